From an optimization exercise on the open Yosys and OpenROAD flow, aimed at small area; shortcuts taken in it are not production practice. RTL that was checked went through simulation tests only; none was proved equivalent to the original. Order is by start time. A run may have started before the one above it ended, and the first run may already hold edits. The series may have gaps, and a smaller design here may also do less where the tests do not look. Only the layout flow was run in runs 3 and 9; the RTL was not checked for function there. The clock port is modelled as an ideal driver; clocking choices that lean on that would not hold on a real chip. Power is estimated from default activity; no workload was simulated.

==> flow/design.v <==
module vga_sync(clk, ce, reset, in_r, in_g, in_b,
	px, py, vga_r, vga_g, vga_b, hsync, vsync, vga_sync, vga_blank, vga_clk);
	input clk, ce;
	input reset;
	input [9:0] in_r, in_g, in_b;
	output reg [9:0] px, py;  
	output [9:0] vga_r, vga_b, vga_g;
	output reg hsync, vsync;
	output vga_sync, vga_blank;
	output vga_clk;
	reg video_on;
	reg [9:0] hcount, vcount;
	always @(posedge clk or posedge reset) begin
		if(reset) hcount<=0;
		else if(ce) begin
			if(hcount==799) hcount<=0;
			else hcount <= hcount+1;
		end
	end
	always @(posedge clk or posedge reset) begin
		if(reset) hsync <= 1;
		else if(ce) if((hcount>=659)&&(hcount<=755)) hsync <= 0;
		else hsync <= 1;
	end
	always @(posedge clk or posedge reset) begin
		if(reset)
			vcount <= 0;
		else if (ce && hcount==799) begin
			if(vcount == 524) vcount <= 0;
			else vcount <= vcount +1;
		end
	end
	always @(posedge clk or posedge reset) begin
		if(reset) vsync <= 1;
		else if(ce) if((vcount >= 493)&&(vcount <= 494)) vsync <= 0;
		else vsync <= 1;
	end
	always @(posedge clk or posedge reset) begin
		if(reset) begin
			video_on <= 0;
			px <= 0;
			py <= 0;
		end else if(ce) begin
			video_on <= (hcount <=639) && (vcount <= 479);
			px <= hcount;
			py <= vcount;
		end
	end
	assign vga_clk = ce;
	assign vga_blank = hsync & vsync;
	assign vga_sync = 1'b0;
	assign vga_r = video_on ? in_r : 10'h000;
	assign vga_g = video_on ? in_g : 10'h000;
	assign vga_b = video_on ? in_b : 10'h000;
endmodule
module vga_datapath(clk, reset, pixel,
	ovga_clk, ovga_r, ovga_g, ovga_b,
	ovga_hs, ovga_vs, ovga_sync_n, ovga_blank_n, px, py);
	input clk, reset;
	input [23:0] pixel;
	output reg ovga_clk;
	output reg [7:0] ovga_r, ovga_g, ovga_b;
	output reg ovga_hs, ovga_vs;
	output reg ovga_sync_n;
	output reg ovga_blank_n;
	output [9:0] px, py;
	wire [7:0] in_r, in_g, in_b;
	wire [7:0] vga_r, vga_g, vga_b;
	wire hsync, vsync, vga_sync, vga_blank, vga_clk;
	reg clk25;
	always @(posedge clk or posedge reset) begin
		if(reset) clk25 <= 0;
		else clk25 <= ~clk25;
	end
	vga_sync u1 (clk, ~clk25, reset, in_r, in_g, in_b, px, py, vga_r, vga_g, vga_b, hsync, vsync, vga_sync, vga_blank, vga_clk);
	always @* begin
		ovga_clk = vga_clk;
		{ovga_r, ovga_g, ovga_b} = {vga_r, vga_g, vga_b};
		{ovga_hs, ovga_vs} = {hsync, vsync};
		ovga_sync_n = vga_sync;
		ovga_blank_n = vga_blank;
	end
	assign in_r = pixel[23:16];
	assign in_g = pixel[15:8];
	assign in_b = pixel[7:0];
endmodule
module monitor_output(clk, reset, pixel, ovga_clk, ovga_r, ovga_g, ovga_b,
	ovga_hs, ovga_vs, ovga_sync_n, ovga_blank_n, px, py);
	input clk, reset;
	input [23:0] pixel;
	output ovga_clk;
	output [7:0] ovga_r, ovga_g, ovga_b;
	output ovga_hs, ovga_vs;
	output ovga_sync_n;
	output ovga_blank_n;
	output [9:0] px, py;
	vga_datapath u1 (clk, reset, pixel, ovga_clk, ovga_r, ovga_g, ovga_b,
		ovga_hs, ovga_vs, ovga_sync_n, ovga_blank_n, px, py);
endmodule
module game_controller(clk, reset, ready_button, right, left,
		sig_dead,  ready_sig, start_sig,  play_sig,  pause_sig, left_sig, right_sig);
	input clk, reset, ready_button;
	input right, left;
	input sig_dead;
	output reg ready_sig, start_sig, play_sig, pause_sig, left_sig, right_sig;
	parameter S0=0, S1=1, S2=2, S3=3, S4=4;
	reg [3:0] state;
	always @(posedge clk or posedge reset) begin
		if(reset) begin	 
			state <= S0;
			play_sig <= 0;
			pause_sig <= 0;
			ready_sig <= 0;
			start_sig <= 0;
			left_sig <= 0;
			right_sig <= 0;
			end
		else begin
			ready_sig <= 0;
			start_sig <= 0;
			left_sig <= 0;
			right_sig <= 0;
			case(state)
			S0 : if(ready_button) begin  
					ready_sig <= 1;
					play_sig <= 0;
					pause_sig <= 0;
					state <= S1;
					end
			S1 : begin
					start_sig <= 1;
					play_sig <= 1;
					state <= S2;
				  end
			S2 : if (sig_dead) begin state <= S3; play_sig <= 0; end
				  else if (left) left_sig <= 1;
				  else if (right) right_sig <= 1;
			S3 : begin
					ready_sig <= 0;
					play_sig <= 0;
					start_sig <= 0;
					pause_sig <= 1;
					state <= S0;
					end
			default : state <= S0;
			endcase
		end  
	end  
endmodule
module game_datapath(clk, game_clk, reset, px, py,
	ready_sig, start_sig, play_sig, pause_sig, left_sig, right_sig,
	pixel, sig_dead);
	input clk, game_clk, reset;
	input [9:0] px, py;
	input ready_sig, start_sig, play_sig, pause_sig, left_sig, right_sig;
	output reg [23:0] pixel;
	output reg sig_dead;
	reg [7:0] player_bar_size_x, player_bar_size_y;
	reg [9:0] player_bar_x, player_bar_y;  
	reg [7:0] player_bar_vx;
	reg [7:0] ai_bar_size_x, ai_bar_size_y;
	reg [9:0] ai_bar_x, ai_bar_y;  
	reg [7:0] ai_bar_vx;
	reg [7:0] ball_size;
	reg [9:0] ball_x, ball_y;  
	reg [7:0] ball_vx, ball_vy; 
	reg ball_vxd, ball_vyd;	 
	always @(posedge clk or posedge reset) begin
		if(reset) pixel <= 24'h000000;
		else if (pause_sig) pixel <= 24'h000000;
		else begin  
			pixel <= 24'h000000;
			if ((px>=player_bar_x)&&(px<player_bar_x+player_bar_size_x)&&(py>=player_bar_y)&&(py<player_bar_y+player_bar_size_y)) begin
				if (!pause_sig && play_sig) pixel <= 24'h00ffff;  
			end else if ((px>=ai_bar_x)&&(px<=ai_bar_x+ai_bar_size_x)&&(py>=ai_bar_y)&&(py<=ai_bar_y+ai_bar_size_y)) begin
				if (!pause_sig && play_sig) pixel <= 24'hf000ff;
			end else if ((px>=ball_x)&&(px<ball_x+ball_size)&&(py>=ball_y)&&(py<ball_y+ball_size)) begin  
				if((px-ball_x >= 3)&&(px-ball_x<7)&&(py-ball_y==0||py-ball_y==9)) begin
					if(!pause_sig && play_sig) pixel <= 24'hfff0ff; 
				end else if((px-ball_x>=1) && (px-ball_x<9) &&(py-ball_y>=1 && py-ball_y<3 || py-ball_y>=7 && py-ball_y<9)) begin
					if(!pause_sig && play_sig) pixel <= 24'hfff0ff;
				end else if(py-ball_y>=3 && py-ball_y<7) begin
					if(!pause_sig && play_sig) pixel<=24'hfff0ff;
				end else begin  
						pixel<=24'h000000;
				end  
			end  
		end  
	end  
	always @(posedge clk or posedge reset) begin	 
		if(reset) begin
			player_bar_x<=290;
			player_bar_y<=450;
			player_bar_vx<=0;
			player_bar_size_x<=0;
			player_bar_size_y<=0;
		end else begin  
			if(ready_sig) begin
				player_bar_x<=290;
				player_bar_y<=450;
				player_bar_vx<=0;
				player_bar_size_x<=60;
				player_bar_size_y<=10;
			end else if(start_sig) begin
				player_bar_vx <= 10;
			end else begin  
				if(play_sig && !pause_sig) begin
					if(game_clk) begin	 
						if(left_sig) begin  
							if(player_bar_x-player_bar_vx <= 0 || player_bar_x-player_bar_vx > 640) player_bar_x <= 0;
							else player_bar_x<=player_bar_x-player_bar_vx;
						end
						else if(right_sig) begin  
							if(player_bar_x+player_bar_vx+player_bar_size_x>=640||player_bar_x+player_bar_size_x+player_bar_vx < 0) 
								player_bar_x <= 640-player_bar_size_x;
							else player_bar_x <= player_bar_x+player_bar_vx;
						end  
					end  
				end  
			end  
		end  
	end  
	always @(posedge clk or posedge reset) begin  
		if(reset) begin
			ai_bar_x <= 290;
			ai_bar_y <= 30;
			ai_bar_vx <= 0;
			ai_bar_size_x <= 0;
			ai_bar_size_y <= 0;
		end else begin  
			if(ready_sig) begin
				ai_bar_x <= 290;
				ai_bar_y <= 30;
				ai_bar_vx <= 0;
				ai_bar_size_x <= 60;
				ai_bar_size_y <= 10;
			end else if (start_sig) begin
				ai_bar_vx <= 20;
				ai_bar_x <= 290;
			end else begin  
				if(play_sig && !pause_sig)	begin
					if(ball_x+ball_size < ai_bar_x) ai_bar_x <= ball_x - 30;
					else if (ball_x > ai_bar_x+ai_bar_size_x) ai_bar_x <= ball_x + 30;
					else if(ai_bar_x-ai_bar_vx<=0 || ai_bar_x-ai_bar_vx>640) ai_bar_x <= 0;
					else if(ai_bar_x+ai_bar_vx+ai_bar_size_x>=640) ai_bar_x <= 640-ai_bar_size_x;
				end 
			end  
		end  
	end  
	always @(posedge clk or posedge reset) begin  
		if(reset) begin  
			ball_y <= 430;
			ball_vy <= 0;
			ball_vyd <= 0;
			ball_x <= 315;
			ball_vx <= 0;
			ball_vxd <= 0;
			ball_size <= 0;
			sig_dead <= 0;
		end else begin  
			sig_dead <= 0;
			if(ready_sig) begin  
				ball_y <= 430;
				ball_vy <= 0;
				ball_x <= 315;
				ball_vx <= 0;
				ball_size <= 10;
			end else if(start_sig) begin  
				ball_vy <= 1; 
				ball_vyd <= 1;  
				ball_vx <=1; 
				ball_vxd <= 1;  
			end else begin  
				if(play_sig&&!pause_sig) begin  
					if(game_clk) begin
						if(ball_vyd) begin  
							if(ball_y+ball_vy+ball_size>=480) begin ball_vyd <= ~ball_vyd; sig_dead <= 1; end 	 
							else if ( ball_x + ball_size > player_bar_x
									&& ball_x < player_bar_x + player_bar_size_x
									&& ball_y + ball_vy + ball_size >= player_bar_y
									&& ball_y + ball_vy <= player_bar_y + player_bar_size_y ) ball_vyd <= ~ball_vyd;
							else ball_y <= ball_y+ball_vy;
						end  
						else begin  
							if(ball_y-ball_vy <= 0) begin sig_dead <= 1; ball_vyd <= ~ball_vyd; end
							else if (ball_x+ball_size > ai_bar_x
									&& ball_x < ai_bar_x + ai_bar_size_x
									&& ball_y - ball_vy <= ai_bar_y + ai_bar_size_y
									&& ball_y+ball_size-ball_vy > ai_bar_y) ball_vyd <= ~ball_vyd;
							else ball_y <= ball_y-ball_vy;
						end  
						if(ball_vxd) begin  
								if(ball_x>=479) ball_vxd <= ~ball_vxd;
								else ball_x <= ball_x + ball_vx;
						end  
						else begin  
								if(ball_x<=1) ball_vxd <= ~ball_vxd;
								else ball_x <= ball_x - ball_vx;
						end  
						end  
					end  
				end  
			end  
		end  
endmodule	
module pong_main(clk, reset, right, left, ready_button,
	px, py, pixel );
	input clk, reset;
	input [9:0] px, py;
	input right, left;
	input ready_button;
	output [23:0] pixel;
	reg [19:0] game_clk_counter;  
	reg game_clk;
	wire sig_dead;
	wire ready_sig, start_sig, play_sig, pause_sig, left_sig, right_sig;
	always @(posedge clk or posedge reset) begin
		if(reset) begin
			game_clk_counter<=20'h00000;
			game_clk<=0;
		end else begin
			game_clk<=0;
			if(game_clk_counter<20'h003E7) begin
				game_clk_counter<=game_clk_counter+1;
			end else begin
				game_clk_counter<=20'h00000;
				game_clk<=1;
			end
		end
	end
	game_controller u1 (clk, reset, ready_button, right, left, sig_dead,
		ready_sig, start_sig, play_sig, pause_sig, left_sig, right_sig);
	game_datapath u2 (clk, game_clk, reset, px, py, ready_sig, start_sig,
		play_sig, pause_sig, left_sig, right_sig, pixel, sig_dead);
endmodule
module pongproject(clk, reset, 
	ready_button, 
	right, left,
	ovga_clk, ovga_r, ovga_g, ovga_b,
	ovga_hs, ovga_vs, ovga_sync_n, ovga_blank_n);
	input clk, reset;
	input ready_button;
	input right, left;
	output ovga_clk;
	output [7:0] ovga_r, ovga_g, ovga_b;
	output ovga_hs, ovga_vs;
	output ovga_sync_n;
	output ovga_blank_n;
	wire [9:0] px, py;
	wire [23:0] pixel;
	monitor_output u2 (clk, reset, pixel, ovga_clk, ovga_r, ovga_g,
		ovga_b, ovga_hs, ovga_vs, ovga_sync_n, ovga_blank_n, px, py);
	pong_main u1(clk, reset, right, left, ready_button, px, py, pixel);
endmodule
==> flow/run.sh <==
#!/bin/bash
# synth_recipe.tcl (not shown) runs the flow's synth.tcl, then flattens the netlist and writes it again
# the make line also repeats each setting of config.mk as NAME=value (left out here)
make -C /OpenROAD-flow-scripts/flow DESIGN_CONFIG=/design/flow/config.mk WORK_HOME=/design/flow/orfs CLKGATE_MAP_FILE= SYNTH_SCRIPT=/design/flow/synth_recipe.tcl finish
==> flow/config.mk <==
export PLATFORM = sky130hd
export DESIGN_NAME = pongproject
export DESIGN_NICKNAME = pongproject
export VERILOG_FILES = /design/flow/design.v
export SDC_FILE = /design/flow/constraint.sdc
export NUM_CORES = 4
export LEC_CHECK = 0
export CAP_MARGIN = 20
export CORE_MARGIN = 2
export CORE_UTILIZATION = 40
export SLEW_MARGIN = 20
==> flow/constraint.sdc <==
create_clock -name core_clock -period 10.0 [get_ports {clk}]
set_input_delay 2.0000 -clock core_clock [delete_from_list [all_inputs] [get_ports {clk}]]
set_output_delay 2.0000 -clock core_clock [all_outputs]
set_load 0.01 [all_outputs]
==> results.tsv, run 1 <==
stage	metric	value	unit
route	routed vias/inst	5.81	
clock_network	H-tree Lvls	4	
clock_network	post-CTS sizing	0	
logic_synthesis	share of the yosys chip area belonging to registers	25.2	%
logic_synthesis	Yosys reg bits	122	
logic_synthesis	Syn Inst Count	1406	
logic_synthesis	Synth top area share	20.9	%
sta	endpoints failing setup	0	
route	Post-Route WL	34600	µm
clock_network	Reg clk slew, reported paths	0.06	ns
min_path	Hold Crit Start	u1.u2.sig_dead$_DFF_PP0_	
clock_network	CTS tree	yes	
final_layout	diodes inserted	0	
sta	share of the clock period used by the worst path after layout	46.9	%
global_route	first-pass GRT wire length	56000	µm
sta	Final min period	4.69	ns
logic_synthesis	Unique masters post-synth	91	
logic_synthesis	syn_area_per_cell	8.69	µm²
global_route	vias in the first global route	10398	
route	met1 wire length	16400	µm
pwr	Power Dens Cells	248	nW/µm²
route	Routed Antenna Nets	0	
placed_design	DP HPWL	26200	µm
floorplan	die footprint	32000	µm²
clock_network	clock latency at the later pin of the worst-skew pair	0.45	ns
route	Wirelength per Cell	19.0	µm
route	WL met3	1450	µm
sta	clk_skew	0.0224	ns
setup_path	CP Capture Type	flop	
min_path	worst hold-check path type	reg -> reg	
final_layout	synthesis-to-finish area growth	9.39	%
setup_path	Reg2Reg Setup Slack	5.31	ns
global_route	pin count of the biggest net entering global routing	67	
logic_synthesis	Synth async-reset ratio	100	%
placed_design	IO buf count	32	
setup_path	CP startpoint kind	flop	
logic_synthesis	number of synthesized flops with an enable pin	0	
sta	Final Hold Fails	0	
floorplan	Die W	179	µm
sta	pin slew with the least headroom to its limit	0.874	ns
clock_network	Num CTS Buffers	17	
clock_network	clock sinks	122	
clock_network	Max Buffers Root-to-Sink	2	
floorplan	Core Region	29900	µm²
route	met2 wire len	15900	µm
clock_network	Post-CTS Hold Buffers	0	
global_route	GRT Overall Usage	22.4	%
route	1st-iter DRT viols	723	
final_layout	# nets final	1613	
sta	total negative slack	0	ns
logic_synthesis	largest area contributor in the netlist	dfrtp_1	
route	# DRC	0	
setup_path	Worst Path Class, Setup	reg -> reg	
logic_synthesis	Warnings, synthesis	11	
setup_path	Crit path required time	10.34	ns
logic_synthesis	Synth area leaders	dfrtp_1, ha_1, xnor2_1	
setup_path	FF-to-FF End	u1.u2.ai_bar_x[2]$_DFFE_PP0P_	
logic_synthesis	synthesized area	12200	µm²
placed_design	placed cells	1786	
route	top sig layer	met4	
sta	max-slew violation count	0	
floorplan	# rows	63	
sta	worst hold margin	0.470	ns
pwr	Peak VDD IR	121	µV
setup_path	Worst Path Max Fanout	26	
min_path	WHS Endpoint	u1.u1.left_sig$_DFF_PP0_	
global_route	initial antenna violation count	0	
setup_path	r2r startpoint	u1.u2.ball_size[1]$_DFFE_PP0P_	
clock_network	Post-CTS Setup Bufs	0	
floorplan	Initial Utilization	40.9	%
placed_design	GP Congestion	0.916	
setup_path	Worst Path Arrival	5.03	ns
setup_path	Reg2Reg Depth	16	
sta	Worst slew margin	41.7	%
min_path	hold path depth	1	
run	Max-Cap Viols	0	
final_layout	post-route insts no fill	1818	
floorplan	# IOs	34	
pwr	total power	3.32	mW
pwr	LEAKAGE	6.06	nW
outcome	status	finished clean	
route	DR pass1 iterations	5	
final_layout	FILL cells	2928	
floorplan	Die H	179	µm
sta	RSZ-0062 raised after global routing	false	
route	via count	10558	
final_layout	share of cells above drive strength 1	7.63	%
clock_network	CTS root buf	clkbuf_16	
logic_synthesis	dominant synthesized flop cell	dfrtp_1	
global_route	gr ovfl total	0	
sta	Max Clk Rate	213	MHz
[Yosys cell counts (all sizes together) (21+ instances only)]
library cell	number
dfrtp	102
nor2b	25
mux2	21
clkbuf	23
nor2	98
nand3	44
nand4	27
ha	182
o21ai	70
xnor2	68
a21oi	84
buf	34
inv	106
xor2	27
nor3	33
a21o	28
nand2	84
[worst max path at each step]
| stage | start | endpoint | slack (ns) | cells after the start |
|---|---|---|---|---|
| floorplan | reset | u1.game_clk$_DFF_PP0_ | 4.79 | 1 |
| global placement | u1.u2.ball_size[1]$_DFFE_PP0P_ | u1.u2.ai_bar_x[5]$_DFFE_PP1P_ | 5.51 | 16 |
| detailed placement | u1.u2.ball_size[1]$_DFFE_PP0P_ | u1.u2.ai_bar_x[2]$_DFFE_PP0P_ | 5.37 | 16 |
| CTS | u1.u2.ball_size[1]$_DFFE_PP0P_ | u1.u2.ai_bar_x[2]$_DFFE_PP0P_ | 5.33 | 16 |
| global route | u1.u2.ball_size[1]$_DFFE_PP0P_ | u1.u2.ai_bar_x[2]$_DFFE_PP0P_ | 4.92 | 16 |
| finish | u1.u2.ball_size[1]$_DFFE_PP0P_ | u1.u2.ai_bar_x[2]$_DFFE_PP0P_ | 5.31 | 16 |
[cells by family after synthesis]
family / count (synthesis) / synth area share, %
AO/OA/AOI/OAI: 356 / 19.7
XOR/XNOR: 96 / 6.99
adder cells (fa/ha/maj): 194 / 20.5
buffers and inverters: 166 / 5.88
flip-flops: 122 / 25.2
multiplexers: 32 / 2.84
other: 1 / 0.0307
AND/OR/NAND/NOR: 439 / 18.9
[cells in the final DEF, fill, tap and decap left out, types with 16 or more instances in the layout]
cell type          n
nand2_1           84
a21oi_1           84
a21o_1            28
mux2_2            21
nand4_1           27
o21ai_0           69
dfrtp_1          102
nor2_1            97
ha_1             182
nor3_1            32
xnor2_1           68
clkdlybuf4s50_1   32
nor4_1            20
dfstp_2           20
nand3_1           42
nor2b_1           25
or3_1             16
clkbuf_16         17
inv_1            103
xor2_1            27
a31oi_1           18
a211oi_1          17
o211ai_1          17
[metrics by stage]
stage | area [µm²] | worst slack (ns) | utilization, %
after global routing | 13400 | 4.92 | 44.8
after detailed placement | 12800 | 5.37 | 42.9
after floorplan | 12300 | 4.79 | -
after CTS | 13400 | 5.33 | 44.8
after global placement | 12800 | 5.51 | 42.8
final | 13400 | 5.31 | 44.8
[report_power, final]
group,total (mW),switching (mW),internal (mW)
Combinational,1.97,1.15,0.817
Sequential,0.732,0.163,0.570
Clock,0.619,0.289,0.331
Total,3.32,1.60,1.72
[critical path: stages (launching register included)]
cell and delay, ns:
dfrtp_1 0.37, buf_4 0.26, ha_1 0.29, fa_1 0.41, a21o_1 0.18, a21oi_1 0.22
nor3_1 0.09, xnor2_1 0.23, ha_1 0.29, nand4_1 0.12, inv_1 0.05, a221oi_1 0.75
or2_2 0.28, and3_1 0.24, a21o_1 0.45, a211oi_1 0.10, a211oi_1 0.24
[per-layer routing]
metal | GRT usage, % | vias to the layer above
met1 | 31.0 | 5095
met2 | 36.3 | 263
met5 | 0 | -
met3 | 3.10 | 54
met4 | 7.01 | 0
li1 | - | 5146
[area by class of cell]
class | count | area [µm²] | share of cell area (%)
Inverter | 109 | 412 | 3.08
Sequential cell | 122 | 3080 | 23.0
Timing Repair Buffer | 37 | 358 | 2.68
Tap cell | 390 | 488 | 3.65
Clock inverter | 15 | 140 | 1.05
Clock buffer | 17 | 425 | 3.18
Multi-Input combinational cell | 1128 | 8470 | 63.3
[registers in the layout, indices dropped and copies added, names as in the netlist, 2 cells and up]
signal / flops
u2.u1.u1.hcount: 10
u2.u1.u1.px: 10
u1.game_clk_counter: 20
u2.u1.u1.py: 10
u1.u2.ball_x: 10
u1.u1.state: 2
u2.u1.u1.vcount: 10
u1.u2.pixel: 5
u1.u2.ball_y: 10
u1.u2.player_bar_x: 9
u1.u2.ai_bar_x: 10
==> inputs of run 2 (changes only) <==
==> flow/design.v (replaced) <==
module pongproject(clk, reset,
	ready_button,
	right, left,
	ovga_clk, ovga_r, ovga_g, ovga_b,
	ovga_hs, ovga_vs, ovga_sync_n, ovga_blank_n);
	input clk, reset;
	input ready_button;
	input right, left;
	output ovga_clk;
	output [7:0] ovga_r, ovga_g, ovga_b;
	output ovga_hs, ovga_vs;
	output ovga_sync_n;
	output ovga_blank_n;
	reg clk25;
	reg [9:0] px, py;
	wire ce = ~clk25;
	wire hend = px[9] & px[8] & (&px[4:0]);       
	wire vend = py[9] & py[3] & py[2];            
	always @(posedge clk or posedge reset)
		if (reset) clk25 <= 1'b0;
		else clk25 <= ~clk25;
	always @(posedge clk or posedge reset)
		if (reset) begin
			px <= 10'd799;
			py <= 10'd524;
		end else if (ce) begin
			px <= hend ? 10'd0 : px + 10'd1;
			if (hend) py <= vend ? 10'd0 : py + 10'd1;
		end
	wire hs = ~((px >= 10'd659) & (px <= 10'd755));
	wire vs = ~((py == 10'd493) | (py == 10'd494));
	reg [9:0] gc;
	wire tick = (gc == 10'b1000111000);
	always @(posedge clk or posedge reset)
		if (reset) gc <= 10'b0000111000;
		else gc <= {gc[8:0], gc[9] ^ gc[6] ^ tick};
	reg p, q1, q0;
	reg lsig, rsig;
	wire init = q0;             
	wire run  = p & ~q0;        
	wire dead;
	always @(posedge clk or posedge reset)
		if (reset) begin
			p <= 1'b0; q1 <= 1'b0; q0 <= 1'b0;
			lsig <= 1'b0; rsig <= 1'b0;
		end else begin
			p  <= q0 | (p & ~q1);
			q0 <= ~p & (q0 | (~q1 & ready_button));
			q1 <= p & (q1 | dead);
			lsig <= p & ~q1 & left;
			rsig <= p & ~q1 & ~left & right;
		end
	reg [8:0] bx, by;           
	reg vxd, vyd;
	reg [8:0] plh;              
	reg [9:0] ax;               
	wire [9:0] plx = {plh, 1'b0};
	wire move = tick & run;
	wire pick_pl = tick & vyd;
	wire [9:0] ysel = pick_pl ? plx : ax;
	wire [10:0] db = {2'b10, bx} - {1'b0, ysel};
	wire hit_x = (db >= 11'd1015) & (db <= 11'd1083);
	wire far_l = (db <= 11'd1013);
	wire far_r = (db >= 11'd1085);
	wire hit_pl = hit_x & (by >= 9'd439) & (by <= 9'd459);
	wire hit_ai = hit_x & (by >= 9'd22) & (by <= 9'd41);
	wire bot = (by >= 9'd469);
	wire top = (by <= 9'd1);
	assign dead = move & (vyd ? bot : top);
	always @(posedge clk or posedge reset)
		if (reset) begin
			bx <= 9'd315; by <= 9'd430; vxd <= 1'b0; vyd <= 1'b0;
		end else if (init) begin
			bx <= 9'd315; by <= 9'd430; vxd <= 1'b1; vyd <= 1'b1;
		end else if (move) begin
			if (vyd) begin
				if (bot | hit_pl) vyd <= 1'b0;
				else by <= by + 9'd1;
			end else begin
				if (top | hit_ai) vyd <= 1'b1;
				else by <= by - 9'd1;
			end
			if (vxd) begin
				if (bx >= 9'd479) vxd <= 1'b0;
				else bx <= bx + 9'd1;
			end else begin
				if (bx <= 9'd1) vxd <= 1'b1;
				else bx <= bx - 9'd1;
			end
		end
	always @(posedge clk or posedge reset)
		if (reset) plh <= 9'd145;
		else if (init) plh <= 9'd145;
		else if (tick & lsig) plh <= (plh <= 9'd5) ? 9'd0 : plh - 9'd5;
		else if (tick & rsig) plh <= (plh >= 9'd285) ? 9'd290 : plh + 9'd5;
	always @(posedge clk or posedge reset)
		if (reset) ax <= 10'd290;
		else if (init) ax <= 10'd290;
		else if (run & ~tick) begin
			if (far_l) ax <= {1'b0, bx} - 10'd30;
			else if (far_r) ax <= {1'b0, bx} + 10'd30;
			else if (ax <= 10'd20) ax <= 10'd0;
		end
	wire pl_row = (py >= 10'd450) & (py < 10'd460);
	wire ai_row = (py >= 10'd30) & (py <= 10'd40);
	wire [9:0] xrow = py[8] ? plx : ax;
	wire [10:0] dpx = {1'b0, px} - {1'b0, xrow};
	wire in_pl = pl_row & ~dpx[10] & (dpx[9:0] <= 10'd59) & ~(ce & (px == 10'd639));
	wire in_ai = ai_row & ~dpx[10] & (dpx[9:0] <= 10'd60);
	wire [9:0] pbx = px - {1'b0, bx};
	wire [9:0] pby = py - {1'b0, by};
	wire in_bx = (px >= {1'b0, bx}) & (pbx < 10'd10) & (py >= {1'b0, by}) & (pby < 10'd10);
	wire edge_row = (pby == 10'd0) | (pby == 10'd9);
	wire near_row = (pby == 10'd1) | (pby == 10'd2) | (pby == 10'd7) | (pby == 10'd8);
	wire shape = edge_row ? (pbx >= 10'd3 && pbx < 10'd7) :
	             near_row ? (pbx >= 10'd1 && pbx < 10'd9) : 1'b1;
	wire in_ball = in_bx & shape;
	reg [1:0] c;
	always @(posedge clk or posedge reset)
		if (reset) c <= 2'b00;
		else if (~p) c <= 2'b00;
		else if (in_pl) c <= 2'b01;
		else if (in_ai) c <= 2'b10;
		else if (in_ball) c <= 2'b11;
		else c <= 2'b00;
	wire b_on = c[1] | c[0];
	assign ovga_r = {{4{c[1]}}, {4{c[1] & c[0]}}};
	assign ovga_g = {{4{c[0]}}, {4{c[0] & ~c[1]}}};
	assign ovga_b = {8{b_on}};
	assign ovga_clk = ce;
	assign ovga_hs = hs;
	assign ovga_vs = vs;
	assign ovga_sync_n = 1'b0;
	assign ovga_blank_n = hs & vs;
endmodule
--- a/flow/config.mk
+++ b/flow/config.mk
@@ -7,5 +7,5 @@
 export LEC_CHECK = 0
 export CAP_MARGIN = 20
 export CORE_MARGIN = 2
-export CORE_UTILIZATION = 40
+export CORE_UTILIZATION = 70
 export SLEW_MARGIN = 20
==> run 2 against run 1 <==
Effect of this change: still clean; via count down 36%; combinational power is 75% lower; setup slack got worse by 0.71 ns; critical path depth is 2 higher; non-clock buffer count shrank 3; critical endpoint is now by[8]$_DFFE_PP1P_; largest power group unchanged.
==> results.tsv, run 2 <==
stage	metric	value	unit	change
setup_path	CP startpoint kind	flop		
setup_path	Worst Path Class, Setup	reg -> reg		
final_layout	FILL cells	739		-75%
global_route	vias in the first global route	6316		-39%
placed_design	GP Congestion	0.938		+2.3%
clock_network	clock latency at the later pin of the worst-skew pair	0.38	ns	-0.07 ns
final_layout	share of cells above drive strength 1	8.21	%	+0.58 points
floorplan	Initial Utilization	71.0	%	+30 points
route	routed vias/inst	6.73		+16%
floorplan	Die W	106	µm	-41%
sta	RSZ-0062 raised after global routing	false		
logic_synthesis	Synth top area share	15.9	%	-5.0 points
setup_path	Worst Path Arrival	5.72	ns	+0.69 ns
run	Max-Cap Viols	0		unchanged
logic_synthesis	Unique masters post-synth	87		-4.4%
final_layout	synthesis-to-finish area growth	5.26	%	
placed_design	IO buf count	32		unchanged
sta	Final min period	5.39	ns	+0.708 ns
logic_synthesis	most instantiated library cell after synthesis	nor2_1		
final_layout	diodes inserted	0		unchanged
sta	endpoints failing setup	0		unchanged
final_layout	# nets final	925		-43%
logic_synthesis	Synth async-reset ratio	100	%	unchanged
logic_synthesis	share of the yosys chip area belonging to registers	27.2	%	+2.0 points
logic_synthesis	Synth area leaders	dfrtp_1, dfstp_2, ha_1		
clock_network	H-tree Lvls	3		-1
floorplan	Die H	106	µm	-41%
clock_network	post-CTS sizing	0		unchanged
route	# DRC	0		unchanged
logic_synthesis	list of most frequent post-synthesis cells	nor2_1, o21ai_0, nand2_1, ha_1, inv_1		
logic_synthesis	Syn Inst Count	875		-38%
clock_network	clock sinks	77		-37%
clock_network	Num CTS Buffers	9		-8
clock_network	Reg clk slew, reported paths	0.09	ns	+0.03 ns
floorplan	# rows	37		-41%
pwr	Power Dens Cells	142	nW/µm²	-43%
logic_synthesis	largest area contributor in the netlist	dfrtp_1		
logic_synthesis	dominant synthesized flop cell	dfrtp_1		
sta	clk_skew	0.00804	ns	-0.0143 ns
setup_path	Crit path required time	10.33	ns	about the same
final_layout	most common cell after layout, fill and taps aside	nor2_1		
floorplan	# IOs	34		unchanged
route	Post-Route WL	18300	µm	-47%
sta	Max Clk Rate	185	MHz	-13%
final_layout	FF+latch area	1970	µm²	-36%
logic_synthesis	Yosys reg bits	77		-37%
clock_network	Post-CTS Setup Bufs	0		unchanged
pwr	total power	1.08	mW	-67%
clock_network	Max Buffers Root-to-Sink	2		unchanged
route	1st-iter DRT viols	667		-7.7%
logic_synthesis	Warnings, synthesis	1		-10
global_route	initial antenna violation count	0		unchanged
route	via count	6738		-36%
global_route	pin count of the biggest net entering global routing	55		-18%
setup_path	Reg2Reg Depth	18		+2
logic_synthesis	number of synthesized flops with an enable pin	0		unchanged
sta	total negative slack	0	ns	unchanged
placed_design	placed cells	985		-45%
floorplan	die footprint	11200	µm²	-65%
sta	share of the clock period used by the worst path after layout	53.9	%	+7.1 points
sta	max-slew violation count	0		unchanged
final_layout	post-route insts no fill	1001		-45%
min_path	hold path depth	0		-1
sta	Worst slew margin	48.1	%	+6.4 points
route	DR pass1 iterations	8		+3
sta	Final Hold Fails	0		unchanged
clock_network	Post-CTS Hold Buffers	0		unchanged
placed_design	DP HPWL	13600	µm	-48%
global_route	gr ovfl total	0		unchanged
outcome	status	finished clean		
setup_path	Worst Path Max Fanout	12		-54%
clock_network	CTS root buf	clkbuf_8		
logic_synthesis	synthesized area	7230	µm²	-41%
route	Routed Antenna Nets	0		unchanged
global_route	GRT Overall Usage	33.5	%	+11 points
final_layout	area of the multi-input gates	4740	µm²	-44%
clock_network	CTS tree	yes		
pwr	LEAKAGE	3.22	nW	-47%
logic_synthesis	syn_area_per_cell	8.26	µm²	-5.0%
route	Wirelength per Cell	18.3	µm	-3.8%
placed_design	Place WS	4.75	ns	-0.624 ns
global_route	first-pass GRT wire length	30400	µm	-46%
floorplan	Core Region	10200	µm²	-66%
min_path	worst hold-check path type	reg -> reg		
pwr	Peak VDD IR	141	µV	+16%
sta	fin worst setup slack	4.61	ns	-0.708 ns
sta	pin slew with the least headroom to its limit	0.778	ns	-0.0954 ns
setup_path	CP Capture Type	flop		
final_layout	most frequent cells in the layout	nor2_1, o21ai_0, nand2_1, ha_1, inv_1		
[run 2: changes by cell type after synthesis, moves of 21 or more]
cell / delta
ha_1: -126
dfrtp_1: -56
inv_1: -51
xnor2_1: -38
a21oi_1: -35
nand2_1: -26
nand3_1: -25
nor2_1: -21
[run 2: metrics by stage]
stage / utilization [%] / hold WS [ns] / cell area (µm²)
after global routing: 74.7 / 0.379 / 7610
final: 74.7 / 0.374 / 7610
after floorplan: - / 0.354 / 7230
after CTS: 74.7 / 0.376 / 7610
after global placement: 72.9 / 0.356 / 7420
after detailed placement: 72.9 / 0.359 / 7420
[run 2: area by class of cell]
type,count,area share [%]
multi-input combinational,683,62.3
sequential,77,25.8
timing repair buffer,34,4.41
inverter,55,2.71
tap,136,2.24
clock buffer,9,1.63
clock inverter,7,0.839
[run 2: logic make-up after synthesis]
group                      share of synthesized area [%]
AOI/OAI and AO/OA                                   23.5
adders and majority gates                           10.8
muxes                                               4.52
other                                             0.0519
DFF                                                 27.2
buffers and inverters                               7.18
xor gates and xnor gates                            5.33
and+or+nand+nor                                     21.4
[run 2: report_power, final]
group	switching, mW	total [mW]	internal (mW)	leakage, nW
clock network	0.140	0.237	0.0961	0.0907
logic	0.291	0.486	0.195	2.20
registers	0.0267	0.361	0.334	0.928
[run 2: path summary, 6_finish.rpt]
kind / end / slack [ns] / startpoint
min in group asynchronous: py[5]$_DFFE_PP0P_ / 1.96 / reset
max: by[8]$_DFFE_PP1P_ / 4.61 / gc[5]$_DFF_PP1_
max in group asynchronous: bx[6]$_DFFE_PP0P_ / 6.97 / reset
max reg2reg: by[8]$_DFFE_PP1P_ / 4.61 / gc[5]$_DFF_PP1_
min: gc[5]$_DFF_PP1_ / 0.37 / gc[4]$_DFF_PP1_
min reg2reg: gc[5]$_DFF_PP1_ / 0.37 / gc[4]$_DFF_PP1_
[run 2: metal layers]
metal / wire, µm / part of all wire, % / track usage, % / vias to the layer above
met5: 0 / 0 / 0 / -
met4: 533 / 2.9 / 12.0 / 0
met3: 1360 / 7.4 / 5.19 / 42
met2: 8510 / 46 / 54.7 / 311
met1: 7930 / 43 / 45.1 / 3239
li1: - / - / - / 3146
[run 2: critical path, cell delays in order, from the launching register on]
cell	delay, ns
dfstp_2	0.54
nor4b_2	0.22
and3b_1	0.27
and2_1	0.22
nand2_1	0.33
and2_1	0.32
ha_1	0.20
inv_1	0.07
fa_1	0.23
a211oi_2	0.15
o21a_1	0.23
o311ai_0	0.47
o31ai_1	0.21
a2111oi_4	0.46
a32oi_2	0.20
nor4_4	0.68
o31ai_1	0.18
o41ai_1	0.23
or2_1	0.14
==> inputs of run 3 (changes only) <==
==> flow/design.v (replaced) <==
module pongproject(clk, reset,
	ready_button,
	right, left,
	ovga_clk, ovga_r, ovga_g, ovga_b,
	ovga_hs, ovga_vs, ovga_sync_n, ovga_blank_n);
	input clk, reset;
	input ready_button;
	input right, left;
	output ovga_clk;
	output [7:0] ovga_r, ovga_g, ovga_b;
	output ovga_hs, ovga_vs;
	output ovga_sync_n;
	output ovga_blank_n;
	function [10:0] add11;       
		input [10:0] a, b;
		input ci;
		reg c;
		integer i;
		begin
			c = ci;
			for (i = 0; i < 11; i = i + 1) begin
				add11[i] = a[i] ^ b[i] ^ c;
				c = (a[i] & b[i]) | (a[i] & c) | (b[i] & c);
			end
		end
	endfunction
	function ge11;               
		input [10:0] a, b;
		reg c;
		integer i;
		begin
			c = 1'b1;
			for (i = 0; i < 11; i = i + 1)
				c = (a[i] & ~b[i]) | (a[i] & c) | (~b[i] & c);
			ge11 = c;
		end
	endfunction
	reg clk25;
	reg [9:0] px, py;
	wire ce = ~clk25;
	wire hend = px[9] & px[8] & (&px[4:0]);       
	wire vend = py[9] & py[3] & py[2];            
	always @(posedge clk or posedge reset)
		if (reset) clk25 <= 1'b0;
		else clk25 <= ~clk25;
	always @(posedge clk or posedge reset)
		if (reset) begin
			px <= 10'd799;
			py <= 10'd524;
		end else if (ce) begin
			px <= hend ? 10'd0 : add11({1'b0, px}, 11'd0, 1'b1);
			if (hend) py <= vend ? 10'd0 : add11({1'b0, py}, 11'd0, 1'b1);
		end
	wire hs = ~(ge11({1'b0, px}, 11'd659) & ~ge11({1'b0, px}, 11'd756));
	wire vs = ~((py == 10'd493) | (py == 10'd494));
	reg [9:0] gc;
	wire tick = (gc == 10'b1000111000);
	always @(posedge clk or posedge reset)
		if (reset) gc <= 10'b0000111000;
		else gc <= {gc[8:0], gc[9] ^ gc[6] ^ tick};
	reg p, q1, q0;
	reg lsig, rsig;
	wire init = q0;             
	wire run  = p & ~q0;        
	wire dead;
	always @(posedge clk or posedge reset)
		if (reset) begin
			p <= 1'b0; q1 <= 1'b0; q0 <= 1'b0;
			lsig <= 1'b0; rsig <= 1'b0;
		end else begin
			p  <= q0 | (p & ~q1);
			q0 <= ~p & (q0 | (~q1 & ready_button));
			q1 <= p & (q1 | dead);
			lsig <= p & ~q1 & left;
			rsig <= p & ~q1 & ~left & right;
		end
	reg [8:0] bx, by;           
	reg vxd, vyd;
	reg [8:0] plh;              
	reg [9:0] ta;               
	wire [9:0] plx = {plh, 1'b0};
	wire ta_off = ~ge11({1'b0, ta}, 11'd30);
	wire move = tick & run;
	wire pick_pl = tick & vyd;
	wire [9:0] ysel = pick_pl ? plx : ta;
	wire [10:0] db = add11({2'b10, bx}, ~{1'b0, ysel}, 1'b1);
	wire hit_plx = ge11(db, 11'd1015) & ~ge11(db, 11'd1084);               
	wire hit_aix = ~ta_off & ge11(db, 11'd985) & ~ge11(db, 11'd1054);      
	wire far_l = ta_off | ~ge11(db, 11'd984);                              
	wire far_r = ge11(db, 11'd1055);                                       
	wire hit_pl = hit_plx & ge11({2'b0, by}, 11'd439) & ~ge11({2'b0, by}, 11'd460);
	wire hit_ai = hit_aix & ge11({2'b0, by}, 11'd22) & ~ge11({2'b0, by}, 11'd42);
	wire bot = ge11({2'b0, by}, 11'd469);
	wire top = ~ge11({2'b0, by}, 11'd2);
	assign dead = move & (vyd ? bot : top);
	wire ystop = vyd ? (bot | hit_pl) : (top | hit_ai);
	wire xstop = vxd ? ge11({2'b0, bx}, 11'd479) : ~ge11({2'b0, bx}, 11'd2);
	wire [10:0] by_n = add11({2'b0, by}, {11{~vyd}}, vyd);
	wire [10:0] bx_n = add11({2'b0, bx}, {11{~vxd}}, vxd);
	always @(posedge clk or posedge reset)
		if (reset) begin
			bx <= 9'd315; by <= 9'd430; vxd <= 1'b0; vyd <= 1'b0;
		end else if (init) begin
			bx <= 9'd315; by <= 9'd430; vxd <= 1'b1; vyd <= 1'b1;
		end else if (move) begin
			if (ystop) vyd <= ~vyd;
			else by <= by_n[8:0];
			if (xstop) vxd <= ~vxd;
			else bx <= bx_n[8:0];
		end
	always @(posedge clk or posedge reset)
		if (reset) plh <= 9'd145;
		else if (init) plh <= 9'd145;
		else if (tick & lsig) plh <= ~ge11({2'b0, plh}, 11'd6) ? 9'd0 : add11({2'b0, plh}, 11'h7fb, 1'b0);
		else if (tick & rsig) plh <= ge11({2'b0, plh}, 11'd285) ? 9'd290 : add11({2'b0, plh}, 11'd5, 1'b0);
	always @(posedge clk or posedge reset)
		if (reset) ta <= 10'd320;
		else if (init) ta <= 10'd320;
		else if (run & ~tick) begin
			if (far_l) ta <= {1'b0, bx};
			else if (far_r) ta <= add11({2'b0, bx}, 11'd60, 1'b0);
			else if (~ge11({1'b0, ta}, 11'd51)) ta <= 10'd30;
		end
	wire pl_row = ge11({1'b0, py}, 11'd450) & ~ge11({1'b0, py}, 11'd460);
	wire ai_row = ge11({1'b0, py}, 11'd30) & ~ge11({1'b0, py}, 11'd41);
	wire [9:0] xrow = py[8] ? plx : ta;
	wire [10:0] dpx = add11({1'b1, px}, ~{1'b0, xrow}, 1'b1);
	wire in_pl = pl_row & ge11(dpx, 11'd1024) & ~ge11(dpx, 11'd1084) & ~(ce & (px == 10'd639));
	wire in_ai = ai_row & ~ta_off & ge11(dpx, 11'd994) & ~ge11(dpx, 11'd1055);
	wire [10:0] pbx = add11({1'b0, px}, ~{2'b0, bx}, 1'b1);
	wire [10:0] pby = add11({1'b0, py}, ~{2'b0, by}, 1'b1);
	wire in_bx = ~pbx[10] & (pbx[9:4] == 6'd0) & (pbx[3:0] < 4'd10) & ~pby[10] & (pby[9:4] == 6'd0) & (pby[3:0] < 4'd10);
	wire edge_row = (pby[3:0] == 4'd0) | (pby[3:0] == 4'd9);
	wire near_row = (pby[3:0] == 4'd1) | (pby[3:0] == 4'd2) | (pby[3:0] == 4'd7) | (pby[3:0] == 4'd8);
	wire shape = edge_row ? (pbx[3:0] >= 4'd3 && pbx[3:0] < 4'd7) :
	             near_row ? (pbx[3:0] >= 4'd1 && pbx[3:0] < 4'd9) : 1'b1;
	wire in_ball = in_bx & shape;
	reg [1:0] c;
	always @(posedge clk or posedge reset)
		if (reset) c <= 2'b00;
		else if (~p) c <= 2'b00;
		else if (in_pl) c <= 2'b01;
		else if (in_ai) c <= 2'b10;
		else if (in_ball) c <= 2'b11;
		else c <= 2'b00;
	wire b_on = c[1] | c[0];
	assign ovga_r = {{4{c[1]}}, {4{c[1] & c[0]}}};
	assign ovga_g = {{4{c[0]}}, {4{c[0] & ~c[1]}}};
	assign ovga_b = {8{b_on}};
	assign ovga_clk = ce;
	assign ovga_hs = hs;
	assign ovga_vs = vs;
	assign ovga_sync_n = 1'b0;
	assign ovga_blank_n = hs & vs;
endmodule
==> flow/flow/run.sh (new file) <==
#!/bin/bash
# Layout flow: the standard synthesis, then the combinational logic of
# that netlist is re-mapped for area with ABC (the flip-flops are kept as
# the standard synthesis made them: same instances, names and cells), then
# the standard layout from floorplan to finish.
set -euo pipefail
WORK=$(pwd)
R=$WORK/orfs/results/$FLOW_PLATFORM/pongproject/base
LIB=$FLOW_HOME/platforms/$FLOW_PLATFORM/lib/sky130_fd_sc_hd__tt_025C_1v80.lib
YOSYS=${YOSYS_EXE:-$(command -v yosys || echo $FLOW_HOME/../tools/install/yosys/bin/yosys)}

bash standard.sh synth > $WORK/flow_synth.log 2>&1
cp $R/1_2_yosys.v $WORK/std_synth.v

sed -e "s#@LIB@#$LIB#g" -e "s#@IN@#$WORK/std_synth.v#g" -e "s#@OUT@#$WORK/reopt.v#g" \
    -e "s#@ABC@#$WORK/flow/area.abc#g" -e "s#@TOP@#$FLOW_TOP#g" \
    flow/reopt.ys > $WORK/reopt.ys
$YOSYS -s $WORK/reopt.ys > $WORK/flow_reopt.log 2>&1

cp $WORK/reopt.v $R/1_2_yosys.v
rm -f $R/1_synth.odb $R/1_synth.sdc
bash standard.sh finish > $WORK/flow_finish.log 2>&1
==> flow/flow/area.abc (new file) <==
strash; &get -n; &deepsyn -T 60; &put; dch -f; map -a; topo; dnsize
==> flow/flow/reopt.ys (new file) <==
# Cell functions from the library; flip-flops stay black boxes so that
# they pass through untouched.
read_liberty -ignore_miss_func @LIB@
blackbox sky130_fd_sc_hd__df* sky130_fd_sc_hd__dl* sky130_fd_sc_hd__sdf* sky130_fd_sc_hd__edf* sky130_fd_sc_hd__sedf*
read_verilog @IN@
hierarchy -top @TOP@
flatten
opt -purge
abc -liberty @LIB@ -dont_use *probe* -dont_use *lpflow* -script @ABC@
opt_clean -purge
setundef -zero
hilomap -singleton -hicell sky130_fd_sc_hd__conb_1 HI -locell sky130_fd_sc_hd__conb_1 LO
insbuf -buf sky130_fd_sc_hd__buf_4 A X
splitnets
opt_clean -purge
stat -liberty @LIB@
write_verilog -noattr -nohex -nodec @OUT@
==> flow/standard.sh (new file) <==
#!/bin/bash
# synth_recipe.tcl (not shown) runs the flow's synth.tcl, then flattens the netlist and writes it again
# the make line also repeats each setting of config.mk as NAME=value (left out here)
make -C /OpenROAD-flow-scripts/flow DESIGN_CONFIG=/design/flow/config.mk WORK_HOME=/design/flow/orfs CLKGATE_MAP_FILE= SYNTH_SCRIPT=/design/flow/synth_recipe.tcl "${@:-finish}"
removed: flow/run.sh
==> run 3 against run 2 <==
Effect of this change: still clean; synthesized cell count shrank 5.6%; clock-buffer cell count grew 2; cell count shrank 4.7%; global-route usage grew 4.5 points; first-iteration DRC count grew 1.6%; utilization grew 3.2 points.
==> results.tsv, run 3 <==
stage	metric	value	unit	change
setup_path	Crit path required time	10.28	ns	-0.05 ns
clock_network	post-CTS sizing	0		unchanged
clock_network	Max Buffers Root-to-Sink	2		unchanged
setup_path	Reg2Reg Depth	39		+21
route	via count	5915		-12%
outcome	status	finished clean		
clock_network	Num CTS Buffers	9		unchanged
final_layout	# nets final	853		-7.8%
final_layout	FF+latch area	1960	µm²	about the same
min_path	WHS Endpoint	gc[5]$_DFF_PP1_		
clock_network	H-tree Lvls	3		unchanged
clock_network	CTS root buf	clkbuf_8		
clock_network	Post-CTS Setup Bufs	0		unchanged
route	# DRC	0		unchanged
setup_path	CP Capture Type	flop		
setup_path	Slowest Stage Delay on Critical Path	0.59	ns	-0.09 ns
logic_synthesis	synthesized area	5480	µm²	-24%
final_layout	most frequent cells in the layout	nor2_1, nand2_1, clkinv_1, o21ai_0, a21oi_1		
floorplan	Initial Utilization	71.6	%	+0.66 points
global_route	first-pass GRT wire length	25500	µm	-16%
setup_path	FF-to-FF End	by[8]$_DFFE_PP1P_		
final_layout	share of cells above drive strength 1	5.63	%	-2.6 points
global_route	initial antenna violation count	0		unchanged
sta	clk_skew	0.00579	ns	-0.00225 ns
route	1st-iter DRT viols	678		+1.6%
setup_path	Worst Path Arrival	6.53	ns	+0.81 ns
route	DR pass1 iterations	6		-2
floorplan	# IOs	34		unchanged
global_route	GRT Overall Usage	37.9	%	+4.5 points
setup_path	r2r startpoint	gc[5]$_DFF_PP1_		
clock_network	Reg clk slew, reported paths	0.08	ns	about the same
setup_path	Slowest-stage cell, CP	nor2_1		
setup_path	Crit path top cell by count	clkinv_1		
route	Routed Antenna Nets	0		unchanged
sta	Final Hold Fails	0		unchanged
min_path	hold path depth	0		unchanged
sta	Worst slew margin	35.1	%	-13 points
sta	endpoints failing setup	0		unchanged
setup_path	Worst Path Max Fanout	13		+1
sta	pin slew with the least headroom to its limit	0.973	ns	+0.195 ns
global_route	pin count of the biggest net entering global routing	78		+42%
final_layout	most common cell after layout, fill and taps aside	nor2_1		
min_path	worst hold-check path type	reg -> reg		
floorplan	# rows	32		-14%
floorplan	Core Region	7650	µm²	-25%
route	routed vias/inst	6.20		-7.9%
placed_design	GP Congestion	0.990		+5.6%
global_route	vias in the first global route	5489		-13%
final_layout	FILL cells	557		-25%
floorplan	Die H	92.5	µm	-12%
route	Post-Route WL	15800	µm	-14%
setup_path	CP startpoint kind	flop		
min_path	Hold Crit Start	gc[4]$_DFF_PP1_		
floorplan	die footprint	8550	µm²	-23%
sta	max-slew violation count	0		unchanged
final_layout	final core occ	77.9	%	+3.2 points
logic_synthesis	Warnings, synthesis	1		unchanged
final_layout	area of the multi-input gates	2840	µm²	-40%
clock_network	clock latency at the later pin of the worst-skew pair	0.36	ns	-0.02 ns
final_layout	synthesis-to-finish area growth	8.79	%	
route	Wirelength per Cell	16.5	µm	-9.8%
placed_design	IO buf count	32		unchanged
clock_network	clock sinks	77		unchanged
setup_path	Reg2Reg Setup Slack	3.75	ns	-0.86 ns
logic_synthesis	syn_area_per_cell	6.63	µm²	-20%
sta	RSZ-0062 raised after global routing	false		
run	Max-Cap Viols	0		unchanged
final_layout	diodes inserted	0		unchanged
floorplan	Die W	92.5	µm	-12%
sta	Final min period	6.25	ns	+0.855 ns
clock_network	CTS tree	yes		
sta	Max Clk Rate	160	MHz	-14%
setup_path	Worst Path Class, Setup	reg -> reg		
placed_design	DP HPWL	11900	µm	-12%
logic_synthesis	Syn Inst Count	826		-5.6%
clock_network	Post-CTS Hold Buffers	0		unchanged
sta	total negative slack	0	ns	unchanged
global_route	gr ovfl total	0		unchanged
sta	share of the clock period used by the worst path after layout	62.5	%	+8.6 points
[run 3: cell types whose count changed in the layout (fill, tap and decap cells not counted), moves of 27 or more]
| cell | previous run | this run |
|---|---|---|
| nor2_1 | 76 | 167 |
| nand2_1 | 58 | 135 |
| mux2i_1 | 27 | 0 |
| inv_1 | 52 | 0 |
| ha_1 | 56 | 0 |
| clkinv_1 | 2 | 134 |
[run 3: through the flow]
step / hold WS [ns] / std cells / setup WS, ns / instance area, µm²
floorplan: 0.354 / 826 / 4.95 / 5480
global placement: 0.356 / 939 / 4.23 / 5770
detailed placement: 0.363 / 939 / 3.87 / 5770
CTS: 0.373 / 954 / 3.82 / 5960
global route: 0.380 / 954 / 2.84 / 5960
finish: 0.374 / 954 / 3.75 / 5960
[run 3: per-layer routing]
layer / routed length, µm / track usage (%) / share of wire (%)
met4: 655 / 17.3 / 4.2
met5: 0 / 0 / 0
met3: 1530 / 8.06 / 9.7
met1: 6150 / 47.3 / 39
met2: 7430 / 63.3 / 47
[run 3: area by class of cell]
cell class / instances / area share, %
Multi-Input combinational cell: 592 / 47.7
Sequential cell: 77 / 33.0
Inverter: 135 / 8.50
Timing Repair Buffer: 33 / 5.50
Clock buffer: 11 / 2.37
Tap cell: 102 / 2.14
Clock inverter: 4 / 0.840
[run 3: worst max path at each step]
stage / startpoint / to / slack, ns
after global routing: gc[5]$_DFF_PP1_ / by[8]$_DFFE_PP1P_ / 2.84
final: gc[5]$_DFF_PP1_ / by[8]$_DFFE_PP1P_ / 3.75
after CTS: gc[5]$_DFF_PP1_ / by[8]$_DFFE_PP1P_ / 3.82
after global placement: gc[5]$_DFF_PP1_ / by[8]$_DFFE_PP1P_ / 4.23
after detailed placement: gc[5]$_DFF_PP1_ / by[8]$_DFFE_PP1P_ / 3.87
after floorplan: gc[5]$_DFF_PP1_ / by[8]$_DFFE_PP1P_ / 4.95
[run 3: critical path: cells and delay by family, from the launching register on]
kind	cells	cell delay, ns
buffers and inverters	10	1.25
flip-flops	1	0.54
AO/OA/AOI/OAI	11	1.80
AND/OR/NAND/NOR	18	2.56
Power of run 3 is not shown: the default activity estimate is doubtful for this run.
==> inputs of run 4 (changes only) <==
--- a/flow/design.v
+++ b/flow/design.v
@@ -24,6 +24,32 @@
 			end
 		end
 	endfunction
+	function [9:0] ud9x;         
+		input [9:0] x;
+		input en;
+		reg t;
+		integer i;
+		begin
+			t = en;
+			for (i = 0; i < 10; i = i + 1) begin
+				ud9x[i] = x[i] ^ t;
+				t = t & x[i];
+			end
+		end
+	endfunction
+	function [8:0] ud9;          
+		input [8:0] x;
+		input en, dn;
+		reg t;
+		integer i;
+		begin
+			t = en;
+			for (i = 0; i < 9; i = i + 1) begin
+				ud9[i] = x[i] ^ t;
+				t = t & (x[i] ^ dn);
+			end
+		end
+	endfunction
 	function ge11;               
 		input [10:0] a, b;
 		reg c;
@@ -47,17 +73,22 @@
 		if (reset) begin
 			px <= 10'd799;
 			py <= 10'd524;
-		end else if (ce) begin
-			px <= hend ? 10'd0 : add11({1'b0, px}, 11'd0, 1'b1);
-			if (hend) py <= vend ? 10'd0 : add11({1'b0, py}, 11'd0, 1'b1);
+		end else begin
+			px <= (ce & hend) ? 10'd0 : ud9x(px, ce);
+			py <= (ce & hend & vend) ? 10'd0 : ud9x(py, ce & hend);
 		end
 	wire hs = ~(ge11({1'b0, px}, 11'd659) & ~ge11({1'b0, px}, 11'd756));
 	wire vs = ~((py == 10'd493) | (py == 10'd494));
-	reg [9:0] gc;
-	wire tick = (gc == 10'b1000111000);
+	reg [2:0] pm5;              
 	always @(posedge clk or posedge reset)
-		if (reset) gc <= 10'b0000111000;
-		else gc <= {gc[8:0], gc[9] ^ gc[6] ^ tick};
+		if (reset) pm5 <= 3'd4;
+		else if (ce & hend) pm5 <= (pm5 == 3'd4) ? 3'd0 : pm5 + 3'd1;
+	wire tick = ce & (
+		((pm5 == 3'd0) & (px == 10'd499)) |
+		((pm5 == 3'd1) & ((px == 10'd199) | (px == 10'd699))) |
+		((pm5 == 3'd2) & (px == 10'd399)) |
+		((pm5 == 3'd3) & ((px == 10'd99) | (px == 10'd599))) |
+		((pm5 == 3'd4) & ((px == 10'd299) | (px == 10'd799))));
 	reg p, q1, q0;
 	reg lsig, rsig;
 	wire init = q0;             
@@ -95,27 +126,23 @@
 	assign dead = move & (vyd ? bot : top);
 	wire ystop = vyd ? (bot | hit_pl) : (top | hit_ai);
 	wire xstop = vxd ? ge11({2'b0, bx}, 11'd479) : ~ge11({2'b0, bx}, 11'd2);
-	wire [10:0] by_n = add11({2'b0, by}, {11{~vyd}}, vyd);
-	wire [10:0] bx_n = add11({2'b0, bx}, {11{~vxd}}, vxd);
-	always @(posedge clk or posedge reset)
-		if (reset) begin
-			bx <= 9'd315; by <= 9'd430; vxd <= 1'b0; vyd <= 1'b0;
-		end else if (init) begin
+	always @(posedge clk)
+		if (init) begin
 			bx <= 9'd315; by <= 9'd430; vxd <= 1'b1; vyd <= 1'b1;
-		end else if (move) begin
-			if (ystop) vyd <= ~vyd;
-			else by <= by_n[8:0];
-			if (xstop) vxd <= ~vxd;
-			else bx <= bx_n[8:0];
+		end else begin
+			vyd <= vyd ^ (move & ystop);
+			by <= ud9(by, move & ~ystop, ~vyd);
+			vxd <= vxd ^ (move & xstop);
+			bx <= ud9(bx, move & ~xstop, ~vxd);
 		end
-	always @(posedge clk or posedge reset)
-		if (reset) plh <= 9'd145;
-		else if (init) plh <= 9'd145;
-		else if (tick & lsig) plh <= ~ge11({2'b0, plh}, 11'd6) ? 9'd0 : add11({2'b0, plh}, 11'h7fb, 1'b0);
-		else if (tick & rsig) plh <= ge11({2'b0, plh}, 11'd285) ? 9'd290 : add11({2'b0, plh}, 11'd5, 1'b0);
-	always @(posedge clk or posedge reset)
-		if (reset) ta <= 10'd320;
-		else if (init) ta <= 10'd320;
+	wire pl_l = tick & lsig & (plh != 9'd0);
+	wire pl_r = tick & rsig & (plh != 9'd290);
+	wire [10:0] pl_step = pl_l ? 11'h7fb : pl_r ? 11'd5 : 11'd0;
+	always @(posedge clk)
+		if (init) plh <= 9'd145;
+		else plh <= add11({2'b0, plh}, pl_step, 1'b0);
+	always @(posedge clk)
+		if (init) ta <= 10'd320;
 		else if (run & ~tick) begin
 			if (far_l) ta <= {1'b0, bx};
 			else if (far_r) ta <= add11({2'b0, bx}, 11'd60, 1'b0);
--- a/flow/flow/run.sh
+++ b/flow/flow/run.sh
@@ -2,7 +2,7 @@
 # Layout flow: the standard synthesis, then the combinational logic of
 # that netlist is re-mapped for area with ABC (the flip-flops are kept as
 # the standard synthesis made them: same instances, names and cells), then
-# the standard layout from floorplan to finish.
+# the standard layout from floorplan to finish, with small port buffers.
 set -euo pipefail
 WORK=$(pwd)
 R=$WORK/orfs/results/$FLOW_PLATFORM/pongproject/base
@@ -19,4 +19,8 @@
 
 cp $WORK/reopt.v $R/1_2_yosys.v
 rm -f $R/1_synth.odb $R/1_synth.sdc
+# Port buffers of the smallest size (every port still gets its own buffer),
+# and no dummy clock loads from CTS.
+export BUFFER_PORTS_ARGS="-buffer_cell sky130_fd_sc_hd__buf_1"
+export CTS_ARGS="-sink_clustering_enable -repair_clock_nets -dont_use_dummy_load"
 bash standard.sh finish > $WORK/flow_finish.log 2>&1
==> run 4 against run 3 <==
Effect of this change: still clean on timing, DRC and antenna; critical path depth rose by 2; global-route usage shrank 0.27 points; maximum frequency shrank 8.7%; cell count decreased by 1.9%; utilization fell by 3.4 points; hold slack improved by 0.097 ns; clock-buffer cell count decreased by 2; sequential share of layout area down 3.6 points; register-to-register slack got worse by 0.60 ns; clock skew up 0.022 ns; non-clock buffer count is the same; die area shrank 6.3%; critical path type unchanged; critical endpoint is now by[8]$_SDFF_PP1_.
==> results.tsv, run 4 <==
stage	metric	value	unit	change
outcome	status	finished clean		
sta	Worst slew margin	33.0	%	-2.1 points
sta	clk_skew	0.0278	ns	+0.0220 ns
global_route	gr ovfl total	0		unchanged
sta	Final Hold Fails	0		unchanged
placed_design	DP HPWL	11300	µm	-5.7%
placed_design	IO buf count	32		unchanged
setup_path	Worst Path Class, Setup	reg -> reg		
global_route	met2 usage	57.4	%	-5.9 points
logic_synthesis	Syn Inst Count	817		-1.1%
placed_design	GP Congestion	1.10		+11%
setup_path	Crit path top cell by count	nand2_1		
floorplan	Initial Utilization	71.4	%	-0.29 points
route	DR pass1 iterations	6		unchanged
route	Post-Route WL	14500	µm	-7.8%
global_route	Most Crowded Layer GR	met2		
setup_path	CP delay by family, top	compound AO/OA/AOI/OAI gates		
setup_path	Worst Path Arrival	7.14	ns	+0.61 ns
clock_network	CTS root buf	clkbuf_8		
setup_path	Crit path required time	10.29	ns	about the same
sta	Final min period	6.85	ns	+0.598 ns
logic_synthesis	synthesized area	5120	µm²	-6.6%
global_route	pin count of the biggest net entering global routing	25		-68%
final_layout	share of cells above drive strength 1	3.70	%	-1.9 points
final_layout	# nets final	844		-1.1%
global_route	vias in the first global route	5008		-8.8%
final_layout	most frequent cells in the layout	nor2_1, nand2_1, clkinv_1, o21ai_0, a21oi_1		
floorplan	# rows	31		-3.1%
clock_network	post-CTS sizing	0		unchanged
final_layout	FILL cells	593		+6.5%
route	Wirelength per Cell	15.5	µm	-6.0%
global_route	first-pass GRT wire length	23000	µm	-9.7%
setup_path	Worst Path Max Fanout	19		+6
global_route	met1 Use GR	50.4	%	+3.0 points
final_layout	biggest regs	px x10, py x10, ta x10		
logic_synthesis	Warnings, synthesis	1		unchanged
global_route	initial antenna violation count	0		unchanged
route	routed vias/inst	6.06		-2.3%
clock_network	Reg clk slew, reported paths	0.09	ns	about the same
setup_path	Slowest-stage cell, CP	dfstp_2		
logic_synthesis	syn_area_per_cell	6.27	µm²	-5.5%
setup_path	CP startpoint kind	flop		
clock_network	clock latency at the later pin of the worst-skew pair	0.36	ns	about the same
clock_network	Post-CTS Setup Bufs	0		unchanged
sta	Max Clk Rate	146	MHz	-8.7%
setup_path	r2r startpoint	px[9]$_DFF_PP1_		
setup_path	Bufs and invs on worst path	8		-2
clock_network	Max Buffers Root-to-Sink	2		unchanged
floorplan	die footprint	8010	µm²	-6.3%
final_layout	FF+latch area	1570	µm²	-20%
sta	endpoints failing setup	0		unchanged
clock_network	Post-CTS Hold Buffers	0		unchanged
sta	pin slew with the least headroom to its limit	0.997	ns	+0.0243 ns
sta	max-slew violation count	0		unchanged
route	1st-iter DRT viols	574		-15%
sta	share of the clock period used by the worst path after layout	68.5	%	+6.0 points
setup_path	Worst Setup SP	px[9]$_DFF_PP1_		
clock_network	H-tree Lvls	3		unchanged
global_route	GR Util met3	6.74	%	-1.3 points
run	Max-Cap Viols	0		unchanged
final_layout	diodes inserted	0		unchanged
route	Routed Antenna Nets	0		unchanged
final_layout	area of the multi-input gates	2930	µm²	+3.1%
floorplan	Die W	89.5	µm	-3.2%
clock_network	clock sinks	70		-9.1%
global_route	GRT Overall Usage	37.7	%	-0.27 points
route	via count	5670		-4.1%
sta	RSZ-0062 raised after global routing	false		
route	# DRC	0		unchanged
min_path	Hold Crit Start	clk25$_DFF_PP0_		
min_path	worst hold-check path type	reg -> reg		
clock_network	CTS tree	yes		
setup_path	Slowest Stage Delay on Critical Path	0.55	ns	-0.04 ns
final_layout	most common cell after layout, fill and taps aside	nor2_1		
sta	total negative slack	0	ns	unchanged
floorplan	# IOs	34		unchanged
floorplan	Core Region	7180	µm²	-6.2%
floorplan	Die H	89.5	µm	-3.2%
clock_network	Num CTS Buffers	9		unchanged
setup_path	CP Capture Type	flop		
final_layout	synthesis-to-finish area growth	4.50	%	
[run 4: area by class of cell]
cell class	count	area share (%)
Multi-Input combinational cell	604	54.8
Sequential cell	70	29.3
Inverter	121	8.49
Timing Repair Buffer	33	2.76
Clock buffer	9	2.32
Tap cell	99	2.32
[run 4: layer usage]
layer / part of all wire, % / routed length [µm] / vias up
li1: - / - / 2760
met1: 43 / 6190 / 2521
met2: 44 / 6330 / 327
met3: 8.8 / 1290 / 62
met4: 5.0 / 731 / 0
met5: 0 / 0 / -
[run 4: path summary, 6_finish.rpt]
path,to,slack (ns),cells past startpoint
worst max-delay path,by[8]$_SDFF_PP1_,3.15,41
worst max register to register,by[8]$_SDFF_PP1_,3.15,41
min in group asynchronous,c[1]$_DFF_PP0_,1.62,2
worst min register to register,px[0]$_DFF_PP1_,0.47,1
max in group asynchronous,px[9]$_DFF_PP1_,7.81,3
worst min-delay path,px[0]$_DFF_PP1_,0.47,1
[run 4: stage by stage]
step | setup slack [ns] | hold WS (ns) | instance area (µm²) | std cells | utilization, %
after global routing | 2.45 | 0.515 | 5350 | 936 | 74.6
after CTS | 3.38 | 0.479 | 5350 | 936 | 74.6
after floorplan | 4.53 | 0.441 | 5120 | 817 | -
after detailed placement | 3.43 | 0.467 | 5230 | 927 | 72.8
final | 3.15 | 0.471 | 5350 | 936 | 74.6
after global placement | 3.92 | 0.456 | 5200 | 926 | 72.4
Power of run 4 is not shown: the default activity estimate is doubtful for this run.
==> inputs of run 5 (changes only) <==
--- a/flow/flow/run.sh
+++ b/flow/flow/run.sh
@@ -22,5 +22,5 @@
 # Port buffers of the smallest size (every port still gets its own buffer),
 # and no dummy clock loads from CTS.
 export BUFFER_PORTS_ARGS="-buffer_cell sky130_fd_sc_hd__buf_1"
-export CTS_ARGS="-sink_clustering_enable -repair_clock_nets -dont_use_dummy_load"
+export CTS_ARGS="-sink_clustering_enable -repair_clock_nets -dont_use_dummy_load -buf_list sky130_fd_sc_hd__clkbuf_4 -sink_clustering_size 12 -sink_clustering_max_diameter 50"
 bash standard.sh finish > $WORK/flow_finish.log 2>&1
==> flow/flow/area.abc (replaced) <==
strash; &get -n; &deepsyn -T 120; &put; &get -n; &nf -R 1000 -a; &put; topo; dnsize
--- a/flow/flow/reopt.ys
+++ b/flow/flow/reopt.ys
@@ -6,7 +6,7 @@
 hierarchy -top @TOP@
 flatten
 opt -purge
-abc -liberty @LIB@ -dont_use *probe* -dont_use *lpflow* -script @ABC@
+abc -liberty @LIB@ -dont_use *probe* -dont_use *lpflow* -dont_use sky130_fd_sc_hd__inv_1 -dont_use sky130_fd_sc_hd__clkinv_1 -script @ABC@
 opt_clean -purge
 setundef -zero
 hilomap -singleton -hicell sky130_fd_sc_hd__conb_1 HI -locell sky130_fd_sc_hd__conb_1 LO
==> run 5 against run 4 <==
Effect of this change: first-iteration DRC count down 22%; flip-flop and latch count unchanged; synthesized cell count down 20%; critical path type unchanged; die area down 1.2%; global-route usage down 3.3 points; clock skew up 0.0096 ns; utilization up 1.1 points; maximum frequency up 7.8%; clock-buffer cell count unchanged; non-clock buffer count up 1.
==> results.tsv, run 5 <==
stage	metric	value	unit	change
outcome	status	finished clean		
floorplan	Die H	89.0	µm	-0.61%
final_layout	FILL cells	562		-5.2%
global_route	first-pass GRT wire length	21000	µm	-8.7%
clock_network	post-CTS sizing	0		unchanged
final_layout	most frequent cells in the layout	nand2_1, a21oi_1, nor2_1, o21ai_0, dfxtp_1		
sta	Final Hold Fails	0		unchanged
route	DR pass1 iterations	5		-1
route	Wirelength per Cell	16.9	µm	+8.6%
logic_synthesis	synthesized area	5050	µm²	-1.3%
floorplan	Initial Utilization	73.2	%	+1.8 points
floorplan	die footprint	7920	µm²	-1.2%
route	Routed Antenna Nets	0		unchanged
setup_path	CP startpoint kind	flop		
sta	total negative slack	0	ns	unchanged
setup_path	Worst Path Max Fanout	11		-8
final_layout	most common cell after layout, fill and taps aside	nand2_1		
route	routed vias/inst	6.49		+7.1%
sta	endpoints failing setup	0		unchanged
clock_network	clock sinks	70		unchanged
floorplan	# rows	30		-3.2%
setup_path	r2r startpoint	px[3]$_DFF_PP1_		
global_route	GRT Overall Usage	34.4	%	-3.3 points
clock_network	Num CTS Buffers	9		unchanged
pwr	Power Dens Cells	163	nW/µm²	
placed_design	DP HPWL	9680	µm	-14%
pwr	LEAKAGE	1.95	nW	
clock_network	CTS tree	yes		
setup_path	Crit path required time	10.33	ns	+0.04 ns
logic_synthesis	syn_area_per_cell	7.72	µm²	+23%
logic_synthesis	Syn Inst Count	655		-20%
global_route	vias in the first global route	4418		-12%
setup_path	Worst Setup SP	px[3]$_DFF_PP1_		
placed_design	GP Congestion	1.02		-7.4%
clock_network	Max Buffers Root-to-Sink	2		unchanged
final_layout	share of cells above drive strength 1	7.40	%	+3.7 points
sta	pin slew with the least headroom to its limit	0.914	ns	-0.0831 ns
final_layout	diodes inserted	0		unchanged
pwr	Peak VDD IR	140	µV	
setup_path	Worst Path Arrival	6.68	ns	-0.46 ns
clock_network	Reg clk slew, reported paths	0.12	ns	+0.03 ns
sta	Final min period	6.35	ns	-0.498 ns
sta	Worst slew margin	38.9	%	+5.9 points
route	via count	5010		-12%
clock_network	clock latency at the later pin of the worst-skew pair	0.42	ns	+0.06 ns
min_path	Hold Crit Start	clk25$_DFF_PP0_		
sta	clk_skew	0.0374	ns	+0.00962 ns
route	# DRC	0		unchanged
final_layout	biggest regs	px x10, py x10, ta x10		
route	Post-Route WL	13000	µm	-10%
min_path	worst hold-check path type	reg -> reg		
clock_network	Post-CTS Hold Buffers	0		unchanged
placed_design	Place WS	3.45	ns	+0.0205 ns
setup_path	CP Capture Type	flop		
placed_design	IO buf count	32		unchanged
global_route	initial antenna violation count	0		unchanged
sta	share of the clock period used by the worst path after layout	63.5	%	-5.0 points
clock_network	CTS root buf	clkbuf_4		
run	Max-Cap Viols	0		unchanged
global_route	pin count of the biggest net entering global routing	37		+48%
final_layout	# nets final	683		-19%
sta	max-slew violation count	0		unchanged
floorplan	Die W	89.0	µm	-0.61%
clock_network	H-tree Lvls	3		unchanged
setup_path	Worst Path Class, Setup	reg -> reg		
clock_network	Post-CTS Setup Bufs	0		unchanged
logic_synthesis	Warnings, synthesis	1		unchanged
sta	Max Clk Rate	158	MHz	+7.8%
sta	fin worst setup slack	3.65	ns	+0.498 ns
global_route	gr ovfl total	0		unchanged
floorplan	Core Region	6910	µm²	-3.7%
final_layout	synthesis-to-finish area growth	3.44	%	
floorplan	# IOs	34		unchanged
sta	RSZ-0062 raised after global routing	false		
route	1st-iter DRT viols	448		-22%
[run 5: worst max-delay path: stages, from the launching register on]
cell and delay (ns):
dfstp_2 0.66, inv_2 0.07, nor2_1 0.14, nand3b_1 0.11, a221oi_1 0.33, a21oi_1 0.17, nor4_4 0.67, o21ai_0 0.29
maj3_1 0.43, nor2_1 0.16, a211oi_1 0.09, a21o_1 0.18, o21ai_0 0.28, xnor2_1 0.20, and3_1 0.21, o21ai_0 0.10
a21boi_0 0.70, nand4_1 0.15, o21ai_0 0.17, o21ai_0 0.13, nand3_1 0.20, a221o_1 0.18, a21oi_1 0.08, o2111ai_1 0.17
nand2b_1 0.19, nor2_1 0.05, nor2_1 0.09, nand2_1 0.06
[run 5: final cells by class]
class,instances,area [µm²],share of cell area [%]
Clock buffer,9,67.6,1.29
Inverter,27,101,1.94
Timing Repair Buffer,34,135,2.58
Multi-Input combinational cell,536,3230,61.9
Tap cell,96,120,2.30
Sequential cell,70,1570,30.0
[run 5: path summary, 6_finish.rpt]
| kind | to | slack (ns) | cells after the start |
|---|---|---|---|
| max | by[8]$_SDFF_PP1_ | 3.65 | 27 |
| min | px[0]$_DFF_PP1_ | 0.47 | 1 |
| max reg2reg | by[8]$_SDFF_PP1_ | 3.65 | 27 |
| min reg2reg | px[0]$_DFF_PP1_ | 0.47 | 1 |
| max in group asynchronous | py[8]$_DFF_PP0_ | 7.90 | 2 |
| min in group asynchronous | py[1]$_DFF_PP0_ | 1.66 | 2 |
[run 5: power breakdown]
part / leakage (nW) / internal [mW] / switching [mW]
Combinational: 1.21 / 0.151 / 0.226
Sequential: 0.699 / 0.303 / 0.0379
Clock: 0.0414 / 0.0419 / 0.0914
Total: 1.95 / 0.496 / 0.355
[run 5: metal layers]
metal / GRT usage, % / vias up / routed length, µm
met3: 6.83 / 56 / 1180
met2: 53.8 / 274 / 5860
li1: - / 2410 / -
met4: 16.0 / 0 / 566
met5: 0 / - / 0
met1: 46.0 / 2270 / 5410
[run 5: metrics by stage]
| stage | instances | power (mW) | util, % | cell area (µm²) | hold WS (ns) |
|---|---|---|---|---|---|
| detailed placement | 763 | 0.706 | 74.6 | 5150 | 0.456 |
| global placement | 763 | 0.691 | 74.6 | 5150 | 0.436 |
| finish | 772 | 0.851 | 75.7 | 5230 | 0.473 |
| global route | 772 | 0.908 | 75.7 | 5230 | 0.499 |
| floorplan | 655 | 0.629 | - | 5050 | 0.429 |
| CTS | 772 | 0.838 | 75.6 | 5220 | 0.484 |
==> inputs of run 6 (changes only) <==
--- a/flow/flow/run.sh
+++ b/flow/flow/run.sh
@@ -22,5 +22,5 @@
 # Port buffers of the smallest size (every port still gets its own buffer),
 # and no dummy clock loads from CTS.
 export BUFFER_PORTS_ARGS="-buffer_cell sky130_fd_sc_hd__buf_1"
-export CTS_ARGS="-sink_clustering_enable -repair_clock_nets -dont_use_dummy_load -buf_list sky130_fd_sc_hd__clkbuf_4 -sink_clustering_size 12 -sink_clustering_max_diameter 50"
+export CTS_ARGS="-sink_clustering_enable -repair_clock_nets -dont_use_dummy_load -root_buf sky130_fd_sc_hd__clkbuf_8 -buf_list sky130_fd_sc_hd__clkbuf_4 -sink_clustering_size 16 -sink_clustering_max_diameter 60"
 bash standard.sh finish > $WORK/flow_finish.log 2>&1
==> run 6 against run 5 <==
Effect of this change: global-route usage increased by 0.67 points; flip-flop and latch count unchanged; routed wire length increased by 2.3%; via count increased by 2.0%; register-to-register slack about the same; cell count unchanged; clock skew decreased by 0.012 ns; sequential power about the same; cell area increased by 1.1%; hold slack got worse by 0.0061 ns; highest routed layer unchanged.
==> results.tsv, run 6 <==
stage	metric	value	unit	change
floorplan	Initial Utilization	73.2	%	unchanged
final_layout	diodes inserted	0		unchanged
min_path	Hold Crit Start	clk25$_DFF_PP0_		
global_route	gr ovfl total	0		unchanged
placed_design	GP Congestion	1.02		unchanged
sta	Final Hold Fails	0		unchanged
route	DR pass1 iterations	5		unchanged
outcome	status	finished clean		
final_layout	# nets final	683		unchanged
placed_design	IO buf count	32		unchanged
route	1st-iter DRT viols	508		+13%
final_layout	share of cells above drive strength 1	7.40	%	unchanged
floorplan	Die H	89.0	µm	unchanged
final_layout	final core occ	76.5	%	+0.82 points
route	Routed Antenna Nets	0		unchanged
final_layout	biggest regs	px x10, py x10, ta x10		
clock_network	CTS tree	yes		
pwr	Peak VDD IR	140	µV	+0.27%
global_route	pin count of the biggest net entering global routing	37		unchanged
floorplan	# rows	30		unchanged
setup_path	Worst Path Class, Setup	reg -> reg		
setup_path	CP startpoint kind	flop		
setup_path	Worst Setup SP	px[3]$_DFF_PP1_		
sta	worst hold margin	0.467	ns	-0.00610 ns
clock_network	Post-CTS Hold Buffers	0		unchanged
pwr	total power	0.901	mW	+5.9%
logic_synthesis	Warnings, synthesis	1		unchanged
route	routed vias/inst	6.62		+2.0%
setup_path	CP Capture Type	flop		
sta	fin worst setup slack	3.65	ns	+0.00249 ns
sta	max-slew violation count	0		unchanged
pwr	Power Dens Cells	170	nW/µm²	+4.7%
clock_network	clock latency at the later pin of the worst-skew pair	0.35	ns	-0.07 ns
sta	Max Clk Rate	158	MHz	about the same
pwr	LEAKAGE	1.97	nW	+1.2%
min_path	worst hold-check path type	reg -> reg		
global_route	initial antenna violation count	0		unchanged
clock_network	Reg clk slew, reported paths	0.07	ns	-0.05 ns
sta	total negative slack	0	ns	unchanged
run	Max-Cap Viols	0		unchanged
logic_synthesis	syn_area_per_cell	7.72	µm²	unchanged
final_layout	synthesis-to-finish area growth	4.55	%	
floorplan	Die W	89.0	µm	unchanged
logic_synthesis	synthesized area	5050	µm²	unchanged
sta	clk_skew	0.0257	ns	-0.0118 ns
global_route	GRT Overall Usage	35.0	%	+0.67 points
setup_path	r2r startpoint	px[3]$_DFF_PP1_		
sta	endpoints failing setup	0		unchanged
route	Wirelength per Cell	17.3	µm	+2.3%
clock_network	Post-CTS Setup Bufs	0		unchanged
sta	pin slew with the least headroom to its limit	0.902	ns	-0.0123 ns
sta	RSZ-0062 raised after global routing	false		
clock_network	H-tree Lvls	3		unchanged
setup_path	Worst Path Arrival	6.60	ns	-0.08 ns
sta	share of the clock period used by the worst path after layout	63.5	%	about the same
setup_path	Worst Path Max Fanout	11		unchanged
clock_network	Num CTS Buffers	9		unchanged
route	Post-Route WL	13300	µm	+2.3%
logic_synthesis	Syn Inst Count	655		unchanged
global_route	first-pass GRT wire length	21500	µm	+2.2%
clock_network	CTS root buf	clkbuf_8		
placed_design	Place WS	3.45	ns	unchanged
global_route	vias in the first global route	4469		+1.2%
floorplan	# IOs	34		unchanged
route	via count	5108		+2.0%
floorplan	die footprint	7920	µm²	unchanged
sta	Worst slew margin	39.7	%	+0.82 points
clock_network	clock sinks	70		unchanged
placed_design	DP HPWL	9680	µm	unchanged
setup_path	Crit path required time	10.25	ns	-0.08 ns
route	# DRC	0		unchanged
clock_network	post-CTS sizing	0		unchanged
clock_network	Max Buffers Root-to-Sink	2		unchanged
final_layout	most common cell after layout, fill and taps aside	nand2_1		
floorplan	Core Region	6910	µm²	unchanged
final_layout	most frequent cells in the layout	nand2_1, a21oi_1, nor2_1, o21ai_0, dfxtp_1		
sta	Final min period	6.35	ns	-0.00249 ns
## run 6: power by group
part           switching, mW  internal (mW)
registers             0.0380          0.303
clock network         0.0983         0.0803
logic                  0.230          0.151
## run 6: routing by layer
metal	vias up	GRT usage (%)	part of all wire [%]
li1	2403	-	-
met1	2346	46.7	41
met2	285	55.6	45
met3	74	6.19	8.7
met4	0	16.4	4.9
met5	-	0	0
## run 6: final timing paths
check,slack [ns],cells after the start,to
hold / removal,0.47,1,px[0]$_DFF_PP1_
hold reg to reg,0.47,1,px[0]$_DFF_PP1_
max in group asynchronous,7.83,2,py[7]$_DFF_PP0_
min in group asynchronous,1.74,2,rsig$_DFF_PP0_
setup reg to reg,3.65,27,by[8]$_SDFF_PP1_
setup / recovery,3.65,27,by[8]$_SDFF_PP1_
## run 6: layout make-up
cell class                      count  area (µm²)
Multi-Input combinational cell    536        3230
Fill cell                         560        1620
Sequential cell                    70        1570
Timing Repair Buffer               34         135
Clock buffer                        9         124
Tap cell                           96         120
Inverter                           27         101
## run 6: worst max-delay path, stage by stage, from the launching register on
cell,delay (ns)
dfstp_2,0.65
inv_2,0.07
nor2_1,0.14
nand3b_1,0.10
a221oi_1,0.30
a21oi_1,0.18
nor4_4,0.69
o21ai_0,0.29
maj3_1,0.42
nor2_1,0.16
a211oi_1,0.09
a21o_1,0.18
o21ai_0,0.29
xnor2_1,0.19
and3_1,0.21
o21ai_0,0.10
a21boi_0,0.69
nand4_1,0.15
o21ai_0,0.18
o21ai_0,0.13
nand3_1,0.20
a221o_1,0.18
a21oi_1,0.08
o2111ai_1,0.17
nand2b_1,0.18
nor2_1,0.05
nor2_1,0.10
nand2_1,0.06
## run 6: stage by stage
| step | cells | cell area (µm²) |
|---|---|---|
| 4_1_cts | 772 | 5280 |
| 5_1_grt | 772 | 5290 |
| 3_3_place_gp | 763 | 5150 |
| 3_5_place_dp | 763 | 5150 |
| 2_1_floorplan | 655 | 5050 |
| 6_report | 772 | 5290 |
==> inputs of run 7 (changes only) <==
--- a/flow/flow/run.sh
+++ b/flow/flow/run.sh
@@ -22,5 +22,5 @@
 # Port buffers of the smallest size (every port still gets its own buffer),
 # and no dummy clock loads from CTS.
 export BUFFER_PORTS_ARGS="-buffer_cell sky130_fd_sc_hd__buf_1"
-export CTS_ARGS="-sink_clustering_enable -repair_clock_nets -dont_use_dummy_load -root_buf sky130_fd_sc_hd__clkbuf_8 -buf_list sky130_fd_sc_hd__clkbuf_4 -sink_clustering_size 16 -sink_clustering_max_diameter 60"
+export CTS_ARGS="-sink_clustering_enable -repair_clock_nets -dont_use_dummy_load -root_buf sky130_fd_sc_hd__clkbuf_8 -buf_list sky130_fd_sc_hd__clkbuf_4 -sink_clustering_size 12 -sink_clustering_max_diameter 50"
 bash standard.sh finish > $WORK/flow_finish.log 2>&1
--- a/flow/flow/reopt.ys
+++ b/flow/flow/reopt.ys
@@ -10,7 +10,7 @@
 opt_clean -purge
 setundef -zero
 hilomap -singleton -hicell sky130_fd_sc_hd__conb_1 HI -locell sky130_fd_sc_hd__conb_1 LO
-insbuf -buf sky130_fd_sc_hd__buf_4 A X
+insbuf -buf sky130_fd_sc_hd__buf_1 A X
 splitnets
 opt_clean -purge
 stat -liberty @LIB@
==> run 7 against run 6 <==
Effect of this change: clock power hardly changed; sequential share of layout area did not move; non-clock buffer count is the same; power hardly changed; combinational power about the same; global-route usage grew 0.74 points; area after synthesis down 1.6%; setup slack got worse by 0.044 ns; utilization grew 0.84 points; synthesized cell count stayed put; register-to-register slack got worse by 0.04 ns; critical path depth increased by 1; critical endpoint unchanged.
==> results.tsv, run 7 <==
stage	metric	value	unit	change
final_layout	final core occ	77.4	%	+0.84 points
route	Routed Antenna Nets	0		unchanged
clock_network	clock latency at the later pin of the worst-skew pair	0.36	ns	about the same
global_route	initial antenna violation count	0		unchanged
route	Wirelength per Cell	17.5	µm	+1.2%
sta	max-slew violation count	0		unchanged
setup_path	Crit path top cell by count	o21ai_0		
clock_network	Post-CTS Hold Buffers	0		unchanged
route	routed vias/inst	6.56		-0.86%
placed_design	GP Congestion	0.950		-6.7%
route	Post-Route WL	13500	µm	+1.2%
placed_design	IO buf count	32		unchanged
setup_path	Bufs and invs on worst path	1		unchanged
setup_path	Slowest-stage cell, CP	a21boi_0		
route	# DRC	0		unchanged
route	via count	5064		-0.86%
floorplan	# rows	30		unchanged
outcome	status	finished clean		
setup_path	Slowest Stage Delay on Critical Path	0.79	ns	+0.10 ns
pwr	Peak VDD IR	172	µV	+23%
sta	RSZ-0062 raised after global routing	false		
floorplan	Die W	88.3	µm	-0.78%
setup_path	Worst Path Class, Setup	reg -> reg		
final_layout	diodes inserted	0		unchanged
route	1st-iter DRT viols	464		-8.7%
clock_network	clock sinks	70		unchanged
sta	clk_skew	0.0185	ns	-0.00714 ns
clock_network	Reg clk slew, reported paths	0.08	ns	about the same
sta	share of the clock period used by the worst path after layout	63.9	%	+0.44 points
setup_path	Worst Path Arrival	6.65	ns	+0.05 ns
sta	Worst slew margin	33.3	%	-6.4 points
floorplan	Core Region	6830	µm²	-1.1%
final_layout	# nets final	683		unchanged
logic_synthesis	Warnings, synthesis	1		unchanged
clock_network	CTS root buf	clkbuf_8		
floorplan	Initial Utilization	72.8	%	-0.40 points
logic_synthesis	syn_area_per_cell	7.59	µm²	-1.6%
setup_path	CP delay by family, top	compound AO/OA/AOI/OAI gates		
global_route	gr ovfl total	0		unchanged
final_layout	share of cells above drive strength 1	7.40	%	unchanged
sta	Final Hold Fails	0		unchanged
setup_path	CP Capture Type	flop		
sta	pin slew with the least headroom to its limit	0.991	ns	+0.0894 ns
floorplan	# IOs	34		unchanged
final_layout	biggest regs	px x10, py x10, ta x10		
run	Max-Cap Viols	0		unchanged
global_route	vias in the first global route	4395		-1.7%
pwr	LEAKAGE	1.97	nW	unchanged
sta	endpoints failing setup	0		unchanged
clock_network	Post-CTS Setup Bufs	0		unchanged
logic_synthesis	Syn Inst Count	655		unchanged
placed_design	Place WS	3.43	ns	-0.0204 ns
pwr	Power Dens Cells	170	nW/µm²	about the same
route	DR pass1 iterations	6		+1
clock_network	CTS tree	yes		
global_route	GRT Overall Usage	35.8	%	+0.74 points
setup_path	CP startpoint kind	flop		
sta	fin worst setup slack	3.61	ns	-0.0444 ns
final_layout	synthesis-to-finish area growth	6.29	%	
min_path	worst hold-check path type	reg -> reg		
final_layout	most frequent cells in the layout	nand2_1, a21oi_1, nor2_1, o21ai_0, dfxtp_1		
clock_network	H-tree Lvls	3		unchanged
sta	Max Clk Rate	156	MHz	-0.70%
global_route	pin count of the biggest net entering global routing	38		+2.7%
clock_network	Num CTS Buffers	9		unchanged
clock_network	Max Buffers Root-to-Sink	2		unchanged
sta	Final min period	6.39	ns	+0.0444 ns
floorplan	Die H	88.3	µm	-0.78%
global_route	first-pass GRT wire length	21600	µm	+0.45%
logic_synthesis	synthesized area	4970	µm²	-1.6%
placed_design	DP HPWL	9960	µm	+2.9%
floorplan	die footprint	7790	µm²	-1.6%
final_layout	most common cell after layout, fill and taps aside	nand2_1		
setup_path	Crit path required time	10.26	ns	about the same
setup_path	Worst Path Max Fanout	11		unchanged
sta	total negative slack	0	ns	unchanged
clock_network	post-CTS sizing	0		unchanged
[run 7: where the power goes]
group          total [mW]  switching, mW  internal (mW)
logic               0.383          0.231          0.151
registers           0.339         0.0365          0.303
clock network       0.179         0.0984         0.0803
[run 7: path summary, 6_finish.rpt]
| path | start | endpoint | slack, ns | depth (start not counted) |
|---|---|---|---|---|
| worst max-delay path | px[3]$_DFF_PP1_ | by[8]$_SDFF_PP1_ | 3.61 | 28 |
| worst min-delay path | clk25$_DFF_PP0_ | px[0]$_DFF_PP1_ | 0.47 | 1 |
| worst max register to register | px[3]$_DFF_PP1_ | by[8]$_SDFF_PP1_ | 3.61 | 28 |
| worst min register to register | clk25$_DFF_PP0_ | px[0]$_DFF_PP1_ | 0.47 | 1 |
| max in group asynchronous | reset | py[8]$_DFF_PP0_ | 7.88 | 2 |
| min in group asynchronous | reset | px[5]$_DFF_PP0_ | 1.71 | 2 |
[run 7: layout make-up]
| type | instances | area [µm²] |
|---|---|---|
| tap | 96 | 120 |
| fill | 521 | 1550 |
| multi-input combinational | 536 | 3230 |
| inverter | 27 | 101 |
| clock buffer | 9 | 124 |
| sequential | 70 | 1570 |
| timing repair buffer | 34 | 135 |
[run 7: worst register-to-register path, delay by kind of cell, from the launching register on]
family	cells	cell delay (ns)
DFF	1	0.66
buffers and inverters	1	0.07
adders and majority gates	1	0.26
AOI/OAI and AO/OA	16	3.57
and+or+nand+nor	10	1.75
[run 7: metal layers]
metal	vias to the layer above	global-route usage, %	part of all wire [%]
li1	2406	-	-
met1	2382	48.1	43
met2	230	58.9	46
met3	46	4.94	7.4
met4	0	13.2	3.4
met5	-	0	0
[run 7: metrics by stage]
step,std cells,hold slack [ns],total power [mW],instance area [µm²]
finish,772,0.470,0.901,5290
global route,772,0.486,0.952,5290
CTS,772,0.472,0.887,5280
detailed placement,763,0.461,0.710,5150
global placement,763,0.445,0.693,5150
floorplan,655,0.429,0.629,4970
==> inputs of run 8 (changes only) <==
--- a/flow/flow/run.sh
+++ b/flow/flow/run.sh
@@ -22,5 +22,5 @@
 # Port buffers of the smallest size (every port still gets its own buffer),
 # and no dummy clock loads from CTS.
 export BUFFER_PORTS_ARGS="-buffer_cell sky130_fd_sc_hd__buf_1"
-export CTS_ARGS="-sink_clustering_enable -repair_clock_nets -dont_use_dummy_load -root_buf sky130_fd_sc_hd__clkbuf_8 -buf_list sky130_fd_sc_hd__clkbuf_4 -sink_clustering_size 12 -sink_clustering_max_diameter 50"
+export CTS_ARGS="-sink_clustering_enable -repair_clock_nets -dont_use_dummy_load -buf_list sky130_fd_sc_hd__clkbuf_4 -sink_clustering_size 9 -sink_clustering_max_diameter 40"
 bash standard.sh finish > $WORK/flow_finish.log 2>&1
==> run 8 against run 7 <==
Effect of this change: still clean; hold slack improved by 0.0056 ns; utilization decreased by 0.82 points; synthesized cell count unchanged; routed wire length increased by 0.22%; clock-buffer cell count unchanged; sequential share of layout area increased by 0.32 points; largest cell class unchanged; largest power group unchanged.
==> results.tsv, run 8 <==
stage	metric	value	unit	change
outcome	status	finished clean		
min_path	WHS Endpoint	px[0]$_DFF_PP1_		
run	Max-Cap Viols	0		unchanged
setup_path	Reg2Reg Setup Slack	3.57	ns	-0.04 ns
clock_network	Max Buffers Root-to-Sink	2		unchanged
setup_path	r2r startpoint	px[3]$_DFF_PP1_		
global_route	met2 usage	58.9	%	-0.068 points
setup_path	Bufs and invs on worst path	1		unchanged
logic_synthesis	Syn Inst Count	655		unchanged
floorplan	Core Region	6830	µm²	unchanged
clock_network	Num CTS Buffers	9		unchanged
clock_network	CTS tree	yes		
final_layout	share of cells above drive strength 1	7.40	%	unchanged
route	Wirelength per Cell	17.5	µm	+0.22%
sta	endpoints failing setup	0		unchanged
pwr	Power Dens Cells	164	nW/µm²	-4.0%
setup_path	Crit path required time	10.34	ns	+0.08 ns
pwr	LEAKAGE	1.95	nW	-1.2%
logic_synthesis	syn_area_per_cell	7.59	µm²	unchanged
setup_path	Worst Path Max Fanout	11		unchanged
route	# DRC	0		unchanged
route	routed vias/inst	6.46		-1.5%
setup_path	Worst Path Class, Setup	reg -> reg		
route	1st-iter DRT viols	521		+12%
sta	RSZ-0062 raised after global routing	false		
final_layout	FILL cells	532		+2.1%
final_layout	most frequent cells in the layout	nand2_1, a21oi_1, nor2_1, o21ai_0, dfxtp_1		
pwr	Peak VDD IR	183	µV	+6.2%
sta	share of the clock period used by the worst path after layout	64.3	%	+0.39 points
setup_path	Slowest Stage Delay on Critical Path	0.83	ns	+0.04 ns
min_path	Hold Crit Start	clk25$_DFF_PP0_		
setup_path	Crit path top cell by count	o21ai_0		
placed_design	IO buf count	32		unchanged
route	Post-Route WL	13500	µm	+0.22%
clock_network	post-CTS sizing	0		unchanged
final_layout	final core occ	76.5	%	-0.82 points
sta	Final Hold Fails	0		unchanged
floorplan	Initial Utilization	72.8	%	unchanged
sta	clk_skew	0.0308	ns	+0.0122 ns
clock_network	clock sinks	70		unchanged
global_route	Most Crowded Layer GR	met2		
min_path	hold path depth	1		unchanged
route	Routed Antenna Nets	0		unchanged
floorplan	Die H	88.3	µm	unchanged
placed_design	DP HPWL	9960	µm	unchanged
setup_path	Worst Setup SP	px[3]$_DFF_PP1_		
logic_synthesis	Warnings, synthesis	1		unchanged
global_route	gr ovfl total	0		unchanged
global_route	initial antenna violation count	0		unchanged
floorplan	# rows	30		unchanged
final_layout	biggest regs	px x10, py x10, ta x10		
setup_path	FF-to-FF End	by[8]$_SDFF_PP1_		
clock_network	clock latency at the later pin of the worst-skew pair	0.42	ns	+0.06 ns
sta	Max Clk Rate	156	MHz	-0.61%
floorplan	Die W	88.3	µm	unchanged
final_layout	most common cell after layout, fill and taps aside	nand2_1		
placed_design	placed cells	763		unchanged
final_layout	synthesis-to-finish area growth	5.16	%	
final_layout	diodes inserted	0		unchanged
placed_design	GP Congestion	0.950		unchanged
global_route	GR Util met3	6.53	%	+1.6 points
logic_synthesis	synthesized area	4970	µm²	unchanged
setup_path	Reg2Reg Depth	27		-3.6%
setup_path	CP startpoint kind	flop		
sta	Worst slew margin	31.0	%	-2.3 points
clock_network	Reg clk slew, reported paths	0.12	ns	+0.04 ns
clock_network	H-tree Lvls	3		unchanged
sta	pin slew with the least headroom to its limit	1.03	ns	+0.0349 ns
setup_path	CP Capture Type	flop		
global_route	pin count of the biggest net entering global routing	38		unchanged
route	DR pass1 iterations	5		-1
global_route	first-pass GRT wire length	21500	µm	-0.19%
clock_network	Post-CTS Hold Buffers	0		unchanged
setup_path	Worst Path Arrival	6.77	ns	+0.12 ns
clock_network	CTS root buf	clkbuf_4		
global_route	GRT Overall Usage	35.8	%	unchanged
floorplan	die footprint	7790	µm²	unchanged
floorplan	# IOs	34		unchanged
clock_network	Post-CTS Setup Bufs	0		unchanged
sta	total negative slack	0	ns	unchanged
final_layout	area of the multi-input gates	3230	µm²	unchanged
setup_path	Slowest-stage cell, CP	a21boi_0		
route	via count	4987		-1.5%
final_layout	# nets final	683		unchanged
setup_path	CP delay by family, top	compound AO/OA/AOI/OAI gates		
min_path	worst hold-check path type	reg -> reg		
final_layout	FF+latch area	1570	µm²	unchanged
global_route	vias in the first global route	4406		+0.25%
sta	max-slew violation count	0		unchanged
sta	Final min period	6.43	ns	+0.0390 ns
pwr	total power	0.855	mW	-5.0%
global_route	met1 Use GR	47.6	%	-0.47 points
final_layout	post-route insts no fill	772		unchanged
run 8: worst reg2reg max path: stages (launching register included):
cell and delay [ns]:
dfstp_2 0.67, inv_2 0.07, nor2_1 0.13, nand3b_1 0.09, a221oi_1 0.30, a21oi_1 0.17
nor4_4 0.71, o21ai_0 0.29, maj3_1 0.42, nor2_1 0.18, a211oi_1 0.10, a21o_1 0.18
o21ai_0 0.26, xnor2_1 0.19, and3_1 0.20, o21ai_0 0.08, a21boi_0 0.83, nand4_1 0.16
o21ai_0 0.20, o21ai_0 0.14, nand3_1 0.20, a221o_1 0.18, a21oi_1 0.09, o2111ai_1 0.17
nand2b_1 0.16, nor2_1 0.04, nor2_1 0.09, nand2_1 0.05
run 8: per-stage QoR:
step	cell area, µm²	hold WS [ns]	worst slack [ns]
6_report	5230	0.476	3.57
2_1_floorplan	4970	0.429	3.79
4_1_cts	5220	0.477	3.35
3_3_place_gp	5150	0.445	3.75
5_1_grt	5230	0.490	3.04
3_5_place_dp	5150	0.461	3.43
run 8: cell type report:
type                       instances  area share [%]
clock buffer                       9            1.29
inverter                          27            1.94
multi-input combinational        536            61.9
sequential                        70            30.0
tap                               96            2.30
timing repair buffer              34            2.58
run 8: how the worst max path moves through the flow:
stage                        to  slack, ns  cells after the start
2_1_floorplan  by[8]$_SDFF_PP1_       3.79                     27
3_3_place_gp   by[8]$_SDFF_PP1_       3.75                     27
3_5_place_dp   by[8]$_SDFF_PP1_       3.43                     27
4_1_cts        by[8]$_SDFF_PP1_       3.35                     28
5_1_grt        by[8]$_SDFF_PP1_       3.04                     28
6_report       by[8]$_SDFF_PP1_       3.57                     27
run 8: metal layers:
layer | wire (µm) | vias to the layer above
met5 | 0 | -
met4 | 375 | 0
met3 | 1040 | 39
met2 | 6260 | 216
met1 | 5830 | 2327
li1 | - | 2405
run 8: where the power goes:
| group | total (mW) | leakage, nW | switching [mW] | internal, mW |
|---|---|---|---|---|
| clock | 0.135 | 0.0414 | 0.0936 | 0.0419 |
| combinational | 0.380 | 1.21 | 0.229 | 0.151 |
| sequential | 0.339 | 0.699 | 0.0367 | 0.303 |
==> inputs of run 9 (changes only) <==
--- a/flow/design.v
+++ b/flow/design.v
@@ -62,7 +62,9 @@
 		end
 	endfunction
 	reg clk25;
-	reg [9:0] px, py;
+	reg [9:0] pxs, pys;
+	wire [9:0] px = pxs ^ 10'd799;
+	wire [9:0] py = pys ^ 10'd524;
 	wire ce = ~clk25;
 	wire hend = px[9] & px[8] & (&px[4:0]);       
 	wire vend = py[9] & py[3] & py[2];            
@@ -71,18 +73,19 @@
 		else clk25 <= ~clk25;
 	always @(posedge clk or posedge reset)
 		if (reset) begin
-			px <= 10'd799;
-			py <= 10'd524;
+			pxs <= 10'd0;
+			pys <= 10'd0;
 		end else begin
-			px <= (ce & hend) ? 10'd0 : ud9x(px, ce);
-			py <= (ce & hend & vend) ? 10'd0 : ud9x(py, ce & hend);
+			pxs <= ((ce & hend) ? 10'd0 : ud9x(px, ce)) ^ 10'd799;
+			pys <= ((ce & hend & vend) ? 10'd0 : ud9x(py, ce & hend)) ^ 10'd524;
 		end
 	wire hs = ~(ge11({1'b0, px}, 11'd659) & ~ge11({1'b0, px}, 11'd756));
 	wire vs = ~((py == 10'd493) | (py == 10'd494));
-	reg [2:0] pm5;              
+	reg [2:0] pm5s;             
+	wire [2:0] pm5 = pm5s ^ 3'd4;
 	always @(posedge clk or posedge reset)
-		if (reset) pm5 <= 3'd4;
-		else if (ce & hend) pm5 <= (pm5 == 3'd4) ? 3'd0 : pm5 + 3'd1;
+		if (reset) pm5s <= 3'd0;
+		else if (ce & hend) pm5s <= ((pm5 == 3'd4) ? 3'd0 : pm5 + 3'd1) ^ 3'd4;
 	wire tick = ce & (
 		((pm5 == 3'd0) & (px == 10'd499)) |
 		((pm5 == 3'd1) & ((px == 10'd199) | (px == 10'd699))) |
@@ -154,9 +157,9 @@
 	wire [10:0] dpx = add11({1'b1, px}, ~{1'b0, xrow}, 1'b1);
 	wire in_pl = pl_row & ge11(dpx, 11'd1024) & ~ge11(dpx, 11'd1084) & ~(ce & (px == 10'd639));
 	wire in_ai = ai_row & ~ta_off & ge11(dpx, 11'd994) & ~ge11(dpx, 11'd1055);
-	wire [10:0] pbx = add11({1'b0, px}, ~{2'b0, bx}, 1'b1);
-	wire [10:0] pby = add11({1'b0, py}, ~{2'b0, by}, 1'b1);
-	wire in_bx = ~pbx[10] & (pbx[9:4] == 6'd0) & (pbx[3:0] < 4'd10) & ~pby[10] & (pby[9:4] == 6'd0) & (pby[3:0] < 4'd10);
+	wire [10:0] pbx = add11({2'b0, px[8:0]}, ~{2'b0, bx}, 1'b1);
+	wire [10:0] pby = add11({2'b0, py[8:0]}, ~{2'b0, by}, 1'b1);
+	wire in_bx = ~px[9] & ~py[9] & ~pbx[10] & (pbx[8:4] == 5'd0) & (pbx[3:0] < 4'd10) & ~pby[10] & (pby[8:4] == 5'd0) & (pby[3:0] < 4'd10);
 	wire edge_row = (pby[3:0] == 4'd0) | (pby[3:0] == 4'd9);
 	wire near_row = (pby[3:0] == 4'd1) | (pby[3:0] == 4'd2) | (pby[3:0] == 4'd7) | (pby[3:0] == 4'd8);
 	wire shape = edge_row ? (pbx[3:0] >= 4'd3 && pbx[3:0] < 4'd7) :
--- a/flow/flow/run.sh
+++ b/flow/flow/run.sh
@@ -20,7 +20,9 @@
 cp $WORK/reopt.v $R/1_2_yosys.v
 rm -f $R/1_synth.odb $R/1_synth.sdc
 # Port buffers of the smallest size (every port still gets its own buffer),
-# and no dummy clock loads from CTS.
+# no dummy clock loads from CTS, small clock buffers with a larger one at
+# the root of the tree.
 export BUFFER_PORTS_ARGS="-buffer_cell sky130_fd_sc_hd__buf_1"
 export CTS_ARGS="-sink_clustering_enable -repair_clock_nets -dont_use_dummy_load -buf_list sky130_fd_sc_hd__clkbuf_4 -sink_clustering_size 9 -sink_clustering_max_diameter 40"
+export POST_CTS_TCL=$WORK/flow/post_cts.tcl
 bash standard.sh finish > $WORK/flow_finish.log 2>&1
==> flow/flow/post_cts.tcl (new file) <==
# After CTS: drive the top of the clock tree with a larger buffer, and
# upsize any clock buffer whose estimated output slew is high, so that
# every flip-flop clock pin gets a sharp edge; then legalise the placement.
if { [llength [get_cells -quiet clkbuf_0_clk]] == 1 } {
  replace_cell clkbuf_0_clk sky130_fd_sc_hd__clkbuf_8
}
estimate_parasitics -placement
foreach c [get_cells -quiet clkbuf_*] {
  set n [get_full_name $c]
  set s [get_property [get_pins $n/X] slew_max]
  puts "clock buffer $n [get_property [get_lib_cells -of_objects $c] name] slew $s"
  if { $s > 0.105 && [get_property [get_lib_cells -of_objects $c] name] ne "sky130_fd_sc_hd__clkbuf_8" } {
    replace_cell $n sky130_fd_sc_hd__clkbuf_8
    puts "  upsized $n"
  }
}
detailed_placement
check_placement -verbose
==> run 9 against run 8 <==
Effect of this change: via count increased by 1.1%; non-clock buffer count rose by 1; routed wire length is 1.3% lower; largest cell class unchanged; cell area down 0.96%; setup slack got worse by 1.4 ns; clock-buffer cell count unchanged; utilization fell by 0.31 points; still clean; first-iteration DRC count down 6.9%; sequential power fell by 1%.
==> results.tsv, run 9 <==
stage	metric	value	unit	change
sta	max-slew violation count	0		unchanged
sta	RSZ-0062 raised after global routing	false		
route	# DRC	0		unchanged
setup_path	Worst Path Class, Setup	reg -> reg		
final_layout	share of cells above drive strength 1	5.74	%	-1.7 points
final_layout	biggest regs	pxs x10, pys x10, ta x10		
logic_synthesis	syn_area_per_cell	7.67	µm²	+0.98%
setup_path	Crit path top cell by count	maj3_1		
clock_network	clock latency at the later pin of the worst-skew pair	0.36	ns	-0.06 ns
route	routed vias/inst	6.65		+2.9%
global_route	initial antenna violation count	0		unchanged
final_layout	synthesis-to-finish area growth	5.56	%	
setup_path	Worst Path Arrival	8.02	ns	+1.25 ns
setup_path	Reg2Reg Setup Slack	2.21	ns	-1.36 ns
outcome	status	finished clean		
clock_network	CTS tree	yes		
placed_design	IO buf count	32		unchanged
global_route	gr ovfl total	0		unchanged
global_route	GRT Overall Usage	35.9	%	+0.098 points
pwr	Power Dens Cells	168	nW/µm²	+2.8%
floorplan	Die H	87.7	µm	-0.64%
sta	Final min period	7.79	ns	+1.36 ns
logic_synthesis	synthesized area	4910	µm²	-1.3%
logic_synthesis	Warnings, synthesis	1		unchanged
pwr	Peak VDD IR	93.1	µV	-49%
placed_design	GP Congestion	0.971		+2.3%
sta	Worst slew margin	45.7	%	+15 points
pwr	total power	0.871	mW	+1.8%
run	Max-Cap Viols	0		unchanged
floorplan	# rows	30		unchanged
setup_path	CP Capture Type	flop		
global_route	pin count of the biggest net entering global routing	35		-7.9%
setup_path	CP startpoint kind	flop		
sta	share of the clock period used by the worst path after layout	77.9	%	+14 points
sta	Max Clk Rate	128	MHz	-17%
sta	clk_skew	0.0237	ns	-0.00703 ns
global_route	vias in the first global route	4545		+3.2%
setup_path	Crit path required time	10.23	ns	-0.11 ns
global_route	first-pass GRT wire length	21700	µm	+0.73%
floorplan	Core Region	6790	µm²	-0.55%
final_layout	most common cell after layout, fill and taps aside	nand2_1		
route	Post-Route WL	13300	µm	-1.3%
pwr	LEAKAGE	2.01	nW	+3.2%
sta	pin slew with the least headroom to its limit	0.811	ns	-0.215 ns
placed_design	Post-DP Area	5090	µm²	-1.3%
min_path	worst hold-check path type	reg -> reg		
setup_path	Worst Path Max Fanout	13		+2
setup_path	Slowest Stage Delay on Critical Path	0.65	ns	-0.18 ns
floorplan	Die W	87.7	µm	-0.64%
route	via count	5040		+1.1%
clock_network	clock sinks	70		unchanged
route	Wirelength per Cell	17.6	µm	+0.49%
floorplan	# IOs	34		unchanged
placed_design	DP HPWL	9890	µm	-0.65%
logic_synthesis	Syn Inst Count	640		-2.3%
clock_network	Reg clk slew, reported paths	0.10	ns	-0.02 ns
final_layout	# nets final	669		-2.0%
sta	endpoints failing setup	0		unchanged
route	1st-iter DRT viols	485		-6.9%
route	Routed Antenna Nets	0		unchanged
sta	worst hold margin	0.502	ns	+0.0258 ns
sta	total negative slack	0	ns	unchanged
final_layout	most frequent cells in the layout	nand2_1, a21oi_1, nor2_1, o21ai_0, xnor2_1		
final_layout	diodes inserted	0		unchanged
sta	Final Hold Fails	0		unchanged
final_layout	post-route cell area	5180	µm²	-0.96%
floorplan	Initial Utilization	72.2	%	-0.57 points
floorplan	die footprint	7690	µm²	-1.3%
setup_path	Slowest-stage cell, CP	dfrtp_1		
route	DR pass1 iterations	6		+1
==> run 9: critical path, delay by kind of cell, from the launching register on <==
| kind | cells | cell delay [ns] |
|---|---|---|
| AO/OA/AOI/OAI | 11 | 1.96 |
| AND/OR/NAND/NOR | 11 | 3.06 |
| adder cells (fa/ha/maj) | 5 | 2.00 |
| flip-flops | 1 | 0.65 |
==> run 9: layout make-up <==
type                       count  area, µm²
multi-input combinational    523       3180
sequential                    70       1560
timing repair buffer          35        143
inverter                      25       93.8
tap                           96        120
fill                         506       1620
clock buffer                   9       86.3
==> run 9: power breakdown <==
part           switching [mW]  internal (mW)  total, mW  leakage, nW
sequential             0.0330          0.302      0.335        0.692
combinational           0.229          0.154      0.383         1.27
clock                  0.0978         0.0552      0.153       0.0492
==> run 9: path summary, 6_finish.rpt <==
| path | from | to | cells after the start |
|---|---|---|---|
| worst min-delay path | ta[7]$_SDFFE_PP0P_ | ta[7]$_SDFFE_PP0P_ | 2 |
| worst max register to register | pxs[4]$_DFF_PP0_ | by[8]$_SDFF_PP1_ | 27 |
| max in group asynchronous | reset | pxs[8]$_DFF_PP0_ | 2 |
| worst min register to register | ta[7]$_SDFFE_PP0P_ | ta[7]$_SDFFE_PP0P_ | 2 |
| worst max-delay path | pxs[4]$_DFF_PP0_ | by[8]$_SDFF_PP1_ | 27 |
| min in group asynchronous | reset | pys[4]$_DFF_PP0_ | 2 |
==> run 9: through the flow <==
step,setup slack [ns],instances,utilization [%]
3_5_place_dp,2.46,749,74.9
5_1_grt,1.73,758,76.2
2_1_floorplan,3.51,640,-
3_3_place_gp,2.83,749,74.9
6_report,2.21,758,76.2
==> run 9: metal layers <==
metal / vias to the layer above / share of wire, % / GRT usage [%] / routed length [µm]
met5: - / 0 / 0 / 0
met4: 0 / 3.4 / 14.0 / 456
met3: 55 / 8.3 / 5.47 / 1100
met2: 298 / 47 / 59.4 / 6200
met1: 2359 / 42 / 47.2 / 5570
li1: 2328 / - / - / -
==> inputs of run 10 (changes only) <==
--- a/flow/design.v
+++ b/flow/design.v
@@ -100,14 +100,15 @@
 	always @(posedge clk or posedge reset)
 		if (reset) begin
 			p <= 1'b0; q1 <= 1'b0; q0 <= 1'b0;
-			lsig <= 1'b0; rsig <= 1'b0;
 		end else begin
 			p  <= q0 | (p & ~q1);
 			q0 <= ~p & (q0 | (~q1 & ready_button));
 			q1 <= p & (q1 | dead);
-			lsig <= p & ~q1 & left;
-			rsig <= p & ~q1 & ~left & right;
 		end
+	always @(posedge clk) begin
+		lsig <= p & ~q1 & left;
+		rsig <= p & ~q1 & ~left & right;
+	end
 	reg [8:0] bx, by;           
 	reg vxd, vyd;
 	reg [8:0] plh;              
==> run 10 against run 9 <==
Effect of this change: via count is 1.3% lower; flip-flop and latch count is the same; cell area fell by 0.29%; first-iteration DRC count increased by 7.6%; hold slack worse by 0.019 ns; sequential share of layout area shrank 0.11 points; clock skew rose by 0.0093 ns; global-route usage decreased by 1.9 points; area after synthesis down 0.31%; clock power is essentially flat; clock-buffer cell count unchanged; critical endpoint is now by[7]$_SDFF_PP1_; highest routed layer unchanged.
==> results.tsv, run 10 <==
stage	metric	value	unit	change
outcome	status	finished clean		
final_layout	# nets final	681		+1.8%
sta	share of the clock period used by the worst path after layout	64.6	%	-13 points
setup_path	FF-to-FF End	by[7]$_SDFF_PP1_		
setup_path	Crit path required time	10.26	ns	+0.03 ns
placed_design	Place WS	3.62	ns	+1.17 ns
final_layout	most common cell after layout, fill and taps aside	nand2_1		
min_path	Hold Crit Start	clk25$_DFF_PP0_		
logic_synthesis	synthesized area	4890	µm²	-0.31%
global_route	gr ovfl total	0		unchanged
clock_network	clock latency at the later pin of the worst-skew pair	0.37	ns	about the same
sta	pin slew with the least headroom to its limit	0.792	ns	-0.0189 ns
floorplan	Die H	87.6	µm	-0.14%
setup_path	Slowest Stage Delay on Critical Path	0.57	ns	-0.08 ns
sta	RSZ-0062 raised after global routing	false		
final_layout	area of the multi-input gates	3190	µm²	+0.35%
final_layout	FILL cells	554		+9.5%
sta	clk_skew	0.0331	ns	+0.00933 ns
route	top sig layer	met4		
setup_path	Worst Path Class, Setup	reg -> reg		
setup_path	CP startpoint kind	flop		
final_layout	FF+latch area	1550	µm²	-0.64%
pwr	LEAKAGE	2.02	nW	+0.65%
global_route	GRT Overall Usage	34.0	%	-1.9 points
sta	Final min period	6.46	ns	-1.34 ns
setup_path	Reg2Reg Depth	28		+3.7%
route	WL met3	1030	µm	-6.9%
pwr	total power	0.910	mW	+4.5%
floorplan	Core Region	6790	µm²	unchanged
route	1st-iter DRT viols	522		+7.6%
clock_network	Reg clk slew, reported paths	0.08	ns	-0.02 ns
min_path	worst hold-check path type	reg -> reg		
placed_design	IO buf count	32		unchanged
final_layout	most frequent cells in the layout	nand2_1, a21oi_1, nor2_1, o21ai_0, dfxtp_1		
floorplan	# rows	30		unchanged
route	Wirelength per Cell	16.3	µm	-7.3%
setup_path	CP Capture Type	flop		
pwr	Power Dens Cells	176	nW/µm²	+4.8%
sta	Worst slew margin	46.7	%	+0.97 points
sta	Final Hold Fails	0		unchanged
sta	fin worst setup slack	3.54	ns	+1.34 ns
floorplan	Initial Utilization	72.0	%	-0.22 points
sta	worst hold margin	0.483	ns	-0.0188 ns
min_path	hold path depth	1		-1
final_layout	synthesis-to-finish area growth	5.58	%	about the same
min_path	WHS Endpoint	clk25$_DFF_PP0_		
setup_path	Reg2Reg Setup Slack	3.54	ns	+1.34 ns
setup_path	Slowest-stage cell, CP	dfrtp_1		
route	DR pass1 iterations	5		-1
final_layout	biggest regs	pxs x10, pys x10, ta x10		
global_route	initial antenna violation count	0		unchanged
floorplan	Die W	87.6	µm	-0.14%
global_route	pin count of the biggest net entering global routing	36		+2.9%
final_layout	share of cells above drive strength 1	4.60	%	-1.1 points
sta	endpoints failing setup	0		unchanged
pwr	Peak VDD IR	105	µV	+13%
clock_network	clock sinks	70		unchanged
global_route	first-pass GRT wire length	20400	µm	-5.8%
floorplan	die footprint	7670	µm²	-0.28%
sta	Max Clk Rate	155	MHz	+21%
global_route	vias in the first global route	4395		-3.3%
final_layout	diodes inserted	0		unchanged
route	via count	4973		-1.3%
final_layout	final core occ	76.0	%	-0.22 points
route	Routed Antenna Nets	0		unchanged
placed_design	DP HPWL	9210	µm	-6.9%
route	Post-Route WL	12600	µm	-5.8%
logic_synthesis	Warnings, synthesis	1		unchanged
route	# DRC	0		unchanged
clock_network	CTS tree	yes		
sta	max-slew violation count	0		unchanged
placed_design	GP Congestion	0.928		-4.4%
route	met2 wire len	5950	µm	-4.1%
floorplan	# IOs	34		unchanged
logic_synthesis	syn_area_per_cell	7.50	µm²	-2.1%
setup_path	Worst Path Max Fanout	16		+3
route	met1 wire length	5260	µm	-5.5%
run	Max-Cap Viols	0		unchanged
logic_synthesis	Syn Inst Count	652		+1.9%
route	routed vias/inst	6.46		-2.9%
setup_path	r2r startpoint	pxs[7]$_DFF_PP0_		
setup_path	Worst Path Arrival	6.71	ns	-1.31 ns
sta	total negative slack	0	ns	unchanged
[run 10: per-stage QoR]
| step | area [µm²] | cells |
|---|---|---|
| 6_report | 5160 | 770 |
| 5_1_grt | 5160 | 770 |
| 3_5_place_dp | 5070 | 761 |
| 3_3_place_gp | 5070 | 761 |
| 2_1_floorplan | 4890 | 652 |
[run 10: area by class of cell]
type	instances	area share [%]
Clock buffer	9	1.79
Sequential cell	70	29.9
Timing Repair Buffer	35	2.76
Tap cell	96	2.33
Inverter	19	1.38
Multi-Input combinational cell	541	61.8
[run 10: where the power goes]
group          total [mW]  switching, mW  internal [mW]  leakage (nW)
Clock               0.151         0.0919         0.0593        0.0518
Sequential          0.351         0.0456          0.305         0.685
Combinational       0.408          0.248          0.160          1.29
Total               0.910          0.385          0.525          2.02
[run 10: worst max-delay path, delay by kind of cell, from the launching register on]
family	cells	cell delay [ns]
buf+inv	1	0.22
simple gates	8	1.34
compound gates	16	3.62
flops	1	0.57
mux	1	0.32
xor+xnor	2	0.29
[run 10: worst max path at each step]
stage | slack, ns | depth (start not counted) | start | end
global placement | 4.00 | 28 | pxs[7]$_DFF_PP0_ | by[7]$_SDFF_PP1_
floorplan | 3.99 | 27 | pxs[7]$_DFF_PP0_ | by[8]$_SDFF_PP1_
global route | 2.93 | 28 | pxs[7]$_DFF_PP0_ | by[7]$_SDFF_PP1_
finish | 3.54 | 28 | pxs[7]$_DFF_PP0_ | by[7]$_SDFF_PP1_
detailed placement | 3.62 | 28 | pxs[7]$_DFF_PP0_ | by[8]$_SDFF_PP1_
[run 10: routing by layer]
metal	up-vias	track usage, %
li1	2391	-
met1	2295	45.4
met2	243	55.2
met3	44	6.31
met4	0	12.4
met5	-	0
==> inputs of run 11 (changes only) <==
==> flow/flow/area.abc (replaced) <==
strash; &get -n; &deepsyn -T 120; &put; &get -n; &nf -R 3000 -a -p; &put; topo; dnsize
==> run 11 against run 10 <==
Effect of this change: maximum frequency rose by 4.2%; power fell by 2.2%; utilization fell by 0.17 points; flip-flop and latch count did not move; register-to-register slack improved by 0.26 ns; critical path type unchanged; first-iteration DRC count fell by 20%; die area barely moved; clock-buffer cell count did not move; still clean on timing, DRC and antenna; global-route usage fell by 1.2 points; setup slack improved by 0.26 ns; clock skew fell by 0.0020 ns; via count fell by 3.1%; largest power group unchanged.
==> results.tsv, run 11 <==
stage	metric	value	unit	change
route	Wirelength per Cell	15.9	µm	-2.6%
final_layout	most frequent cells in the layout	nand2_1, a21oi_1, nor2_1, o21ai_0, dfxtp_1		
floorplan	die footprint	7680	µm²	about the same
sta	max-slew violation count	0		unchanged
global_route	vias in the first global route	4368		-0.61%
global_route	first-pass GRT wire length	20000	µm	-1.9%
setup_path	CP Capture Type	flop		
setup_path	Worst Path Class, Setup	reg -> reg		
final_layout	synthesis-to-finish area growth	5.29	%	
route	Post-Route WL	12100	µm	-3.6%
sta	share of the clock period used by the worst path after layout	61.9	%	-2.6 points
pwr	Power Dens Cells	173	nW/µm²	-2.0%
final_layout	most common cell after layout, fill and taps aside	nand2_1		
final_layout	share of cells above drive strength 1	4.65	%	+0.055 points
logic_synthesis	syn_area_per_cell	7.59	µm²	+1.1%
global_route	pin count of the biggest net entering global routing	35		-2.8%
clock_network	clock sinks	70		unchanged
placed_design	DP HPWL	8910	µm	-3.3%
global_route	met1 Use GR	41.8	%	-3.6 points
setup_path	Worst Path Arrival	6.41	ns	-0.30 ns
sta	Max Clk Rate	161	MHz	+4.2%
final_layout	FILL cells	509		-8.1%
sta	clk_skew	0.0311	ns	-0.00196 ns
route	# DRC	0		unchanged
route	routed vias/inst	6.33		-2.0%
clock_network	CTS tree	yes		
route	1st-iter DRT viols	420		-20%
sta	RSZ-0062 raised after global routing	false		
global_route	GRT Overall Usage	32.8	%	-1.2 points
logic_synthesis	Syn Inst Count	645		-1.1%
final_layout	# nets final	673		-1.2%
final_layout	biggest regs	pxs x10, pys x10, ta x10		
run	Max-Cap Viols	0		unchanged
min_path	worst hold-check path type	reg -> reg		
final_layout	FF+latch area	1550	µm²	unchanged
sta	total negative slack	0	ns	unchanged
logic_synthesis	synthesized area	4890	µm²	about the same
route	via count	4821		-3.1%
sta	pin slew with the least headroom to its limit	0.746	ns	-0.0465 ns
clock_network	Reg clk slew, reported paths	0.10	ns	+0.02 ns
route	DR pass1 iterations	5		unchanged
global_route	initial antenna violation count	0		unchanged
global_route	met2 usage	54.3	%	-0.83 points
floorplan	Die W	87.6	µm	about the same
placed_design	IO buf count	32		unchanged
pwr	Peak VDD IR	101	µV	-3.5%
floorplan	Die H	87.6	µm	about the same
floorplan	# rows	30		unchanged
floorplan	Initial Utilization	72.0	%	about the same
floorplan	Core Region	6790	µm²	unchanged
route	Routed Antenna Nets	0		unchanged
setup_path	CP startpoint kind	flop		
setup_path	Worst Path Max Fanout	14		-2
pwr	LEAKAGE	2.00	nW	-1.3%
final_layout	diodes inserted	0		unchanged
placed_design	GP Congestion	0.959		+3.3%
floorplan	# IOs	34		unchanged
sta	Final Hold Fails	0		unchanged
sta	Worst slew margin	49.8	%	+3.1 points
global_route	gr ovfl total	0		unchanged
global_route	Most Crowded Layer GR	met2		
logic_synthesis	Warnings, synthesis	1		unchanged
final_layout	area of the multi-input gates	3190	µm²	about the same
final_layout	final core occ	75.8	%	-0.17 points
sta	Final min period	6.19	ns	-0.262 ns
setup_path	Crit path required time	10.22	ns	-0.04 ns
sta	endpoints failing setup	0		unchanged
outcome	status	finished clean		
global_route	GR Util met3	8.39	%	+2.1 points
clock_network	clock latency at the later pin of the worst-skew pair	0.35	ns	-0.02 ns
[run 11: where the power goes]
group	total, mW	leakage [nW]	internal (mW)	switching [mW]
registers	0.341	0.685	0.304	0.0373
logic	0.403	1.26	0.173	0.230
clock network	0.145	0.0492	0.0551	0.0898
total	0.889	2.00	0.532	0.357
[run 11: metrics by stage]
stage / setup WS, ns / hold slack (ns) / total power, mW / cells / cell area [µm²]
after floorplan: 4.74 / 0.455 / 0.662 / 645 / 4890
after global placement: 4.25 / 0.474 / 0.722 / 753 / 5070
after detailed placement: 3.99 / 0.493 / 0.736 / 753 / 5070
after global routing: 3.32 / 0.533 / 0.946 / 762 / 5150
final: 3.81 / 0.510 / 0.889 / 762 / 5150
[run 11: critical path: stages, from the launching register on]
cell      delay (ns)
dfrtp_1         0.53
nand2_1         0.14
nand2_1         0.09
o41ai_1         0.37
o21ai_0         0.13
a21oi_1         0.46
nand2_1         0.45
mux2i_1         0.25
maj3_1          0.40
nor2b_1         0.16
o21ai_0         0.23
nand2_1         0.12
maj3_1          0.41
a21oi_1         0.13
nor3_1          0.06
o221ai_1        0.36
o21ai_0         0.18
nand2b_1        0.16
o31a_1          0.15
a21oi_1         0.05
nand2b_1        0.17
a21oi_1         0.22
nand2_1         0.12
a21o_1          0.20
a211o_1         0.31
nor2_1          0.12
o21ai_0         0.08
[run 11: final cells by class]
class / instances / area share, %
clock buffers: 9 / 1.68
inverters: 20 / 1.46
multi-input cells: 533 / 61.9
flip-flops and latches: 70 / 30.0
well taps: 96 / 2.33
repair buffers: 34 / 2.62
[run 11: worst paths after layout]
check | startpoint | end | slack, ns | cells after the start
max | pxs[7]$_DFF_PP0_ | by[8]$_SDFF_PP1_ | 3.81 | 26
min | q1$_DFF_PP0_ | rsig$_DFF_P_ | 0.51 | 1
max reg2reg | pxs[7]$_DFF_PP0_ | by[8]$_SDFF_PP1_ | 3.81 | 26
min reg2reg | q1$_DFF_PP0_ | rsig$_DFF_P_ | 0.51 | 1
max in group asynchronous | reset | pys[4]$_DFF_PP0_ | 7.90 | 2
min in group asynchronous | reset | clk25$_DFF_PP0_ | 1.69 | 2
[run 11: per-layer routing]
metal / part of all wire, % / routed length (µm)
met5: 0 / 0
met4: 2.0 / 242
met3: 7.9 / 956
met2: 47 / 5720
met1: 43 / 5190

## re-timing with driven ports
How much do the figures lean on ideal ports? The routed layouts below were timed once more, with nothing changed but the port constraints.
Step 1, drivers: a clkbuf_16 drives clk and a buf_2 each remaining input, both assumed.
Step 2 moves the port delays by t, midway between the first and last clock arrival at a register: inputs arrive t later, outputs are due t later. That takes back most of the time a late clock gives input paths.
Three values: ideal, step 1, step 2; two values: the first two.
| run | t (ns) | setup slack, ns | worst setup path after step 2 | clock arrival spread, ns | cell pins on the clock port's net |
|---|---|---|---|---|---|
| run 1 | 0.488 | 5.315 / 5.315 / 5.315 | register to register | 0.022 / 0.023 | 1 |
| run 2 | 0.415 | 4.607 / 4.607 / 4.607 | register to register | 0.009 / 0.009 | 1 |
| run 3 | 0.390 | 3.752 / 3.752 / 3.752 | register to register | 0.006 / 0.006 | 1 |
| run 4 | 0.375 | 3.153 / 3.153 / 3.153 | register to register | 0.028 / 0.028 | 1 |
| run 5 | 0.439 | 3.652 / 3.652 / 3.652 | register to register | 0.037 / 0.037 | 1 |
| run 6 | 0.376 | 3.654 / 3.654 / 3.654 | register to register | 0.025 / 0.026 | 1 |
| run 7 | 0.380 | 3.610 / 3.610 / 3.610 | register to register | 0.025 / 0.025 | 1 |
| run 8 | 0.440 | 3.571 / 3.571 / 3.571 | register to register | 0.038 / 0.038 | 1 |
| run 9 | 0.383 | 2.209 / 2.209 / 2.209 | register to register | 0.024 / 0.024 | 1 |
| run 10 | 0.385 | 3.544 / 3.544 / 3.544 | register to register | 0.034 / 0.033 | 1 |
| run 11 | 0.368 | 3.806 / 3.806 / 3.806 | register to register | 0.031 / 0.032 | 1 |
After both steps setup and hold are still met in every run listed.
